Context: an optimization exercise on an open-source flow, tuned for small area. The choices shown serve that exercise and are no tape-out recipe. At most, simulation tests tie the RTL to the original design; equivalence was not proved. Order is by start time. A run may have started before the one above it ended, and the first run may already hold edits. The series may have gaps, and a smaller design here may also do less where the tests do not look. No functional check of the RTL was part of runs 9 and 10.

File: flow/run.sh
#!/bin/bash
# synth_recipe.tcl (not shown) runs the flow's synth.tcl, then flattens the netlist and writes it again
# the make line also repeats each setting of config.mk as NAME=value (left out here)
make -C /OpenROAD-flow-scripts/flow DESIGN_CONFIG=/design/flow/config.mk WORK_HOME=/design/flow/orfs CLKGATE_MAP_FILE= SYNTH_SCRIPT=/design/flow/synth_recipe.tcl finish
File: flow/config.mk
export PLATFORM = sky130hd
export DESIGN_NAME = rs232
export DESIGN_NICKNAME = rs232
export VERILOG_FILES = /design/flow/design.v
export SDC_FILE = /design/flow/constraint.sdc
export NUM_CORES = 4
export LEC_CHECK = 0
export CAP_MARGIN = 20
export CORE_MARGIN = 2
export CORE_UTILIZATION = 40
export SLEW_MARGIN = 20
File: flow/constraint.sdc
create_clock -name core_clock -period 20.0 [get_ports {clk_i}]
set_input_delay 4.0000 -clock core_clock [delete_from_list [all_inputs] [get_ports {clk_i}]]
set_output_delay 4.0000 -clock core_clock [all_outputs]
set_load 0.01 [all_outputs]
File: flow/design.v
`timescale 1ns / 1ps
module rs232(TXD_o, clk_i, rst_i, RXD_i);		 
	 output TXD_o;
	 input clk_i;
    input rst_i;
    input RXD_i;
	 wire [7:0] toedit;		 
	 wire [1:0] state;		 
	 rxd r(toedit, state, clk_i, rst_i, RXD_i);		 
	 txd t(TXD_o, clk_i, rst_i, state, toedit);		 
endmodule
module rxd (toedit, state, clk_i, rst_i, RXD_i);		 
output [7:0] toedit;
output [1:0] state;
input clk_i, rst_i, RXD_i;
reg [1:0] state;
reg [7:0] frame, toedit; 						 
reg enable;											 
integer counter, little_counter;				 
reg [1:0] state_n;
reg [7:0] frame_n, toedit_n;
reg enable_n;
integer counter_n, little_counter_n;
always @(posedge clk_i or posedge rst_i )				 
	begin
		if(rst_i)												 
			begin
				frame <= 8'b11111111;
				counter <= 0;
				little_counter <= 0;
				state <= 2'b00;
				enable <= 1'b0;
				toedit <= 8'b11111111;
			end
		else
			begin
				frame <= frame_n;
				counter <= counter_n;
				little_counter <= little_counter_n;
				state <= state_n;
				enable <= enable_n;
				toedit <= toedit_n;
			end
	end
always @*
	begin
		frame_n = frame;
		counter_n = counter;
		little_counter_n = little_counter;
		state_n = state;
		enable_n = enable;
		toedit_n = toedit;
				if(enable_n == 1'b0)							 
					begin
						if(RXD_i == 1'b1)
							begin
								state_n = 2'b00;				 
							end
						else
							begin
								state_n = 2'b01;				 
								enable_n = 1'b1;					 
							end
					end
				else
					begin
						counter_n = counter_n + 1;				 
						if(state_n == 2'b01 && RXD_i == 1'b0 && counter_n == 2604)	 
							begin
								state_n = 2'b10;													 
								counter_n = 0;
							end
						else if(state_n == 2'b01 && RXD_i == 1'b1 && counter_n == 2604)	 
							begin
								state_n = 2'b00;
								enable_n = 1'b0;
								counter_n = 0;
							end
						else if(state_n == 2'b10 && counter_n == 5208)					 
							begin
								if(little_counter_n != 8)										 
									begin
										frame_n[little_counter_n] = RXD_i;
										little_counter_n = little_counter_n + 1;
									end
								else																 
									begin
										little_counter_n = 0;
										state_n = 2'b11;
										toedit_n = frame_n + 8'h20;								 
									end
								counter_n = 0;
							end
						else if(state_n == 2'b11)												 
							begin
								enable_n = 1'b0;
								counter_n = 0;
							end
					end
	end
endmodule
module txd(TXD_o, clk_i, rst_i, state, toedit);								 
output TXD_o;
input clk_i, rst_i;
input [1:0] state;
input [7:0] toedit;
integer counter, bitNr;																 
reg enable;																				 
reg TXD_o;
always @(posedge clk_i or posedge rst_i)											 
	begin
		if(rst_i)
			begin
				counter = 0;
				bitNr = 0;
				enable = 1'b0;
				TXD_o = 1'b1;
			end
		else
			begin
		if(state == 2'b11)															 
			begin
				enable = 1'b1;
			end
		if(enable == 1'b0)															 
			begin
				TXD_o = 1'b1;
			end
		else if(enable == 1'b1)
			begin
				if(counter == 5208)													 
					begin
						case (bitNr)
							0			:begin											 
											TXD_o = 1'b0;
											bitNr = bitNr + 1;
										end
							9			:begin											 
											TXD_o = 1'b1;
											bitNr = 0;
											enable = 1'b0;
										end
							default	:begin											 
											TXD_o = toedit[bitNr-1];				 
											bitNr = bitNr + 1;
										end
						endcase
						counter = 0;
					end
				counter = counter + 1;
			end
			end
	end
endmodule
==> flow_summary.json, run 1 <==
{
  "normalized_max_slew_margin_pct": 37.0,
  "cp.required_ps": 16000,
  "cts_repair_resized_insts": 0,
  "worst_path_max_delay_cell": "sky130_fd_sc_hd__dfstp_2",
  "hold_violation_total_from_the_final_report": 0,
  "critical-path-top-delay-family": "flip-flops",
  "cts_hold_buffers": 0,
  "post_synth_num_cell_types": 74,
  "vias": 7648,
  "die_h_um": 157,
  "layout_commonest_cell": "sky130_fd_sc_hd__dfrtp_1",
  "routability_driven_placement_congestion_ratio": 0.841,
  "cap_viol_max_count": 0,
  "status": "complete, no violations",
  "synth_edf_count": 0,
  "synth.cell_area_um2": 9380,
  "top_level_ports": 4,
  "final.setup.worst_slack_ps": 14530,
  "fin_nets": 1011,
  "achievable-frequency_ghz": 0.183,
  "port_buffers": 3,
  "via_per_inst": 5.75,
  "end_kind": "output pin",
  "multi_input_comb_area_um2": 5220,
  "route.detailed.drc": 0,
  "detailedPlacementHpwl_um": 14800,
  "regArea_um2": 3750,
  "cts.sinks": 149,
  "worstPathBufferInverterCount": 1,
  "synth.net_count": 1051,
  "class_of_the_most_critical_setup_path": "register to output pin",
  "synth_cells": 1038,
  "critical_path.cell_chain": "clkdlybuf4s50_1",
  "die_width_um": 157,
  "global_route.usage.total_pct": 18.7,
  "n_fill_cell": 2307,
  "antennaDiodeCount": 0,
  "fin_crit_sh_pct": 27.4,
  "post_cts.repair.setup_buffers": 0,
  "post_synth.cell_area_avg_um2": 9.04,
  "wire_length_of_the_first_global_routing_pass_um": 37500,
  "coreArea_um2": 23300,
  "clk-insertion-delay-late_ps": 440,
  "utilization_pct": 44.1,
  "detail_route.iter0.violations": 548,
  "pre_cts_slack_ps": 14100,
  "most-common-layout-cells": "sky130_fd_sc_hd__dfrtp_1, sky130_fd_sc_hd__nand2_1, sky130_fd_sc_hd__nor2_1",
  "yosysSeqAreaShare_pct": 40.0,
  "cts-buffers-inserted": 17,
  "clk_pin_slew_ps": 60,
  "grt_pass1_vias": 7295,
  "overflow": 0,
  "total_number_of_h_tree_levels": 4,
  "synth-main-ff-cell": "sky130_fd_sc_hd__dfrtp_1",
  "die_area_um2": 24700,
  "slew_violations": 0,
  "timing.final.crit_period_ps": 5470,
  "finish.cell_count_without_fillers": 1330,
  "antenna_found_initial": 0,
  "root_buffer": "sky130_fd_sc_hd__clkbuf_16",
  "grt_setup_unrepaired": "false",
  "synth_async_sr_flop_share_pct": 100,
  "path_max_fanout": 2,
  "number_of_placement_rows": 56,
  "first_pass_iters": 5,
  "synth_largest_area_cell": "sky130_fd_sc_hd__dfrtp_1",
  "total_negative_slack_ps": 0,
  "placedCellCount": 1297,
  "drive_above_1_share_pct": 10.8,
  "syn2layout_area_growth_pct": 9.35,
  "synth_largest_type_area_fraction_pct": 35.2,
  "final.setup_skew_ps": 16.2,
  "floorplan.initialDensity_pct": 40.3,
  "cp.arrival_ps": 1470,
  "worst_pin_slew_ps": 944,
  "synth.ff_latch_count": 149,
  "critical-path-max-stage-delay_ps": 520,
  "synth-warning-count": 2,
  "tritoncts": "built",
  "critical_path.startpoint_type": "register",
  "ant_nets": 0,
  "min-delay-path-class": "register to register",
  "timing.final.setup_violations": 0,
  "cts_max_path_buffers": 2,
  "post_synth_main_area_contributors": "sky130_fd_sc_hd__dfrtp_1, sky130_fd_sc_hd__xnor2_1, sky130_fd_sc_hd__dfstp_2",
  "largest_net_degree_at_the_start_of_global_routing": 106,
  "drt_wl_total_um": 22000,
  "wl_per_cell_um": 16.5
}
## logic make-up after synthesis
group                    share of synthesized area (%)
AND/OR/NAND/NOR                                   28.1
AO/OA/AOI/OAI                                     12.4
flip-flops                                        40.0
XOR/XNOR                                          9.98
buffers and inverters                             4.36
multiplexers                                      3.85
adder cells (fa/ha/maj)                           1.33
## Yosys cell counts, types with 5 or more instances
master / instances
sky130_fd_sc_hd__dfrtp_1: 132
sky130_fd_sc_hd__nand2_1: 78
sky130_fd_sc_hd__nor2_1: 76
sky130_fd_sc_hd__xnor2_1: 71
sky130_fd_sc_hd__nand3_1: 58
sky130_fd_sc_hd__clkbuf_1: 56
sky130_fd_sc_hd__o21ai_0: 51
sky130_fd_sc_hd__nand4_1: 49
sky130_fd_sc_hd__nor3_1: 48
sky130_fd_sc_hd__inv_1: 37
sky130_fd_sc_hd__nor4_1: 37
sky130_fd_sc_hd__xor2_1: 34
sky130_fd_sc_hd__and3_1: 23
sky130_fd_sc_hd__mux2_2: 21
sky130_fd_sc_hd__a21oi_1: 17
sky130_fd_sc_hd__dfstp_2: 17
sky130_fd_sc_hd__and4_1: 16
sky130_fd_sc_hd__a22o_1: 13
sky130_fd_sc_hd__a31oi_1: 11
sky130_fd_sc_hd__or4_1: 11
sky130_fd_sc_hd__and2_1: 10
sky130_fd_sc_hd__ha_1: 10
sky130_fd_sc_hd__o31ai_1: 10
sky130_fd_sc_hd__buf_2: 9
sky130_fd_sc_hd__nor2b_1: 9
sky130_fd_sc_hd__mux2i_1: 8
sky130_fd_sc_hd__nor3b_1: 7
sky130_fd_sc_hd__o2111ai_1: 7
sky130_fd_sc_hd__or2_2: 7
sky130_fd_sc_hd__o22ai_1: 6
sky130_fd_sc_hd__or3_1: 6
sky130_fd_sc_hd__nand2b_1: 5
sky130_fd_sc_hd__nor4b_1: 5
## per-layer routing
metal,vias to the layer above,share of wire (%),global-route usage [%]
li1,3749,-,-
met1,3744,49,26.2
met2,130,47,29.8
met3,25,3.4,3.36
met4,0,1.1,5.19
met5,-,0,0
## final cells by class
class	instances	area share, %
clock buffer	20	4.45
clock inverter	12	1.95
inverter	37	1.40
multi-input combinational	783	50.9
sequential	149	36.6
tap	319	3.89
timing repair buffer	10	0.842
## state kept, by name (all words and copies together), names as in the netlist
name,flops
r.frame,8
t.TXD_o,1
t.enable,1
r.toedit,8
r.enable,1
t.bitNr,32
r.counter,32
t.counter,32
r.state,2
r.little_counter,32
## worst paths after layout
check | from | end | slack [ps] | depth (start not counted)
worst max-delay path | t.TXD_o | TXD_o | 14530 | 1
worst min-delay path | t.bitNr[31] | t.bitNr[31] | 470 | 1
worst max register to register | r.counter[0] | r.little_counter[14] | 15510 | 10
worst min register to register | t.bitNr[31] | t.bitNr[31] | 470 | 1
max in group asynchronous | rst_i | r.little_counter[27] | 14670 | 3
min in group asynchronous | rst_i | t.bitNr[27] | 4170 | 2
## per-stage QoR
stage	hold slack, ps	instance area, um^2
6_report	474	10300
3_3_place_gp	458	9590
5_1_grt	494	10300
2_1_floorplan	443	9380
4_1_cts	485	10200
3_5_place_dp	477	9590
Power of run 1 is not shown: the default activity estimate is doubtful for this run.
==> inputs of run 2 (changes only) <==
==> flow/design.v (replaced) <==
`timescale 1ns / 1ps
module rs232(TXD_o, clk_i, rst_i, RXD_i);
	output TXD_o;
	input clk_i;
	input rst_i;
	input RXD_i;
	reg [3:0]  rs;
	reg [12:0] rcnt;
	reg [8:0]  sr;
	wire r_idle  = (rs == 4'd10) | (rs == 4'd11);
	wire r_start = (rs == 4'd15);
	wire r_data  = ~rs[3];
	wire r_last  = (rs == 4'd8);
	wire r_stop1 = (rs == 4'd9);
	wire r_hit   = (r_start | r_data | r_last) & (rcnt == 13'd6908);
	wire [3:0] lc = (r_data | r_last) ? rs : 4'd0;	 
	always @(posedge clk_i or posedge rst_i)
		if (rst_i)
			rs <= 4'd11;
		else if (r_idle)
			rs <= RXD_i ? 4'd11 : 4'd15;
		else if (r_stop1)
			rs <= 4'd10;
		else if (r_hit)
			rs <= (r_start & RXD_i) ? 4'd11 : rs + 4'd1;
	always @(posedge clk_i)
		if (r_idle)
			rcnt <= 13'd6013;
		else if (r_hit)
			rcnt <= 13'd0;
		else
			rcnt <= {rcnt[11:0], ~(rcnt[12] ^ rcnt[11])};
	wire s_carry = (rs == 4'd5) | ((rs == 4'd6) & ~sr[8]) | ((rs == 4'd7) & ~sr[8] & ~sr[7]);
	always @(posedge clk_i)
		if (r_data & r_hit)
			sr <= {RXD_i ^ s_carry, sr[8:1]};
	reg [3:0]  ts;
	reg [12:0] tcnt;
	reg        TXD_o;
	wire t_trig = r_stop1 | (rs == 4'd10);
	wire t_idle = (ts == 4'd9);
	wire t_run  = ~t_idle | t_trig;
	wire t_hit  = (tcnt == 13'd5625);
	wire [3:0] t_pos = {1'b0, ts[2:0]} + 4'd1 - lc;	 
	always @(posedge clk_i or posedge rst_i)
		if (rst_i)
			ts <= 4'd9;
		else if (t_idle) begin
			if (t_trig)
				ts <= 4'd15;
		end else if (t_hit)
			ts <= ts + 4'd1;
	always @(posedge clk_i or posedge rst_i)
		if (rst_i)
			tcnt[0] <= 1'b0;
		else if (t_run)
			tcnt[0] <= t_hit | ~(tcnt[12] ^ tcnt[11]);
	always @(posedge clk_i)
		if (t_run & ~t_hit)
			tcnt[12:1] <= tcnt[11:0];
		else
			tcnt[12:1] <= 12'd0;
	always @(posedge clk_i or posedge rst_i)
		if (rst_i)
			TXD_o <= 1'b1;
		else if (t_hit)
			TXD_o <= ts[3] ? ~ts[0] : (t_pos[3] ? sr[8] : sr[t_pos[2:0]]);
endmodule
==> run 2 against run 1 <==
Via count fell by 84%. Still clean. First-iteration DRC count fell by 87%. Highest routed layer unchanged. Non-clock buffer count fell by 7.
==> flow_summary.json, run 2 <==
{
  "synth.cell_area_um2": 1980,
  "cap_viol_max_count": 0,
  "path_depth": 1,
  "yosysSeqAreaShare_pct": 51.9,
  "slew_violations": 0,
  "fin_crit_sh_pct": 26.7,
  "biggestRegsByFlops": "rcnt: 13 flops, tcnt: 13 flops, sr: 9 flops",
  "synth.cells.most_frequent": "sky130_fd_sc_hd__dfxtp_1, sky130_fd_sc_hd__ha_1, sky130_fd_sc_hd__inv_1, sky130_fd_sc_hd__nor2_1",
  "crit-reg2reg-launch": "rs[0]",
  "antennaDiodeCount": 0,
  "routability_driven_placement_congestion_ratio": 0.799,
  "drt_wl_total_um": 3320,
  "cts.sinks": 44,
  "synth_largest_type_area_fraction_pct": 25.3,
  "vias": 1240,
  "end_kind": "output pin",
  "overflow": 0,
  "port_buffers": 3,
  "number_of_placement_rows": 25,
  "pre_cts_slack_ps": 14730,
  "grt_pass1_vias": 1259,
  "wire_length_of_the_first_global_routing_pass_um": 5820,
  "worstSetupStartpoint": "TXD_o",
  "timing.final.crit_period_ps": 5340,
  "worst_flop_to_flop_path_endpoint": "TXD_o",
  "timing.final.setup_violations": 0,
  "ant_nets": 0,
  "largest_net_degree_at_the_start_of_global_routing": 14,
  "critical_path.cell_chain": "clkdlybuf4s50_1",
  "tritoncts": "built",
  "final.setup_skew_ps": 5.44,
  "clk-insertion-delay-late_ps": 290,
  "path_max_fanout": 2,
  "cts-buffers-inserted": 5,
  "synth_cells": 176,
  "worst_case_register_to_register_setup_slack_ps": 17200,
  "class_of_the_most_critical_setup_path": "register to output pin",
  "cts_max_path_buffers": 2,
  "fin_nets": 195,
  "synth_edf_count": 9,
  "die_h_um": 74.4,
  "detailedPlacementHpwl_um": 2460,
  "synth_largest_area_cell": "sky130_fd_sc_hd__dfxtp_1",
  "synth_async_sr_flop_share_pct": 22.7,
  "synth.ff_latch_count": 44,
  "post_synth_num_cell_types": 46,
  "status": "complete, no violations",
  "die_area_um2": 5530,
  "detail_route.iter0.violations": 71,
  "worstPathBufferInverterCount": 1,
  "worst_pin_slew_ps": 748,
  "total_negative_slack_ps": 0,
  "worst_path_max_delay_cell": "sky130_fd_sc_hd__dfstp_2",
  "grt_setup_unrepaired": "false",
  "achievable-frequency_ghz": 0.187,
  "synth-main-ff-cell": "sky130_fd_sc_hd__dfxtp_1",
  "cp.arrival_ps": 1340,
  "route.detailed.drc": 0,
  "hold_path_origin": "rcnt[8]",
  "post_place_cell_area_um2": 2070,
  "critical_path_capture_point": "TXD_o",
  "normalized_max_slew_margin_pct": 49.9,
  "drive_above_1_share_pct": 13.7,
  "post_synth.cell_area_avg_um2": 11.3,
  "cts_repair_resized_insts": 0,
  "antenna_found_initial": 0,
  "critical-path-top-delay-family": "flip-flops",
  "first_pass_iters": 4,
  "post_cts.repair.setup_buffers": 0,
  "floorplan.initialDensity_pct": 41.7,
  "final.setup.worst_slack_ps": 14660,
  "synth.net_count": 190,
  "post-synth-top-count-cell": "sky130_fd_sc_hd__dfxtp_1",
  "global_route.usage.total_pct": 14.0,
  "cp.required_ps": 16000,
  "clk_pin_slew_ps": 80,
  "wl_per_cell_um": 13.3,
  "post_synth_main_area_contributors": "sky130_fd_sc_hd__dfxtp_1, sky130_fd_sc_hd__edfxtp_1, sky130_fd_sc_hd__dfstp_2",
  "worst_r2r_path_depth": 13,
  "total_number_of_h_tree_levels": 2,
  "cts_hold_buffers": 0,
  "die_width_um": 74.4,
  "root_buffer": "sky130_fd_sc_hd__clkbuf_8",
  "syn2layout_area_growth_pct": 8.97,
  "coreArea_um2": 4750,
  "via_per_inst": 4.98,
  "postLayoutCellArea_um2": 2160,
  "hold_violation_total_from_the_final_report": 0,
  "most-common-layout-cells": "sky130_fd_sc_hd__dfxtp_1, sky130_fd_sc_hd__nor2_1, sky130_fd_sc_hd__inv_1, sky130_fd_sc_hd__ha_1",
  "synth-warning-count": 1,
  "critical-path-max-stage-delay_ps": 530,
  "min-delay-path-class": "register to register",
  "top_level_ports": 4,
  "critical_path.startpoint_type": "register",
  "layout_commonest_cell": "sky130_fd_sc_hd__dfxtp_1"
}
==> run 2: cell types whose count changed in the layout (fill, tap and decap cells not counted), moves of 19 or more <==
| cell | before | now |
|---|---|---|
| sky130_fd_sc_hd__nor4_1 | 37 | 0 |
| sky130_fd_sc_hd__o21ai_0 | 51 | 2 |
| sky130_fd_sc_hd__dfrtp_1 | 132 | 4 |
| sky130_fd_sc_hd__nor3_1 | 48 | 1 |
| sky130_fd_sc_hd__mux2_2 | 21 | 0 |
| sky130_fd_sc_hd__nand4_1 | 49 | 4 |
| sky130_fd_sc_hd__nand2_1 | 78 | 6 |
| sky130_fd_sc_hd__xor2_1 | 34 | 2 |
| sky130_fd_sc_hd__dfxtp_1 | 0 | 25 |
| sky130_fd_sc_hd__and3_1 | 23 | 4 |
| sky130_fd_sc_hd__nor2_1 | 76 | 10 |
| sky130_fd_sc_hd__inv_1 | 36 | 10 |
| sky130_fd_sc_hd__nand3_1 | 58 | 3 |
| sky130_fd_sc_hd__xnor2_1 | 71 | 4 |
==> run 2: layout make-up <==
type                    instances  area, um^2
clock inverters                 2        10.0
repair buffers                  3        30.0
clock buffers                   6        82.6
fillers                       464        2600
multi-input cells             117         886
flip-flops and latches         44        1030
inverters                      10        37.5
well taps                      67        83.8
==> run 2: stage by stage <==
step                std cells  utilization [%]  hold slack (ps)
finish                    249             45.4              438
global route              249             45.4              465
CTS                       249             45.4              444
detailed placement        241             43.4              419
global placement          241             43.4              417
floorplan                 176                -              402
==> run 2: worst min path at each step <==
stage / endpoint / slack (ps) / depth (start not counted)
after global placement: rcnt[9] / 420 / 1
after floorplan: rcnt[9] / 400 / 1
after CTS: rcnt[2] / 440 / 1
final: rcnt[9] / 440 / 1
after detailed placement: rcnt[9] / 420 / 1
after global routing: sr[0] / 470 / 0
==> run 2: cells by family after synthesis <==
kind of cell             Yosys count  synth area share [%]
multiplexers                       6                  3.03
adder cells (fa/ha/maj)           11                  7.33
XOR/XNOR                           6                  2.65
buffers and inverters             15                  3.35
flip-flops                        44                  51.9
AO/OA/AOI/OAI                     28                  9.48
AND/OR/NAND/NOR                   66                  22.2
==> run 2: layer usage <==
| layer | track usage (%) | vias to the layer above | routed length (um) |
|---|---|---|---|
| li1 | - | 623 | - |
| met1 | 17.3 | 597 | 1600 |
| met2 | 22.0 | 15 | 1540 |
| met3 | 4.34 | 5 | 109 |
| met4 | 7.54 | 0 | 64 |
| met5 | 0 | - | 0 |
Power of run 2 is not shown: the default activity estimate is doubtful for this run.
==> inputs of run 3 (changes only) <==
--- a/flow/config.mk
+++ b/flow/config.mk
@@ -5,6 +5,7 @@
 export SDC_FILE = /design/flow/constraint.sdc
 export NUM_CORES = 4
 export LEC_CHECK = 0
+export ABC_AREA = 1
 export CAP_MARGIN = 20
 export CORE_MARGIN = 2
 export CORE_UTILIZATION = 40
==> run 3 against run 2 <==
Wire length increased by 9.5%. Non-clock buffer count unchanged. Area after synthesis increased by 8.7%. Via count increased by 27%. Hold slack got worse by 3.8 ps. Cell area increased by 8.9%. Sequential share of layout area decreased by 3.9 points. First-iteration DRC count increased by 17%. Core utilization increased by 0.32 points.
==> flow_summary.json, run 3 <==
{
  "drive_above_1_share_pct": 13.9,
  "worst_path_max_delay_cell": "sky130_fd_sc_hd__dfstp_2",
  "critical-path-max-stage-delay_ps": 540,
  "die_h_um": 77.4,
  "end_kind": "output pin",
  "critical_path.cell_chain": "clkdlybuf4s50_1",
  "tritoncts": "built",
  "post_synth_main_area_contributors": "sky130_fd_sc_hd__dfxtp_1, sky130_fd_sc_hd__edfxtp_1, sky130_fd_sc_hd__nand2_1",
  "crit-reg2reg-launch": "rs[0]",
  "status": "complete, no violations",
  "fin_crit_sh_pct": 26.9,
  "number_of_placement_rows": 26,
  "synth_largest_type_area_fraction_pct": 23.2,
  "antenna_found_initial": 0,
  "biggestRegsByFlops": "rcnt: 13 flops, tcnt: 13 flops, sr: 9 flops",
  "synth-main-ff-cell": "sky130_fd_sc_hd__dfxtp_1",
  "top_level_ports": 4,
  "grt_setup_unrepaired": "false",
  "total_number_of_h_tree_levels": 2,
  "global_route.usage.total_pct": 14.0,
  "synth.ff_latch_count": 44,
  "drt_wl_total_um": 3630,
  "worstPathBufferInverterCount": 1,
  "min-delay-path-class": "register to register",
  "cp.required_ps": 16000,
  "ant_nets": 0,
  "route.detailed.drc": 0,
  "most-common-layout-cells": "sky130_fd_sc_hd__nand2_1, sky130_fd_sc_hd__inv_1, sky130_fd_sc_hd__dfxtp_1",
  "cts.sinks": 44,
  "critical_path.startpoint_type": "register",
  "post-synth-top-count-cell": "sky130_fd_sc_hd__nand2_1",
  "fin_nets": 286,
  "synth-warning-count": 1,
  "overflow": 0,
  "synth.cells.most_frequent": "sky130_fd_sc_hd__nand2_1, sky130_fd_sc_hd__inv_1, sky130_fd_sc_hd__dfxtp_1, sky130_fd_sc_hd__nand3_1, sky130_fd_sc_hd__nor2_1",
  "largest_net_degree_at_the_start_of_global_routing": 16,
  "n_fill_cell": 533,
  "timing.final.setup_violations": 0,
  "path_max_fanout": 2,
  "post_synth_num_cell_types": 28,
  "critical-path-top-delay-family": "flip-flops",
  "post_cts.repair.setup_buffers": 0,
  "synth_cells": 266,
  "cap_viol_max_count": 0,
  "synth_edf_count": 9,
  "normalized_max_slew_margin_pct": 50.5,
  "worstSetupStartpoint": "TXD_o",
  "floorplan.initialDensity_pct": 41.9,
  "syn2layout_area_growth_pct": 9.12,
  "achievable-frequency_ghz": 0.186,
  "die_width_um": 77.4,
  "via_per_inst": 4.59,
  "clk-insertion-delay-late_ps": 310,
  "clk_pin_slew_ps": 90,
  "synth.net_count": 280,
  "hold_violation_total_from_the_final_report": 0,
  "cts_repair_resized_insts": 0,
  "coreArea_um2": 5140,
  "root_buffer": "sky130_fd_sc_hd__clkbuf_8",
  "port_buffers": 3,
  "antennaDiodeCount": 0,
  "detailedPlacementHpwl_um": 2680,
  "first_pass_iters": 4,
  "layout_commonest_cell": "sky130_fd_sc_hd__nand2_1",
  "die_area_um2": 5990,
  "timing.final.crit_period_ps": 5370,
  "synth_async_sr_flop_share_pct": 22.7,
  "post_synth.cell_area_avg_um2": 8.10,
  "slew_violations": 0,
  "detail_route.iter0.violations": 83,
  "yosysSeqAreaShare_pct": 47.8,
  "routability_driven_placement_congestion_ratio": 0.853,
  "vias": 1573,
  "cts_max_path_buffers": 2,
  "final.setup_skew_ps": 10.1,
  "total_negative_slack_ps": 0,
  "worst_pin_slew_ps": 740,
  "cts_hold_buffers": 0,
  "wire_length_of_the_first_global_routing_pass_um": 6670,
  "grt_pass1_vias": 1546,
  "wl_per_cell_um": 10.6,
  "synth_largest_area_cell": "sky130_fd_sc_hd__dfxtp_1",
  "class_of_the_most_critical_setup_path": "register to output pin",
  "synth.cell_area_um2": 2150,
  "cp.arrival_ps": 1370,
  "cts-buffers-inserted": 5,
  "hold_path_origin": "rcnt[1]"
}
## run 3: path summary, 6_finish.rpt
| kind | to | slack, ps | cells after the start |
|---|---|---|---|
| max | TXD_o | 14630 | 1 |
| min | rcnt[2] | 430 | 2 |
| max reg2reg | TXD_o | 17170 | 21 |
| min reg2reg | rcnt[2] | 430 | 2 |
| max in group asynchronous | ts[3] | 15720 | 2 |
| min in group asynchronous | tcnt[0] | 3960 | 2 |
## run 3: cell families (layout without fill, tap and decap cells)
group	after synthesis	in the layout	share of synthesized area, %
buffers and inverters	56	63	10.7
DFF	44	44	47.8
xor gates and xnor gates	3	3	1.22
adders and majority gates	11	11	6.74
and+or+nand+nor	143	143	30.6
AOI/OAI and AO/OA	9	9	3.02
## run 3: cell type report
type / instances / area, um^2 / area share, %
clock buffer: 5 / 68.8 / 2.93
clock inverter: 3 / 45.0 / 1.92
inverter: 52 / 195 / 8.31
multi-input combinational: 166 / 895 / 38.1
sequential: 44 / 1030 / 43.8
tap: 70 / 87.6 / 3.73
timing repair buffer: 3 / 30.0 / 1.28
## run 3: metrics by stage
step	hold WS, ps	setup WS [ps]	area, um^2	cells	util (%)
after floorplan	400	15470	2150	266	-
after global placement	403	14910	2240	335	43.5
after detailed placement	419	14890	2240	335	43.5
after CTS	438	14610	2350	343	45.7
after global routing	468	14590	2350	343	45.7
final	434	14630	2350	343	45.7
## run 3: metal layers
| metal | GRT usage, % | vias up | share of wire, % |
|---|---|---|---|
| met4 | 7.14 | 0 | 2.2 |
| met2 | 21.2 | 17 | 43 |
| met1 | 18.5 | 714 | 52 |
| met3 | 3.49 | 8 | 2.8 |
| li1 | - | 834 | - |
| met5 | 0 | - | 0 |
Power of run 3 is not shown: the default activity estimate is doubtful for this run.
==> inputs of run 4 (changes only) <==
--- a/flow/config.mk
+++ b/flow/config.mk
@@ -5,8 +5,10 @@
 export SDC_FILE = /design/flow/constraint.sdc
 export NUM_CORES = 4
 export LEC_CHECK = 0
-export ABC_AREA = 1
 export CAP_MARGIN = 20
 export CORE_MARGIN = 2
 export CORE_UTILIZATION = 40
+export CTS_BUF_LIST = sky130_fd_sc_hd__clkbuf_8
+export CTS_CLUSTER_DIAMETER = 200
+export CTS_CLUSTER_SIZE = 50
 export SLEW_MARGIN = 20
==> run 4 against run 3 <==
Fmax grew 0.63%. Critical endpoint unchanged. Count of clock-buffer cells in the layout grew 1. Synthesized cell count shrank 34%. First-iteration DRC count shrank 14%. Largest cell class unchanged. Area after synthesis shrank 8.0%. Critical path depth is the same. Core utilization shrank 0.32 points.
==> flow_summary.json, run 4 <==
{
  "via_per_inst": 4.98,
  "highest_layer": "met4",
  "timing.final.setup_violations": 0,
  "regArea_um2": 1030,
  "root_buffer": "sky130_fd_sc_hd__clkbuf_8",
  "synthAdderAreaFrac_pct": 7.33,
  "vias": 1240,
  "fin_nets": 195,
  "status": "complete, no violations",
  "detail_route.iter0.violations": 71,
  "wire_length_of_the_first_global_routing_pass_um": 5820,
  "synth.ff_latch_count": 44,
  "clk-insertion-delay-late_ps": 290,
  "wl_met3_um": 109,
  "crit-reg2reg-launch": "rs[0]",
  "synth.cells.most_frequent": "sky130_fd_sc_hd__dfxtp_1, sky130_fd_sc_hd__ha_1, sky130_fd_sc_hd__inv_1, sky130_fd_sc_hd__nor2_1",
  "largest_net_degree_at_the_start_of_global_routing": 14,
  "detailedPlacementHpwl_um": 2460,
  "floorplan.initialDensity_pct": 41.7,
  "cts_hold_buffers": 0,
  "grt_pass1_vias": 1259,
  "drive_above_1_share_pct": 13.7,
  "worst_path_max_delay_cell": "sky130_fd_sc_hd__dfstp_2",
  "synth_async_sr_flop_share_pct": 22.7,
  "critical-path-max-stage-delay_ps": 530,
  "die_h_um": 74.4,
  "cts.sinks": 44,
  "clk_pin_slew_ps": 80,
  "synth.net_count": 190,
  "cts_repair_resized_insts": 0,
  "ant_nets": 0,
  "post_synth_xor_area_fraction_pct": 2.65,
  "synth_edf_count": 9,
  "synth_simple_gate_area_share_pct": 22.2,
  "worst_case_register_to_register_setup_slack_ps": 17200,
  "drt_wl_total_um": 3320,
  "synth_compound_gate_area_share_pct": 9.48,
  "worst_pin_slew_ps": 748,
  "synth-main-ff-cell": "sky130_fd_sc_hd__dfxtp_1",
  "synth.cell_area_um2": 1980,
  "total_number_of_h_tree_levels": 2,
  "first_pass_iters": 4,
  "worst_r2r_path_depth": 13,
  "overflow": 0,
  "multi_input_comb_area_um2": 886,
  "yosysSeqAreaShare_pct": 51.9,
  "die_area_um2": 5530,
  "die_width_um": 74.4,
  "antennaDiodeCount": 0,
  "cp.arrival_ps": 1340,
  "worstPathBufferInverterCount": 1,
  "final.setup_skew_ps": 5.44,
  "min-delay-path-class": "register to register",
  "number_of_placement_rows": 25,
  "path_depth": 1,
  "routability_driven_placement_congestion_ratio": 0.799,
  "hold_violation_total_from_the_final_report": 0,
  "class_of_the_most_critical_setup_path": "register to output pin",
  "wl_per_cell_um": 13.3,
  "cts-buffers-inserted": 5,
  "biggestRegsByFlops": "rcnt: 13 flops, tcnt: 13 flops, sr: 9 flops",
  "synth_cells": 176,
  "syn2layout_area_growth_pct": 8.97,
  "worst_flop_to_flop_path_endpoint": "TXD_o",
  "critical-path-top-delay-family": "flip-flops",
  "achievable-frequency_ghz": 0.187,
  "tritoncts": "built",
  "grt_setup_unrepaired": "false",
  "cts_max_path_buffers": 2,
  "hold_path_origin": "rcnt[8]",
  "critical_path.cell_chain": "clkdlybuf4s50_1",
  "most-common-layout-cells": "sky130_fd_sc_hd__dfxtp_1, sky130_fd_sc_hd__nor2_1, sky130_fd_sc_hd__inv_1, sky130_fd_sc_hd__ha_1",
  "global_route.usage.total_pct": 14.0,
  "top_level_ports": 4,
  "normalized_max_slew_margin_pct": 49.9,
  "timing.final.crit_period_ps": 5340,
  "post_cts.repair.setup_buffers": 0,
  "n_fill_cell": 464,
  "synth_top_family_by_area": "simple AND/OR/NAND/NOR gates",
  "synth-warning-count": 1,
  "port_buffers": 3,
  "cp.required_ps": 16000,
  "synth.mux.area_fraction_pct": 3.03,
  "post-synth-top-count-cell": "sky130_fd_sc_hd__dfxtp_1",
  "critical_path.startpoint_type": "register",
  "fin_crit_sh_pct": 26.7,
  "post_synth.cell_area_avg_um2": 11.3,
  "synth_largest_area_cell": "sky130_fd_sc_hd__dfxtp_1",
  "coreArea_um2": 4750,
  "post_synth_num_cell_types": 46,
  "cap_viol_max_count": 0,
  "synth_largest_type_area_fraction_pct": 25.3,
  "worstSetupStartpoint": "TXD_o",
  "post_synth_main_area_contributors": "sky130_fd_sc_hd__dfxtp_1, sky130_fd_sc_hd__edfxtp_1, sky130_fd_sc_hd__dfstp_2",
  "slew_violations": 0,
  "path_max_fanout": 2,
  "route.detailed.drc": 0,
  "met2_routed_length_um": 1540,
  "met1Wirelength_um": 1600,
  "total_negative_slack_ps": 0,
  "critical_path_capture_point": "TXD_o",
  "antenna_found_initial": 0,
  "end_kind": "output pin",
  "layout_commonest_cell": "sky130_fd_sc_hd__dfxtp_1"
}
==> run 4: cell types whose count changed after synthesis, moves of 7 or more <==
cell                       change
sky130_fd_sc_hd__nand2b_1      +7
sky130_fd_sc_hd__nand2_1      -64
sky130_fd_sc_hd__nand3_1      -21
sky130_fd_sc_hd__nor2_2       -12
sky130_fd_sc_hd__a21oi_1       +7
sky130_fd_sc_hd__inv_1        -38
sky130_fd_sc_hd__and2_1        +7
sky130_fd_sc_hd__nor2_1        -7
sky130_fd_sc_hd__a21o_1        +9
==> run 4: per-stage QoR <==
stage | instance area [um^2] | cells | worst slack [ps] | hold WS [ps] | util, %
floorplan | 1980 | 176 | 15380 | 402 | -
global placement | 2070 | 241 | 14780 | 417 | 43.4
detailed placement | 2070 | 241 | 14730 | 419 | 43.4
CTS | 2160 | 249 | 14640 | 444 | 45.4
global route | 2160 | 249 | 14610 | 465 | 45.4
finish | 2160 | 249 | 14660 | 438 | 45.4
==> run 4: area by class of cell <==
type	instances	area share, %
well taps	67	3.88
repair buffers	3	1.39
multi-input cells	117	41.0
clock buffers	6	3.83
inverters	10	1.74
flip-flops and latches	44	47.7
clock inverters	2	0.464
==> run 4: per-layer routing <==
| metal | GRT usage (%) | vias to the layer above |
|---|---|---|
| met1 | 17.3 | 597 |
| li1 | - | 623 |
| met3 | 4.34 | 5 |
| met2 | 22.0 | 15 |
| met4 | 7.54 | 0 |
| met5 | 0 | - |
==> run 4: kinds of logic (layout without fill, tap and decap cells) <==
logic type,count (synthesis),in the layout
xor gates and xnor gates,6,6
adders and majority gates,11,11
muxes,6,6
DFF,44,44
AOI/OAI and AO/OA,28,28
buffers and inverters,15,21
and+or+nand+nor,66,66
==> run 4: how the worst min path moves through the flow <==
stage	to	slack, ps	cells past startpoint
finish	rcnt[9]	440	1
global route	sr[0]	470	0
CTS	rcnt[2]	440	1
detailed placement	rcnt[9]	420	1
global placement	rcnt[9]	420	1
floorplan	rcnt[9]	400	1
Power of run 4 is not shown: the default activity estimate is doubtful for this run.
==> inputs of run 5 (changes only) <==
--- a/flow/config.mk
+++ b/flow/config.mk
@@ -8,7 +8,7 @@
 export CAP_MARGIN = 20
 export CORE_MARGIN = 2
 export CORE_UTILIZATION = 40
-export CTS_BUF_LIST = sky130_fd_sc_hd__clkbuf_8
+export CTS_BUF_LIST = sky130_fd_sc_hd__clkbuf_16
 export CTS_CLUSTER_DIAMETER = 200
 export CTS_CLUSTER_SIZE = 50
 export SLEW_MARGIN = 20
==> run 5 against run 4 <==
Area after synthesis stayed put. Global-route usage hardly changed. Synthesized cell count stayed put. Fmax is 0.38% higher. Critical path type unchanged. Wire length is 0.33% higher. Cell count stayed put. Via count is 0.81% lower. Register-to-register slack hardly changed. Count of clock-buffer cells in the layout is 1 lower. Sequential share of layout area is 1.0 points lower. Flip-flop and latch count stayed put. First-iteration DRC count is 7.0% lower.
==> flow_summary.json, run 5 <==
{
  "via_per_inst": 4.94,
  "critical-path-max-stage-delay_ps": 520,
  "post_synth_main_area_contributors": "sky130_fd_sc_hd__dfxtp_1, sky130_fd_sc_hd__edfxtp_1, sky130_fd_sc_hd__dfstp_2",
  "clk_pin_slew_ps": 60,
  "cp.required_ps": 16000,
  "timing.final.setup_violations": 0,
  "class_of_the_most_critical_setup_path": "register to output pin",
  "post_place_cell_area_um2": 2070,
  "die_h_um": 74.4,
  "synth_cells": 176,
  "antenna_found_initial": 0,
  "cap_viol_max_count": 0,
  "worst_case_register_to_register_setup_slack_ps": 17210,
  "port_buffers": 3,
  "global_route.usage.total_pct": 14.1,
  "biggestRegsByFlops": "rcnt: 13 flops, tcnt: 13 flops, sr: 9 flops",
  "crit-reg2reg-launch": "rs[0]",
  "post-synth-top-count-cell": "sky130_fd_sc_hd__dfxtp_1",
  "yosysSeqAreaShare_pct": 51.9,
  "path_max_fanout": 2,
  "normalized_max_slew_margin_pct": 50.0,
  "route.detailed.drc": 0,
  "drive_above_1_share_pct": 13.2,
  "total_negative_slack_ps": 0,
  "fin_crit_sh_pct": 26.6,
  "total_number_of_h_tree_levels": 2,
  "layout_commonest_cell": "sky130_fd_sc_hd__dfxtp_1",
  "post_synth_num_cell_types": 46,
  "grt_setup_unrepaired": "false",
  "postLayoutCellArea_um2": 2200,
  "grt_pass1_vias": 1256,
  "min_delay_path_depth": 1,
  "synth_edf_count": 9,
  "top_level_ports": 4,
  "largest_net_degree_at_the_start_of_global_routing": 14,
  "hold_path_origin": "rcnt[8]",
  "cts-buffers-inserted": 5,
  "wire_length_of_the_first_global_routing_pass_um": 5840,
  "detail_route.iter0.violations": 66,
  "root_buffer": "sky130_fd_sc_hd__clkbuf_16",
  "sink_of_the_worst_hold_path": "rcnt[9]",
  "cts_repair_resized_insts": 0,
  "post_synth.cell_area_avg_um2": 11.3,
  "worst_r2r_path_depth": 13,
  "synth_largest_type_area_fraction_pct": 25.3,
  "status": "complete, no violations",
  "end_kind": "output pin",
  "worstPathBufferInverterCount": 1,
  "worst_pin_slew_ps": 747,
  "synth_async_sr_flop_share_pct": 22.7,
  "number_of_placement_rows": 25,
  "synth-warning-count": 1,
  "hold_slack_ps": 434,
  "critical-path-top-delay-family": "flip-flops",
  "synth.ff_latch_count": 44,
  "floorplan.initialDensity_pct": 41.7,
  "achievable-frequency_ghz": 0.188,
  "drt_wl_total_um": 3330,
  "final.setup_skew_ps": 3.46,
  "min-delay-path-class": "register to register",
  "coreArea_um2": 4750,
  "final.setup.worst_slack_ps": 14680,
  "timing.final.crit_period_ps": 5320,
  "first_pass_iters": 5,
  "routability_driven_placement_congestion_ratio": 0.799,
  "synth.net_count": 190,
  "cts_hold_buffers": 0,
  "cts.sinks": 44,
  "ant_nets": 0,
  "synth.cells.most_frequent": "sky130_fd_sc_hd__dfxtp_1, sky130_fd_sc_hd__ha_1, sky130_fd_sc_hd__inv_1, sky130_fd_sc_hd__nor2_1",
  "worst_flop_to_flop_path_endpoint": "TXD_o",
  "synth.cell_area_um2": 1980,
  "pre_cts_slack_ps": 14730,
  "critical_path.startpoint_type": "register",
  "post_cts.repair.setup_buffers": 0,
  "fin_nets": 195,
  "antennaDiodeCount": 0,
  "die_area_um2": 5530,
  "wl_per_cell_um": 13.4,
  "hold_violation_total_from_the_final_report": 0,
  "tritoncts": "built",
  "cp.arrival_ps": 1320,
  "die_width_um": 74.4,
  "detailedPlacementHpwl_um": 2460,
  "clk-insertion-delay-late_ps": 280,
  "most-common-layout-cells": "sky130_fd_sc_hd__dfxtp_1, sky130_fd_sc_hd__nor2_1, sky130_fd_sc_hd__inv_1, sky130_fd_sc_hd__ha_1",
  "worst_path_max_delay_cell": "sky130_fd_sc_hd__dfstp_2",
  "slew_violations": 0,
  "cts_max_path_buffers": 2,
  "syn2layout_area_growth_pct": 11.3,
  "critical_path.cell_chain": "clkdlybuf4s50_1",
  "vias": 1230,
  "overflow": 0,
  "synth_largest_area_cell": "sky130_fd_sc_hd__dfxtp_1",
  "synth-main-ff-cell": "sky130_fd_sc_hd__dfxtp_1"
}
==> run 5: logic make-up (layout without fill, tap and decap cells) <==
kind of cell | after synthesis | count (layout) | synth area share, %
and+or+nand+nor | 66 | 66 | 22.2
AOI/OAI and AO/OA | 28 | 28 | 9.48
muxes | 6 | 6 | 3.03
buffers and inverters | 15 | 21 | 3.35
DFF | 44 | 44 | 51.9
adders and majority gates | 11 | 11 | 7.33
xor gates and xnor gates | 6 | 6 | 2.65
==> run 5: worst max-delay path by stage <==
| stage | from | to | slack, ps | depth (start not counted) |
|---|---|---|---|---|
| finish | TXD_o | TXD_o | 14680 | 1 |
| global route | TXD_o | TXD_o | 14640 | 1 |
| CTS | TXD_o | TXD_o | 14670 | 1 |
| detailed placement | RXD_i | rs[0] | 14730 | 4 |
| global placement | RXD_i | rs[0] | 14780 | 4 |
| floorplan | RXD_i | rs[0] | 15380 | 3 |
==> run 5: metrics by stage <==
stage / instances / utilization [%]
floorplan: 176 / -
global placement: 241 / 43.4
detailed placement: 241 / 43.4
CTS: 249 / 46.4
global route: 249 / 46.4
finish: 249 / 46.4
==> run 5: layer usage <==
metal	routed length (um)	GRT usage, %	part of all wire, %	up-vias
li1	-	-	-	624
met1	1640	17.4	49	594
met2	1570	21.9	47	7
met3	66	4.74	2.0	5
met4	51	6.94	1.5	0
met5	0	0	0	-
==> run 5: layout make-up <==
type	count	area, um^2
Tap cell	67	83.8
Sequential cell	44	1030
Fill cell	461	2550
Clock buffer	5	125
Clock inverter	3	13.8
Inverter	10	37.5
Timing Repair Buffer	3	30.0
Multi-Input combinational cell	117	886
==> run 5: worst register-to-register path, delay by kind of cell, from the launching register on <==
kind                       cells  cell delay (ps)
adders and majority gates      4             1150
AOI/OAI and AO/OA              3              400
and+or+nand+nor                3              400
DFF                            1              580
buffers and inverters          3              200
Power of run 5 is not shown: the default activity estimate is doubtful for this run.
==> inputs of run 6 (changes only) <==
--- a/flow/design.v
+++ b/flow/design.v
@@ -12,7 +12,7 @@
 	wire r_data  = ~rs[3];
 	wire r_last  = (rs == 4'd8);
 	wire r_stop1 = (rs == 4'd9);
-	wire r_hit   = (r_start | r_data | r_last) & (rcnt == 13'd6908);
+	wire r_hit   = (rcnt == 13'd4951);		 
 	wire [3:0] lc = (r_data | r_last) ? rs : 4'd0;	 
 	always @(posedge clk_i or posedge rst_i)
 		if (rst_i)
@@ -25,11 +25,11 @@
 			rs <= (r_start & RXD_i) ? 4'd11 : rs + 4'd1;
 	always @(posedge clk_i)
 		if (r_idle)
-			rcnt <= 13'd6013;
+			rcnt <= 13'd1449;
 		else if (r_hit)
 			rcnt <= 13'd0;
 		else
-			rcnt <= {rcnt[11:0], ~(rcnt[12] ^ rcnt[11])};
+			rcnt <= {~rcnt[11:0], rcnt[12] ^ rcnt[11]};
 	wire s_carry = (rs == 4'd5) | ((rs == 4'd6) & ~sr[8]) | ((rs == 4'd7) & ~sr[8] & ~sr[7]);
 	always @(posedge clk_i)
 		if (r_data & r_hit)
@@ -40,7 +40,7 @@
 	wire t_trig = r_stop1 | (rs == 4'd10);
 	wire t_idle = (ts == 4'd9);
 	wire t_run  = ~t_idle | t_trig;
-	wire t_hit  = (tcnt == 13'd5625);
+	wire t_hit  = (tcnt == 13'd8019);		 
 	wire [3:0] t_pos = {1'b0, ts[2:0]} + 4'd1 - lc;	 
 	always @(posedge clk_i or posedge rst_i)
 		if (rst_i)
@@ -54,12 +54,12 @@
 		if (rst_i)
 			tcnt[0] <= 1'b0;
 		else if (t_run)
-			tcnt[0] <= t_hit | ~(tcnt[12] ^ tcnt[11]);
+			tcnt[0] <= t_hit | (tcnt[12] ^ tcnt[11]);
 	always @(posedge clk_i)
 		if (t_run & ~t_hit)
-			tcnt[12:1] <= tcnt[11:0];
+			tcnt[12:1] <= ~tcnt[11:0];
 		else
-			tcnt[12:1] <= 12'd0;
+			tcnt[12:1] <= 12'd1365;
 	always @(posedge clk_i or posedge rst_i)
 		if (rst_i)
 			TXD_o <= 1'b1;
==> flow/flow/run.sh (new file) <==
#!/bin/bash
# The standard layout with two changes:
#  - synthesis leaves half and full adder cells out (abc maps that logic as plain gates),
#  - clock tree synthesis uses clkbuf_8 only and inserts no dummy loads.
set -euo pipefail
HERE=$(pwd)
cat > "$HERE/flow_config.mk" <<EOM
include $HERE/config.mk
export DONT_USE_CELLS += sky130_fd_sc_hd__ha_1 sky130_fd_sc_hd__ha_2 sky130_fd_sc_hd__ha_4 sky130_fd_sc_hd__fa_1 sky130_fd_sc_hd__fa_2 sky130_fd_sc_hd__fa_4
export CTS_ARGS = -sink_clustering_enable -repair_clock_nets -dont_use_dummy_load -buf_list sky130_fd_sc_hd__clkbuf_8 -root_buf sky130_fd_sc_hd__clkbuf_8 -sink_clustering_size 50 -sink_clustering_max_diameter 500
EOM
bash standard.sh DESIGN_CONFIG="$HERE/flow_config.mk" finish > "$HERE/make_finish.log" 2>&1
==> flow/standard.sh (new file) <==
#!/bin/bash
# synth_recipe.tcl (not shown) runs the flow's synth.tcl, then flattens the netlist and writes it again
# the make line also repeats each setting of config.mk as NAME=value (left out here)
make -C /OpenROAD-flow-scripts/flow DESIGN_CONFIG=/design/flow/config.mk WORK_HOME=/design/flow/orfs CLKGATE_MAP_FILE= SYNTH_SCRIPT=/design/flow/synth_recipe.tcl "${@:-finish}"
--- a/flow/config.mk
+++ b/flow/config.mk
@@ -8,7 +8,4 @@
 export CAP_MARGIN = 20
 export CORE_MARGIN = 2
 export CORE_UTILIZATION = 40
-export CTS_BUF_LIST = sky130_fd_sc_hd__clkbuf_16
-export CTS_CLUSTER_DIAMETER = 200
-export CTS_CLUSTER_SIZE = 50
 export SLEW_MARGIN = 20
removed: flow/run.sh
==> run 6 against run 5 <==
Cell count fell by 12%. Count of clock-buffer cells in the layout stayed put. Area after synthesis is 12% lower. Sequential share of layout area rose by 7.6 points. Flip-flop and latch count did not move. Cell area is 14% lower. First-iteration DRC count is 17% higher. Fmax is 0.72% lower. Non-clock buffer count increased by 1.
==> flow_summary.json, run 6 <==
{
  "synth.cell_area_um2": 1750,
  "critical_path.startpoint_type": "register",
  "end_kind": "output pin",
  "global_route.usage.total_pct": 13.8,
  "grt_setup_unrepaired": "false",
  "fin_crit_sh_pct": 26.8,
  "antenna_found_initial": 0,
  "drive_above_1_share_pct": 7.74,
  "slew_violations": 0,
  "synth-main-ff-cell": "sky130_fd_sc_hd__dfxtp_1",
  "synth_largest_area_cell": "sky130_fd_sc_hd__dfxtp_1",
  "synth-warning-count": 1,
  "detailedPlacementHpwl_um": 2160,
  "post_synth_num_cell_types": 42,
  "fin_nets": 173,
  "wl_per_cell_um": 13.9,
  "cp.arrival_ps": 1360,
  "class_of_the_most_critical_setup_path": "register to output pin",
  "n_fill_cell": 400,
  "root_buffer": "sky130_fd_sc_hd__clkbuf_8",
  "total_number_of_h_tree_levels": 2,
  "cap_viol_max_count": 0,
  "clk_pin_slew_ps": 90,
  "critical_path.cell_chain": "clkdlybuf4s50_1",
  "post_cts.repair.setup_buffers": 0,
  "die_width_um": 70.2,
  "cts_repair_resized_insts": 0,
  "route.detailed.drc": 0,
  "layout_commonest_cell": "sky130_fd_sc_hd__dfxtp_1",
  "status": "complete, no violations",
  "regArea_um2": 1030,
  "min-delay-path-class": "register to register",
  "die_area_um2": 4920,
  "largest_net_degree_at_the_start_of_global_routing": 16,
  "cts_hold_buffers": 0,
  "coreArea_um2": 4290,
  "detail_route.iter0.violations": 77,
  "synth.cells.most_frequent": "sky130_fd_sc_hd__dfxtp_1, sky130_fd_sc_hd__nor2_1, sky130_fd_sc_hd__nand2_1, sky130_fd_sc_hd__edfxtp_1, sky130_fd_sc_hd__xnor2_1",
  "post-synth-top-count-cell": "sky130_fd_sc_hd__dfxtp_1",
  "synth_largest_type_area_fraction_pct": 28.6,
  "syn2layout_area_growth_pct": 8.22,
  "wire_length_of_the_first_global_routing_pass_um": 5280,
  "ant_nets": 0,
  "multi_input_comb_area_um2": 679,
  "critical-path-max-stage-delay_ps": 540,
  "biggestRegsByFlops": "rcnt: 13 flops, tcnt: 13 flops, sr: 9 flops",
  "first_pass_iters": 4,
  "utilization_pct": 44.1,
  "top_level_ports": 4,
  "die_h_um": 70.2,
  "worstPathBufferInverterCount": 1,
  "synth_async_sr_flop_share_pct": 22.7,
  "synth_edf_count": 9,
  "cp.required_ps": 16000,
  "post_synth.cell_area_avg_um2": 10.5,
  "total_negative_slack_ps": 0,
  "final.setup.worst_slack_ps": 14640,
  "critical-path-top-delay-family": "flip-flops",
  "most-common-layout-cells": "sky130_fd_sc_hd__dfxtp_1, sky130_fd_sc_hd__nor2_1, sky130_fd_sc_hd__nand2_1",
  "final.setup_skew_ps": 25.3,
  "synth.ff_latch_count": 44,
  "post_synth_main_area_contributors": "sky130_fd_sc_hd__dfxtp_1, sky130_fd_sc_hd__edfxtp_1, sky130_fd_sc_hd__dfstp_2",
  "port_buffers": 3,
  "via_per_inst": 5.31,
  "normalized_max_slew_margin_pct": 61.5,
  "number_of_placement_rows": 24,
  "synth.net_count": 169,
  "worst_path_max_delay_cell": "sky130_fd_sc_hd__dfstp_2",
  "achievable-frequency_ghz": 0.187,
  "floorplan.initialDensity_pct": 40.8,
  "timing.final.setup_violations": 0,
  "synth_cells": 166,
  "antennaDiodeCount": 0,
  "cts_max_path_buffers": 2,
  "vias": 1169,
  "clk-insertion-delay-late_ps": 300,
  "path_max_fanout": 2,
  "worst_pin_slew_ps": 573,
  "cts-buffers-inserted": 5,
  "routability_driven_placement_congestion_ratio": 0.775,
  "overflow": 0,
  "hold_violation_total_from_the_final_report": 0,
  "drt_wl_total_um": 3060,
  "tritoncts": "built",
  "yosysSeqAreaShare_pct": 58.8,
  "timing.final.crit_period_ps": 5360,
  "grt_pass1_vias": 1155,
  "cts.sinks": 44,
  "pre_cts_slack_ps": 14970
}
==> run 6: layout make-up <==
type / count / share of cell area, %
Clock buffer: 5 / 3.63
Timing Repair Buffer: 4 / 1.98
Sequential cell: 44 / 54.3
Multi-Input combinational cell: 111 / 35.9
Inverter: 4 / 0.793
Tap cell: 52 / 3.43
==> run 6: through the flow <==
stage / hold slack, ps / cell area, um^2 / instances
6_report: 381 / 1890 / 220
5_1_grt: 392 / 1890 / 220
3_3_place_gp: 360 / 1830 / 215
4_1_cts: 385 / 1890 / 220
3_5_place_dp: 367 / 1830 / 215
2_1_floorplan: 353 / 1750 / 166
==> run 6: final timing paths <==
kind / endpoint / startpoint / cells past startpoint / slack (ps)
setup / recovery: TXD_o / TXD_o / 1 / 14640
hold / removal: rcnt[5] / rcnt[4] / 1 / 380
setup reg to reg: TXD_o / ts[0] / 7 / 17530
hold reg to reg: rcnt[5] / rcnt[4] / 1 / 380
max in group asynchronous: rs[3] / rst_i / 2 / 15690
min in group asynchronous: ts[1] / rst_i / 2 / 3970
==> run 6: cells by family after synthesis <==
logic type / after synthesis / share of synthesized area [%]
xor+xnor: 10 / 5.00
compound gates: 22 / 8.15
mux: 6 / 5.36
simple gates: 73 / 20.3
flops: 44 / 58.8
buf+inv: 11 / 2.43
==> run 6: metal layers <==
layer | track usage, % | wire length (um) | vias up | share of wire (%)
met2 | 21.2 | 1380 | 18 | 45
li1 | - | - | 585 | -
met3 | 4.47 | 86 | 7 | 2.8
met4 | 7.05 | 72 | 0 | 2.4
met1 | 17.6 | 1520 | 559 | 50
met5 | 0 | 0 | - | 0
Power of run 6 is not shown: the default activity estimate is doubtful for this run.
==> inputs of run 7 (changes only) <==
==> flow/flow/run.sh (replaced) <==
#!/bin/bash
# The standard layout (standard.sh) with these changes:
#  - synthesis leaves half and full adder cells out, and abc maps the logic
#    for area (area.abc) instead of speed; registers are mapped as before,
#  - clock tree synthesis inserts no dummy loads.
# Each tool's output is in orfs/logs/...; make's own output in make_finish.log.
set -euo pipefail
HERE=$(pwd)
{ head -n 1 synth_recipe.tcl; cat flow/abc_area.tcl; tail -n +2 synth_recipe.tcl; } > flow_synth.tcl
cat > flow_config.mk <<EOM
include $HERE/config.mk
export DONT_USE_CELLS += sky130_fd_sc_hd__ha_1 sky130_fd_sc_hd__ha_2 sky130_fd_sc_hd__ha_4 sky130_fd_sc_hd__fa_1 sky130_fd_sc_hd__fa_2 sky130_fd_sc_hd__fa_4
export FLOW_ABC_SCRIPT = $HERE/flow/area.abc
export CTS_ARGS = -sink_clustering_enable -repair_clock_nets -dont_use_dummy_load
EOM
bash standard.sh DESIGN_CONFIG="$HERE/flow_config.mk" SYNTH_SCRIPT="$HERE/flow_synth.tcl" finish > make_finish.log 2>&1
==> flow/flow/abc_area.tcl (new file) <==
# Map the logic for area: abc runs area.abc (beside this file) in place of the script the flow names.
proc abc {args} {
  set i [lsearch -exact $args -script]
  if { $i >= 0 } { lset args [expr { $i + 1 }] $::env(FLOW_ABC_SCRIPT) }
  yosys abc {*}$args
}
==> flow/flow/area.abc (new file) <==
strash
dch -f
amap
topo
==> run 7 against run 6 <==
Critical path depth stayed put. Flip-flop and latch count did not move. Fmax up 0.16%. Sequential share of layout area up 1.2 points. Die area is 3.2% lower. First-iteration DRC count up 10%. Global-route usage rose by 0.12 points. Highest routed layer unchanged.
==> flow_summary.json, run 7 <==
{
  "post_synth.cell_area_avg_um2": 9.40,
  "worst_case_register_to_register_setup_slack_ps": 17290,
  "global_route.usage.total_pct": 14.0,
  "class_of_the_most_critical_setup_path": "register to output pin",
  "first_pass_iters": 6,
  "grt-busiest-layer": "met2",
  "cap_viol_max_count": 0,
  "post_synth_num_cell_types": 29,
  "root_buffer": "sky130_fd_sc_hd__clkbuf_8",
  "achievable-frequency_ghz": 0.187,
  "normalized_max_slew_margin_pct": 49.9,
  "drive_above_1_share_pct": 5.85,
  "synth.ff_latch_count": 44,
  "vias": 1219,
  "min-delay-path-class": "register to register",
  "synth.cells.most_frequent": "sky130_fd_sc_hd__nor2_1, sky130_fd_sc_hd__clkinv_1, sky130_fd_sc_hd__dfxtp_1, sky130_fd_sc_hd__nand2_1, sky130_fd_sc_hd__o21ai_0",
  "floorplan.initialDensity_pct": 42.0,
  "crit-reg2reg-launch": "rs[1]",
  "overflow": 0,
  "synth_largest_type_area_fraction_pct": 29.6,
  "final.setup_skew_ps": 10.1,
  "antennaDiodeCount": 0,
  "route.detailed.drc": 0,
  "die_area_um2": 4770,
  "grt_pass1_vias": 1205,
  "worst_path_max_delay_cell": "sky130_fd_sc_hd__dfstp_2",
  "tritoncts": "built",
  "synth.cell_area_um2": 1690,
  "worstSetupStartpoint": "TXD_o",
  "timing.final.crit_period_ps": 5350,
  "grt.met2_usage_pct": 25.1,
  "global_route.usage.met3_pct": 4.82,
  "routability_driven_placement_congestion_ratio": 0.776,
  "ant_nets": 0,
  "worst_pin_slew_ps": 749,
  "most-common-layout-cells": "sky130_fd_sc_hd__nor2_1, sky130_fd_sc_hd__clkinv_1, sky130_fd_sc_hd__dfxtp_1",
  "critical_path_capture_point": "TXD_o",
  "yosysSeqAreaShare_pct": 60.8,
  "synth-main-ff-cell": "sky130_fd_sc_hd__dfxtp_1",
  "fin_nets": 193,
  "timing.final.setup_violations": 0,
  "detail_route.iter0.violations": 85,
  "status": "complete, no violations",
  "antenna_found_initial": 0,
  "grt_setup_unrepaired": "false",
  "wl_per_cell_um": 12.6,
  "cts.sinks": 44,
  "synth_cells": 180,
  "post_synth_main_area_contributors": "sky130_fd_sc_hd__dfxtp_1, sky130_fd_sc_hd__edfxtp_1, sky130_fd_sc_hd__dfstp_2",
  "wire_length_of_the_first_global_routing_pass_um": 5250,
  "worst_r2r_path_depth": 14,
  "syn2layout_area_growth_pct": 9.54,
  "worst_flop_to_flop_path_endpoint": "TXD_o",
  "synth_async_sr_flop_share_pct": 22.7,
  "post-synth-top-count-cell": "sky130_fd_sc_hd__nor2_1",
  "cp.required_ps": 16000,
  "path_max_fanout": 2,
  "synth.net_count": 183,
  "total_number_of_h_tree_levels": 2,
  "post_cts.repair.setup_buffers": 0,
  "via_per_inst": 5.12,
  "drt_wl_total_um": 3000,
  "cts_hold_buffers": 0,
  "end_kind": "output pin",
  "hold_slack_ps": 386,
  "worstPathBufferInverterCount": 1,
  "port_buffers": 3,
  "largest_net_degree_at_the_start_of_global_routing": 14,
  "critical-path-top-delay-family": "flip-flops",
  "critical-path-max-stage-delay_ps": 530,
  "cts-buffers-inserted": 5,
  "die_width_um": 69.0,
  "coreArea_um2": 4030,
  "critical_path.cell_chain": "clkdlybuf4s50_1",
  "top_level_ports": 4,
  "number_of_placement_rows": 23,
  "layout_commonest_cell": "sky130_fd_sc_hd__nor2_1",
  "fin_crit_sh_pct": 26.8,
  "total_negative_slack_ps": 0,
  "cp.arrival_ps": 1350,
  "cts_repair_resized_insts": 0,
  "critical_path.startpoint_type": "register",
  "groute.layer.met1.usage_pct": 15.0,
  "synth-warning-count": 1,
  "hold_violation_total_from_the_final_report": 0,
  "path_depth": 1,
  "clk-insertion-delay-late_ps": 290,
  "cts_max_path_buffers": 2,
  "detailedPlacementHpwl_um": 2270,
  "die_h_um": 69.0,
  "biggestRegsByFlops": "rcnt: 13 flops, tcnt: 13 flops, sr: 9 flops",
  "synth_largest_area_cell": "sky130_fd_sc_hd__dfxtp_1",
  "synth_edf_count": 9,
  "clk_pin_slew_ps": 80,
  "slew_violations": 0
}
==> run 7: cell count changes after synthesis, moves of 3 or more <==
cell / previous run / this run
sky130_fd_sc_hd__xnor2_1: 8 / 0
sky130_fd_sc_hd__inv_1: 4 / 0
sky130_fd_sc_hd__and3_1: 3 / 0
sky130_fd_sc_hd__clkinv_1: 0 / 26
sky130_fd_sc_hd__o21ai_0: 1 / 13
sky130_fd_sc_hd__mux2i_1: 3 / 0
sky130_fd_sc_hd__o22ai_1: 0 / 7
sky130_fd_sc_hd__clkbuf_1: 5 / 0
sky130_fd_sc_hd__o21ai_1: 3 / 0
sky130_fd_sc_hd__nand2_1: 20 / 16
sky130_fd_sc_hd__nand3_1: 5 / 2
sky130_fd_sc_hd__nor2_1: 23 / 32
sky130_fd_sc_hd__nor3_1: 3 / 7
==> run 7: worst min path at each step <==
stage / slack (ps) / start / endpoint / cells after the start
finish: 390 / rcnt[6] / rcnt[7] / 1
global route: 410 / rcnt[9] / rcnt[10] / 1
CTS: 390 / rcnt[6] / rcnt[7] / 1
detailed placement: 370 / rcnt[6] / rcnt[7] / 1
global placement: 360 / rcnt[9] / rcnt[10] / 1
floorplan: 360 / rcnt[6] / rcnt[7] / 1
==> run 7: area by class of cell <==
class                      instances  area [um^2]
clock buffer                       5         68.8
sequential                        44         1030
fill                             386         2180
inverter                          26         97.6
timing repair buffer               3         30.0
tap                               50         62.6
multi-input combinational        110          566
==> run 7: metal layers <==
| metal | vias up | part of all wire, % |
|---|---|---|
| met2 | 14 | 52 |
| met5 | - | 0 |
| li1 | 637 | - |
| met1 | 563 | 43 |
| met4 | 0 | 1.7 |
| met3 | 5 | 3.0 |
==> run 7: worst reg2reg max path: stages (launching register included) <==
cell                       delay, ps
sky130_fd_sc_hd__dfstp_2         550
sky130_fd_sc_hd__nor2_1           70
sky130_fd_sc_hd__nand3_1         110
sky130_fd_sc_hd__clkinv_1         90
sky130_fd_sc_hd__nor2_1          130
sky130_fd_sc_hd__nor2_1           70
sky130_fd_sc_hd__nand2_1         110
sky130_fd_sc_hd__o21ai_0         130
sky130_fd_sc_hd__o21ai_0         330
sky130_fd_sc_hd__clkinv_1        140
sky130_fd_sc_hd__a221oi_1        240
sky130_fd_sc_hd__o32ai_1         130
sky130_fd_sc_hd__a221o_1         370
sky130_fd_sc_hd__nand3_1          80
sky130_fd_sc_hd__o21ai_0          90
==> run 7: metrics by stage <==
step | util, % | instance area, um^2 | std cells | setup slack (ps)
after floorplan | - | 1690 | 180 | 15470
after global placement | 44.3 | 1780 | 233 | 14880
after detailed placement | 44.3 | 1780 | 233 | 14850
after CTS | 46.0 | 1850 | 238 | 14640
after global routing | 46.0 | 1850 | 238 | 14610
final | 46.0 | 1850 | 238 | 14650
==> run 7: kinds of logic after synthesis <==
family,Yosys count,share of synthesized area (%)
compound gates,39,14.4
buf+inv,26,5.77
flops,44,60.8
simple gates,71,19.1
Power of run 7 is not shown: the default activity estimate is doubtful for this run.
==> inputs of run 8 (changes only) <==
==> flow/run.sh (new file) <==
#!/bin/bash
# synth_recipe.tcl (not shown) runs the flow's synth.tcl, then flattens the netlist and writes it again
# the make line also repeats each setting of config.mk as NAME=value (left out here)
make -C /OpenROAD-flow-scripts/flow DESIGN_CONFIG=/design/flow/config.mk WORK_HOME=/design/flow/orfs CLKGATE_MAP_FILE= SYNTH_SCRIPT=/design/flow/synth_recipe.tcl finish
removed: flow/flow/run.sh
removed: flow/flow/abc_area.tcl
removed: flow/flow/area.abc
removed: flow/standard.sh
==> run 8 against run 7 <==
Still clean. Wire length grew 5.0%. Count of clock-buffer cells in the layout grew 1. Synthesized cell count is 4.4% lower. Clock skew is 0.51 ps lower. Cell count down 2.1%. Critical endpoint unchanged. Highest routed layer unchanged.
==> flow_summary.json, run 8 <==
{
  "syn2layout_area_growth_pct": 12.4,
  "normalized_max_slew_margin_pct": 50.4,
  "synth_edf_count": 9,
  "grt_setup_unrepaired": "false",
  "final.setup_skew_ps": 9.61,
  "wl_per_cell_um": 13.5,
  "critical-path-max-stage-delay_ps": 530,
  "status": "complete, no violations",
  "post_cts.repair.setup_buffers": 0,
  "timing.final.crit_period_ps": 5350,
  "synth_async_sr_flop_share_pct": 22.7,
  "total_negative_slack_ps": 0,
  "cap_viol_max_count": 0,
  "critical_path.cell_chain": "clkdlybuf4s50_1",
  "drt_wl_total_um": 3150,
  "min-delay-path-class": "register to register",
  "floorplan.initialDensity_pct": 42.5,
  "wire_length_of_the_first_global_routing_pass_um": 5720,
  "pre_cts_slack_ps": 14850,
  "cp.required_ps": 16000,
  "clk_pin_slew_ps": 90,
  "port_buffers": 3,
  "post_synth.cell_area_avg_um2": 11.0,
  "cts_hold_buffers": 0,
  "coreArea_um2": 4440,
  "ant_nets": 0,
  "synth_largest_type_area_fraction_pct": 26.5,
  "total_number_of_h_tree_levels": 2,
  "antenna_found_initial": 0,
  "fin_crit_sh_pct": 26.7,
  "post_synth_main_area_contributors": "sky130_fd_sc_hd__dfxtp_1, sky130_fd_sc_hd__edfxtp_1, sky130_fd_sc_hd__dfstp_2",
  "synth.ff_latch_count": 44,
  "number_of_placement_rows": 24,
  "slew_violations": 0,
  "post-synth-top-count-cell": "sky130_fd_sc_hd__dfxtp_1",
  "first_pass_iters": 4,
  "critical_path.startpoint_type": "register",
  "synth-main-ff-cell": "sky130_fd_sc_hd__dfxtp_1",
  "synth_largest_area_cell": "sky130_fd_sc_hd__dfxtp_1",
  "worstPathBufferInverterCount": 1,
  "cts_max_path_buffers": 2,
  "post_synth_num_cell_types": 41,
  "synth_cells": 172,
  "top_level_ports": 4,
  "via_per_inst": 5.25,
  "timing.final.setup_violations": 0,
  "tritoncts": "built",
  "layout_commonest_cell": "sky130_fd_sc_hd__dfxtp_1",
  "grt_pass1_vias": 1228,
  "utilization_pct": 47.7,
  "detailedPlacementHpwl_um": 2370,
  "antennaDiodeCount": 0,
  "clk-insertion-delay-late_ps": 290,
  "worst_path_max_delay_cell": "sky130_fd_sc_hd__dfstp_2",
  "routability_driven_placement_congestion_ratio": 0.783,
  "vias": 1223,
  "largest_net_degree_at_the_start_of_global_routing": 15,
  "synth.cells.most_frequent": "sky130_fd_sc_hd__dfxtp_1, sky130_fd_sc_hd__nor2_1, sky130_fd_sc_hd__nand2_1, sky130_fd_sc_hd__inv_1, sky130_fd_sc_hd__ha_1",
  "overflow": 0,
  "synth-warning-count": 1,
  "synth.net_count": 186,
  "route.detailed.drc": 0,
  "end_kind": "output pin",
  "most-common-layout-cells": "sky130_fd_sc_hd__dfxtp_1, sky130_fd_sc_hd__nor2_1, sky130_fd_sc_hd__nand2_1",
  "die_area_um2": 5290,
  "synth.cell_area_um2": 1890,
  "die_width_um": 72.7,
  "cts-buffers-inserted": 5,
  "critical-path-top-delay-family": "flip-flops",
  "achievable-frequency_ghz": 0.187,
  "final.setup.worst_slack_ps": 14650,
  "fin_nets": 194,
  "worst_pin_slew_ps": 742,
  "cts.sinks": 44,
  "root_buffer": "sky130_fd_sc_hd__clkbuf_8",
  "drive_above_1_share_pct": 11.6,
  "cts_repair_resized_insts": 0,
  "yosysSeqAreaShare_pct": 54.5,
  "detail_route.iter0.violations": 54,
  "biggestRegsByFlops": "rcnt: 13 flops, tcnt: 13 flops, sr: 9 flops",
  "hold_violation_total_from_the_final_report": 0,
  "class_of_the_most_critical_setup_path": "register to output pin",
  "die_h_um": 72.7,
  "cp.arrival_ps": 1350,
  "global_route.usage.total_pct": 13.9,
  "path_max_fanout": 2
}
-- run 8: cell type report --
cell class | instances | area, um^2
Fill cell | 421 | 2320
Sequential cell | 44 | 1030
Multi-Input combinational cell | 115 | 803
Clock buffer | 6 | 93.8
Tap cell | 52 | 65.1
Clock inverter | 2 | 60.1
Inverter | 11 | 41.3
Timing Repair Buffer | 3 | 30.0
-- run 8: final timing paths --
| path | start | slack [ps] | to | cells after the start |
|---|---|---|---|---|
| hold / removal | tcnt[6] | 380 | tcnt[7] | 1 |
| max in group asynchronous | rst_i | 15690 | rs[1] | 2 |
| setup reg to reg | rs[0] | 17130 | TXD_o | 14 |
| setup / recovery | TXD_o | 14650 | TXD_o | 1 |
| hold reg to reg | tcnt[6] | 380 | tcnt[7] | 1 |
| min in group asynchronous | rst_i | 3980 | ts[1] | 2 |
-- run 8: per-layer routing --
metal	GRT usage (%)	vias up	part of all wire, %
li1	-	609	-
met1	17.4	599	47
met2	22.5	11	49
met3	4.42	4	2.4
met4	5.35	0	1.1
met5	0	-	0
-- run 8: cell families (layout without fill, tap and decap cells) --
| family | count (synthesis) | in the layout | synth area share [%] |
|---|---|---|---|
| adders and majority gates | 11 | 11 | 7.69 |
| DFF | 44 | 44 | 54.5 |
| xor gates and xnor gates | 6 | 6 | 2.78 |
| muxes | 8 | 8 | 4.31 |
| and+or+nand+nor | 69 | 69 | 20.3 |
| AOI/OAI and AO/OA | 21 | 21 | 7.42 |
| buffers and inverters | 13 | 22 | 2.98 |
-- run 8: through the flow --
stage          hold WS [ps]  instance area [um^2]  cells
2_1_floorplan           353                  1890    172
5_1_grt                 401                  2120    233
3_3_place_gp            359                  1970    225
3_5_place_dp            365                  1970    225
6_report                379                  2120    233
4_1_cts                 384                  2120    233
Power of run 8 is not shown: the default activity estimate is doubtful for this run.
==> inputs of run 9 (changes only) <==
--- a/flow/design.v
+++ b/flow/design.v
@@ -35,31 +35,27 @@
 		if (r_data & r_hit)
 			sr <= {RXD_i ^ s_carry, sr[8:1]};
 	reg [3:0]  ts;
-	reg [12:0] tcnt;
+	reg [12:0] tcnt;		 
 	reg        TXD_o;
 	wire t_trig = r_stop1 | (rs == 4'd10);
 	wire t_idle = (ts == 4'd9);
-	wire t_run  = ~t_idle | t_trig;
-	wire t_hit  = (tcnt == 13'd8019);		 
+	wire t_idle0 = (ts == 4'd11);
+	wire t_hit  = (tcnt == 13'd4951);		 
+	wire t_step = t_idle ? t_trig : ~t_idle0 & ~t_hit;
 	wire [3:0] t_pos = {1'b0, ts[2:0]} + 4'd1 - lc;	 
 	always @(posedge clk_i or posedge rst_i)
 		if (rst_i)
-			ts <= 4'd9;
-		else if (t_idle) begin
+			ts <= 4'd11;
+		else if (t_idle | t_idle0) begin
 			if (t_trig)
 				ts <= 4'd15;
 		end else if (t_hit)
 			ts <= ts + 4'd1;
-	always @(posedge clk_i or posedge rst_i)
-		if (rst_i)
-			tcnt[0] <= 1'b0;
-		else if (t_run)
-			tcnt[0] <= t_hit | (tcnt[12] ^ tcnt[11]);
 	always @(posedge clk_i)
-		if (t_run & ~t_hit)
-			tcnt[12:1] <= ~tcnt[11:0];
+		if (t_step)
+			tcnt <= {~tcnt[11:0], tcnt[12] ^ tcnt[11]};
 		else
-			tcnt[12:1] <= 12'd1365;
+			tcnt <= 13'd0;
 	always @(posedge clk_i or posedge rst_i)
 		if (rst_i)
 			TXD_o <= 1'b1;
==> flow/flow/run.sh (new file) <==
#!/bin/bash
# The standard layout (standard.sh) with these changes:
#  - synthesis leaves half and full adder cells out, and abc maps the logic
#    for area (area.abc) instead of speed; registers are mapped as before,
#  - clock tree synthesis inserts no dummy loads.
# Each tool's output is in orfs/logs/...; make's own output in make_finish.log.
set -euo pipefail
HERE=$(pwd)
{ head -n 1 synth_recipe.tcl; cat flow/abc_area.tcl; tail -n +2 synth_recipe.tcl; } > flow_synth.tcl
cat > flow_config.mk <<EOM
include $HERE/config.mk
export DONT_USE_CELLS += sky130_fd_sc_hd__ha_1 sky130_fd_sc_hd__ha_2 sky130_fd_sc_hd__ha_4 sky130_fd_sc_hd__fa_1 sky130_fd_sc_hd__fa_2 sky130_fd_sc_hd__fa_4
export FLOW_ABC_SCRIPT = $HERE/flow/area.abc
export CTS_ARGS = -sink_clustering_enable -repair_clock_nets -dont_use_dummy_load -buf_list sky130_fd_sc_hd__clkbuf_4 -root_buf sky130_fd_sc_hd__clkbuf_4
export BUFFER_PORTS_ARGS = -buffer_cell sky130_fd_sc_hd__buf_1
EOM
bash standard.sh DESIGN_CONFIG="$HERE/flow_config.mk" SYNTH_SCRIPT="$HERE/flow_synth.tcl" finish > make_finish.log 2>&1
==> flow/flow/abc_area.tcl (new file) <==
# Map the logic for area: abc runs area.abc (beside this file) in place of the script the flow names.
proc abc {args} {
  set i [lsearch -exact $args -script]
  if { $i >= 0 } { lset args [expr { $i + 1 }] $::env(FLOW_ABC_SCRIPT) }
  yosys abc {*}$args
}
==> flow/flow/area.abc (new file) <==
strash
dch -f
amap
topo
==> flow/standard.sh (new file) <==
#!/bin/bash
# synth_recipe.tcl (not shown) runs the flow's synth.tcl, then flattens the netlist and writes it again
# the make line also repeats each setting of config.mk as NAME=value (left out here)
make -C /OpenROAD-flow-scripts/flow DESIGN_CONFIG=/design/flow/config.mk WORK_HOME=/design/flow/orfs CLKGATE_MAP_FILE= SYNTH_SCRIPT=/design/flow/synth_recipe.tcl "${@:-finish}"
removed: flow/run.sh
==> run 9 against run 8 <==
Clock skew increased by 17 ps. Critical path type unchanged. Non-clock buffer count did not move. Cell count is 2.1% higher. Global-route usage increased by 1.1 points. Die area shrank 11%. Highest routed layer unchanged. Via count is 2.9% higher.
==> flow_summary.json, run 9 <==
{
  "yosysSeqAreaShare_pct": 61.3,
  "tritoncts": "built",
  "worst_path_max_delay_cell": "sky130_fd_sc_hd__dfstp_2",
  "finish.cell_count_without_fillers": 238,
  "worstPathBufferInverterCount": 1,
  "total_negative_slack_ps": 0,
  "synth.cells.most_frequent": "sky130_fd_sc_hd__nor2_1, sky130_fd_sc_hd__dfxtp_1, sky130_fd_sc_hd__clkinv_1, sky130_fd_sc_hd__o21ai_0, sky130_fd_sc_hd__nand2_1",
  "number_of_placement_rows": 23,
  "synth_cells": 180,
  "biggestRegsByFlops": "rcnt: 13 flops, tcnt: 13 flops, sr: 9 flops",
  "end_kind": "output pin",
  "min_delay_path_depth": 1,
  "ant_nets": 0,
  "synth-warning-count": 1,
  "root_buffer": "sky130_fd_sc_hd__clkbuf_4",
  "antenna_found_initial": 0,
  "critical_path.startpoint_type": "register",
  "antennaDiodeCount": 0,
  "multi_input_comb_area_um2": 569,
  "port_buffers": 3,
  "drt_wl_total_um": 2980,
  "synth.ff_latch_count": 44,
  "die_width_um": 68.7,
  "detail_route.iter0.violations": 75,
  "cap_viol_max_count": 0,
  "fin_nets": 193,
  "critical-path-max-stage-delay_ps": 540,
  "cts.sinks": 44,
  "routability_driven_placement_congestion_ratio": 0.840,
  "synth_async_sr_flop_share_pct": 20.5,
  "regArea_um2": 1020,
  "synth.cell_area_um2": 1670,
  "first_pass_iters": 4,
  "post_synth_main_area_contributors": "sky130_fd_sc_hd__dfxtp_1, sky130_fd_sc_hd__edfxtp_1, sky130_fd_sc_hd__dfstp_2",
  "fin_crit_sh_pct": 25.1,
  "critical_path.cell_chain": "buf_1",
  "hold_path_origin": "tcnt[9]",
  "class_of_the_most_critical_setup_path": "register to output pin",
  "total_number_of_h_tree_levels": 2,
  "final.setup_skew_ps": 26.1,
  "cts_max_path_buffers": 2,
  "post_synth_num_cell_types": 29,
  "die_h_um": 68.7,
  "synth_largest_type_area_fraction_pct": 31.1,
  "synth_largest_area_cell": "sky130_fd_sc_hd__dfxtp_1",
  "status": "complete, no violations",
  "worst_r2r_path_depth": 15,
  "syn2layout_area_growth_pct": 6.66,
  "n_fill_cell": 386,
  "normalized_max_slew_margin_pct": 50.9,
  "largest_net_degree_at_the_start_of_global_routing": 15,
  "synth-main-ff-cell": "sky130_fd_sc_hd__dfxtp_1",
  "detailedPlacementHpwl_um": 2190,
  "die_area_um2": 4720,
  "route.detailed.drc": 0,
  "via_per_inst": 5.29,
  "cp.required_ps": 16000,
  "cts-buffers-inserted": 5,
  "synth_edf_count": 9,
  "placedCellCount": 233,
  "achievable-frequency_ghz": 0.199,
  "worst_flop_to_flop_path_endpoint": "TXD_o",
  "worst_pin_slew_ps": 733,
  "grt_setup_unrepaired": "false",
  "grt_pass1_vias": 1225,
  "top_level_ports": 4,
  "vias": 1259,
  "coreArea_um2": 4000,
  "min-delay-path-class": "register to register",
  "floorplan.initialDensity_pct": 41.8,
  "synth.net_count": 183,
  "drive_above_1_share_pct": 6.38,
  "layout_commonest_cell": "sky130_fd_sc_hd__nor2_1",
  "post_synth.cell_area_avg_um2": 9.29,
  "timing.final.crit_period_ps": 5020,
  "post_place_cell_area_um2": 1750,
  "clk_pin_slew_ps": 120,
  "cts_repair_resized_insts": 0,
  "worst_case_register_to_register_setup_slack_ps": 16770,
  "cts_hold_buffers": 0,
  "post-synth-top-count-cell": "sky130_fd_sc_hd__nor2_1",
  "clk-insertion-delay-late_ps": 350,
  "post_cts.repair.setup_buffers": 0,
  "crit-reg2reg-launch": "rs[3]",
  "wire_length_of_the_first_global_routing_pass_um": 5040,
  "overflow": 0,
  "sink_of_the_worst_hold_path": "tcnt[10]",
  "hold_violation_total_from_the_final_report": 0,
  "timing.final.setup_violations": 0,
  "slew_violations": 0,
  "postLayoutCellArea_um2": 1780,
  "global_route.usage.total_pct": 15.1,
  "path_max_fanout": 2,
  "most-common-layout-cells": "sky130_fd_sc_hd__nor2_1, sky130_fd_sc_hd__dfxtp_1, sky130_fd_sc_hd__clkinv_1",
  "wl_per_cell_um": 12.5,
  "cp.arrival_ps": 1020,
  "critical-path-top-delay-family": "flip-flops"
}
==> run 9: cell type report <==
class	instances	share of cell area, %
Clock buffer	5	2.10
Inverter	21	4.42
Tap cell	50	3.51
Sequential cell	44	57.4
Timing Repair Buffer	3	0.631
Multi-Input combinational cell	115	31.9
==> run 9: worst max path at each step <==
stage / startpoint / to / slack (ps) / depth (start not counted)
2_1_floorplan: TXD_o / TXD_o / 15470 / 0
3_3_place_gp: RXD_i / rs[1] / 15340 / 4
3_5_place_dp: RXD_i / rs[0] / 15300 / 4
4_1_cts: TXD_o / TXD_o / 14950 / 1
5_1_grt: TXD_o / TXD_o / 14920 / 1
6_report: TXD_o / TXD_o / 14980 / 1
==> run 9: layer usage <==
| metal | wire length [um] | vias up | track usage [%] |
|---|---|---|---|
| met1 | 1410 | 596 | 16.4 |
| met4 | 69 | 0 | 8.25 |
| met3 | 116 | 6 | 6.01 |
| met5 | 0 | - | 0 |
| met2 | 1380 | 17 | 24.9 |
| li1 | - | 640 | - |
==> run 9: cells by family after synthesis <==
| group | count (synthesis) | share of synthesized area, % |
|---|---|---|
| AND/OR/NAND/NOR | 73 | 18.8 |
| flip-flops | 44 | 61.3 |
| AO/OA/AOI/OAI | 42 | 15.3 |
| buffers and inverters | 21 | 4.71 |
==> run 9: worst reg2reg max path: stages, from the launching register on <==
cell	delay [ps]
sky130_fd_sc_hd__dfstp_2	580
sky130_fd_sc_hd__clkinv_1	130
sky130_fd_sc_hd__nor2_1	150
sky130_fd_sc_hd__clkinv_1	140
sky130_fd_sc_hd__nor3_1	280
sky130_fd_sc_hd__nor2_1	90
sky130_fd_sc_hd__nor2_1	170
sky130_fd_sc_hd__nor2_1	90
sky130_fd_sc_hd__a21oi_1	380
sky130_fd_sc_hd__clkinv_1	250
sky130_fd_sc_hd__a22oi_1	230
sky130_fd_sc_hd__o22ai_1	100
sky130_fd_sc_hd__a21oi_1	150
sky130_fd_sc_hd__o21ai_0	120
sky130_fd_sc_hd__o221ai_1	160
sky130_fd_sc_hd__o21ai_0	120
==> run 9: stage by stage <==
step / hold WS, ps / utilization [%] / setup slack [ps]
after floorplan: 353 / - / 15470
after global placement: 364 / 43.7 / 15340
after detailed placement: 374 / 43.7 / 15300
after CTS: 401 / 44.6 / 14950
after global routing: 401 / 44.6 / 14920
final: 397 / 44.6 / 14980
Power of run 9 is not shown: the default activity estimate is doubtful for this run.
==> inputs of run 10 (changes only) <==
--- a/flow/flow/run.sh
+++ b/flow/flow/run.sh
@@ -11,7 +11,7 @@
 include $HERE/config.mk
 export DONT_USE_CELLS += sky130_fd_sc_hd__ha_1 sky130_fd_sc_hd__ha_2 sky130_fd_sc_hd__ha_4 sky130_fd_sc_hd__fa_1 sky130_fd_sc_hd__fa_2 sky130_fd_sc_hd__fa_4
 export FLOW_ABC_SCRIPT = $HERE/flow/area.abc
-export CTS_ARGS = -sink_clustering_enable -repair_clock_nets -dont_use_dummy_load -buf_list sky130_fd_sc_hd__clkbuf_4 -root_buf sky130_fd_sc_hd__clkbuf_4
+export CTS_ARGS = -sink_clustering_enable -repair_clock_nets -dont_use_dummy_load -buf_list sky130_fd_sc_hd__clkbuf_2 -root_buf sky130_fd_sc_hd__clkbuf_4
 export BUFFER_PORTS_ARGS = -buffer_cell sky130_fd_sc_hd__buf_1
 EOM
 bash standard.sh DESIGN_CONFIG="$HERE/flow_config.mk" SYNTH_SCRIPT="$HERE/flow_synth.tcl" finish > make_finish.log 2>&1
==> run 10 against run 9 <==
Fmax unchanged. Via count stayed put. Die area is the same. Sequential share of layout area stayed put. Global-route usage stayed put. First-iteration DRC count unchanged. Largest cell class unchanged.
==> flow_summary.json, run 10 <==
{
  "status": "complete, no violations",
  "post_synth.cell_area_avg_um2": 9.29,
  "biggestRegsByFlops": "rcnt: 13 flops, tcnt: 13 flops, sr: 9 flops",
  "via_per_inst": 5.29,
  "total_negative_slack_ps": 0,
  "routability_driven_placement_congestion_ratio": 0.840,
  "floorplan.initialDensity_pct": 41.8,
  "cp.required_ps": 16000,
  "synth.ff_latch_count": 44,
  "critical-path-max-stage-delay_ps": 540,
  "coreArea_um2": 4000,
  "syn2layout_area_growth_pct": 6.66,
  "synth.cells.most_frequent": "sky130_fd_sc_hd__nor2_1, sky130_fd_sc_hd__dfxtp_1, sky130_fd_sc_hd__clkinv_1, sky130_fd_sc_hd__o21ai_0, sky130_fd_sc_hd__nand2_1",
  "antennaDiodeCount": 0,
  "achievable-frequency_ghz": 0.199,
  "grt_setup_unrepaired": "false",
  "drt_wl_total_um": 2980,
  "port_buffers": 3,
  "route.detailed.drc": 0,
  "post-synth-top-count-cell": "sky130_fd_sc_hd__nor2_1",
  "timing.final.crit_period_ps": 5020,
  "timing.final.setup_violations": 0,
  "cts_max_path_buffers": 2,
  "wire_length_of_the_first_global_routing_pass_um": 5040,
  "clk_pin_slew_ps": 120,
  "post_cts.repair.setup_buffers": 0,
  "fin_nets": 193,
  "wl_per_cell_um": 12.5,
  "synth_edf_count": 9,
  "min-delay-path-class": "register to register",
  "critical-path-top-delay-family": "flip-flops",
  "hold_violation_total_from_the_final_report": 0,
  "antenna_found_initial": 0,
  "synth.net_count": 183,
  "fin_crit_sh_pct": 25.1,
  "normalized_max_slew_margin_pct": 50.9,
  "worst_pin_slew_ps": 733,
  "class_of_the_most_critical_setup_path": "register to output pin",
  "yosysSeqAreaShare_pct": 61.3,
  "grt_pass1_vias": 1225,
  "number_of_placement_rows": 23,
  "path_depth": 1,
  "largest_net_degree_at_the_start_of_global_routing": 15,
  "total_number_of_h_tree_levels": 2,
  "final.setup_skew_ps": 26.1,
  "critical_path.startpoint_type": "register",
  "worstPathBufferInverterCount": 1,
  "most-common-layout-cells": "sky130_fd_sc_hd__nor2_1, sky130_fd_sc_hd__dfxtp_1, sky130_fd_sc_hd__clkinv_1",
  "top_level_ports": 4,
  "post_place_cell_area_um2": 1750,
  "synth-warning-count": 1,
  "die_area_um2": 4720,
  "slew_violations": 0,
  "cts_hold_buffers": 0,
  "cap_viol_max_count": 0,
  "ant_nets": 0,
  "end_kind": "output pin",
  "cp.arrival_ps": 1020,
  "critical_path.cell_chain": "buf_1",
  "layout_commonest_cell": "sky130_fd_sc_hd__nor2_1",
  "path_max_fanout": 2,
  "die_h_um": 68.7,
  "first_pass_iters": 4,
  "tritoncts": "built",
  "n_fill_cell": 386,
  "postLayoutCellArea_um2": 1780,
  "synth_async_sr_flop_share_pct": 20.5,
  "synth_largest_area_cell": "sky130_fd_sc_hd__dfxtp_1",
  "drive_above_1_share_pct": 6.38,
  "overflow": 0,
  "post_synth_main_area_contributors": "sky130_fd_sc_hd__dfxtp_1, sky130_fd_sc_hd__edfxtp_1, sky130_fd_sc_hd__dfstp_2",
  "vias": 1259,
  "global_route.usage.total_pct": 15.1,
  "post_synth_num_cell_types": 29,
  "detail_route.iter0.violations": 75,
  "worst_path_max_delay_cell": "sky130_fd_sc_hd__dfstp_2",
  "die_width_um": 68.7,
  "synth_largest_type_area_fraction_pct": 31.1,
  "cts_repair_resized_insts": 0,
  "detailedPlacementHpwl_um": 2190,
  "root_buffer": "sky130_fd_sc_hd__clkbuf_4",
  "synth-main-ff-cell": "sky130_fd_sc_hd__dfxtp_1",
  "synth.cell_area_um2": 1670,
  "cts-buffers-inserted": 5,
  "synth_cells": 180,
  "min_delay_path_depth": 1,
  "worst_r2r_path_depth": 15,
  "clk-insertion-delay-late_ps": 350,
  "cts.sinks": 44
}
-- run 10: cell counts in the layout (fill, tap and decap cells not counted) --
No cell type changed its count.
-- run 10: per-layer routing --
metal | wire, um | vias up | global-route usage [%]
met5 | 0 | - | 0
met4 | 69 | 0 | 8.25
met3 | 116 | 6 | 6.01
met2 | 1380 | 17 | 24.9
met1 | 1410 | 596 | 16.4
li1 | - | 640 | -
-- run 10: worst paths after layout --
check	from	end	slack (ps)
worst min-delay path	tcnt[9]	tcnt[10]	400
worst max register to register	rs[3]	TXD_o	16770
max in group asynchronous	rst_i	ts[3]	16190
worst min register to register	tcnt[9]	tcnt[10]	400
min in group asynchronous	rst_i	rs[2]	3530
worst max-delay path	TXD_o	TXD_o	14980
-- run 10: cells by family after synthesis --
family / synth area share, %
flops: 61.3
simple gates: 18.8
compound gates: 15.3
buf+inv: 4.71
-- run 10: through the flow --
stage | setup WS [ps] | utilization [%] | instances | hold WS [ps]
after detailed placement | 15300 | 43.7 | 233 | 374
after global routing | 14920 | 44.6 | 238 | 401
after CTS | 14950 | 44.6 | 238 | 401
after floorplan | 15470 | - | 180 | 353
final | 14980 | 44.6 | 238 | 397
after global placement | 15340 | 43.7 | 233 | 364
-- run 10: layout make-up --
class	count	area (um^2)	area share [%]
inverters	21	78.8	4.42
repair buffers	3	11.3	0.631
multi-input cells	115	569	31.9
well taps	50	62.6	3.51
flip-flops and latches	44	1020	57.4
clock buffers	5	37.5	2.10
Power of run 10 is not shown: the default activity estimate is doubtful for this run.

[afterwards: timing with drivers on the ports]
How much do the figures lean on ideal ports? The routed layouts below were timed once more, with nothing changed but the port constraints. Step 1: set_driving_cell puts a clkbuf_16 on clk_i and a buf_2 on each other input, an assumption about the parent block. Step 2 moves the port delays by t, midway between the first and last clock arrival at a register: inputs arrive t later, outputs are due t later. That takes back most of the time a late clock gives input paths. a / b / c = ideal / step 1 / step 2; a / b = the first two.
run | shift t [ns] | slack for setup (ns) | hold slack, ns | worst setup path at the end | pins driven straight from the clock port
run 1 | 0.471 | 14.526 / 14.483 / 14.221 | 0.474 / 0.474 / 0.474 | input, reset recovery | 1
run 2 | 0.315 | 14.659 / 14.632 / 14.718 | 0.438 / 0.438 / 0.438 | input to register | 1
run 3 | 0.331 | 14.626 / 14.600 / 14.883 | 0.434 / 0.434 / 0.434 | input to register | 1
run 4 | 0.315 | 14.659 / 14.632 / 14.718 | 0.438 / 0.438 / 0.438 | input to register | 1
run 5 | 0.309 | 14.680 / 14.647 / 14.719 | 0.434 / 0.434 / 0.434 | input to register | 1
run 6 | 0.317 | 14.641 / 14.615 / 14.931 | 0.381 / 0.381 / 0.381 | register to output | 1
run 7 | 0.312 | 14.650 / 14.624 / 14.829 | 0.386 / 0.386 / 0.386 | input to register | 1
run 8 | 0.314 | 14.654 / 14.628 / 14.847 | 0.379 / 0.379 / 0.379 | input to register | 1
run 9 | 0.360 | 14.984 / 14.958 / 15.303 | 0.397 / 0.397 / 0.397 | input to register | 1
run 10 | 0.360 | 14.984 / 14.958 / 15.303 | 0.397 / 0.397 / 0.397 | input to register | 1
After both steps every run listed still meets setup and hold. For run 1, which loses most, drivers alone change the setup slack by -0.043 ns; drivers and shift together by -0.305 ns. Setup slack includes reset recovery checks.
